This is an optimization exercise on Yosys and OpenROAD, whose aim is small area, not a production implementation.
At most, simulation tests tie the RTL to the original design; equivalence was not proved.
Runs are listed by start time; runs that overlapped did not see each other's results, and the first one shown may already differ from the original design.
Not every run is shown, and edits may drop behaviour that the tests do not exercise.
For runs 4 to 6 and 9, only the layout was checked, not whether the RTL still works.

==> design.v <==
module clk_div(
	input clk_25M, reset,
	output reg clk_12_5M, clk_100k, clk_10k, clk_1k, clk_1s, clk_h, clk_step, clk_led,
	output tick_100k, tick_1k, tick_1s, tick_step
);
reg [7:0]	c1;
reg [11:0] c2;
reg [14:0] c3;
reg [25:0] c4;
reg [17:0] c5;
reg [16:0] c6;
reg [23:0] c7;
assign tick_100k = (c1 >= 8'd124) & ~clk_100k;
assign tick_1k   = (c3 >= 15'd12499) & ~clk_1k;
assign tick_1s   = (c4 >= 25'd12499999) & ~clk_1s;
assign tick_step = (c6 >= 17'd62499) & ~clk_step;
always@(posedge clk_25M or negedge reset) begin
	if(reset == 1'b0)
		begin
			c1 <= 0;	c2 <= 0;	c3 <= 0;	c4 <= 0;	c5 <= 0;	c6 <= 0;	c7 <= 0;
			clk_12_5M <= 0;	clk_100k <= 0;	clk_10k <= 0;	clk_1k <= 0;
			clk_1s <= 0;	clk_h <= 0;	clk_step <= 0;	clk_led <= 0;
		end
	else begin
		clk_12_5M <= ~clk_12_5M;
		if(c1 >= 8'd124)
			begin
				clk_100k <= ~clk_100k;
				c1 <= 0;
		end
		else c1 <= c1 + 1'b1;
		if(c2 >= 12'd1249)
			begin
				clk_10k <= ~clk_10k;
				c2 <= 0;
		end
		else c2 <= c2 + 1'b1;
		if(c3 >= 15'd12499)
			begin
				clk_1k <= ~clk_1k;
				c3 <= 0;
		end
		else c3 <= c3 + 1'b1;
		if(c4 >= 25'd12499999)
			begin
				clk_1s <= ~clk_1s;
				c4 <= 0;
		end
		else c4 <= c4 + 1'b1;
		if(c5 >= 18'd124999)
			begin
				clk_h <= ~clk_h;
				c5 <= 0;
		end
		else c5 <= c5 + 1'b1;
		if(c6 >= 17'd62499)
			begin
				clk_step <= ~clk_step;
				c6 <= 0;
		end
		else c6 <= c6 + 1'b1;
		if(c7 >= 24'd6249999)
			begin
				clk_led <= ~clk_led;
				c7 <= 0;
		end
		else c7 <= c7 + 1'b1;
	end	 
end
endmodule
module segment_decode(
	input clk, en, reset,
	input [3:0] data,
	output reg [7:0] seg_data
);
	always@(posedge clk or negedge reset) begin
		if(~reset) begin
			seg_data<=0;
		end
		else if(en) begin
			case(data)
				4'd0 : seg_data<=8'b0011_1111;  
				4'd1 : seg_data<=8'b0000_0110;
				4'd2 : seg_data<=8'b0101_1011;
				4'd3 : seg_data<=8'b0100_1111;
				4'd4 : seg_data<=8'b0110_0110;
				4'd5 : seg_data<=8'b0110_1101;
				4'd6 : seg_data<=8'b0111_1101;
				4'd7 : seg_data<=8'b0010_0111;
				4'd8 : seg_data<=8'b0111_1111;
				4'd9 : seg_data<=8'b0110_0111;
				default: seg_data<=seg_data;
			endcase
		end
	end
endmodule
module segment_clock(
	input clk, en_1k, reset,
	input key,key_1,key_2,key_3,key_4,	 
	output reg [15:0] led,
	output reg [7:0] seg_data, seg_com
);
	reg carry_1s, carry_10s, carry_1m, carry_10m, carry_1h, carry_10h, carry_1d;
	reg [3:0] c_1w, c_1s, c_1m, c_1h, c_1d;
	reg [3:0] c_10w, c_10s, c_10m, c_10h, c_10d;
	reg [2:0] sel_count;
	wire [3:0] cnt;
	wire rise_1s, rise_10s, rise_1m;
	assign rise_1s  = en_1k && key && (c_1s >= 9) && !carry_1s;
	assign rise_10s = rise_1s && (c_10s >= 5) && !carry_10s;
	assign rise_1m  = rise_10s && (c_1m >= 9) && !carry_1m;
	always@(posedge clk or negedge reset) begin
		if(~reset) begin
			seg_com <= 0; sel_count <= 3'd0;
			end  
		else if(en_1k) begin
			sel_count <= sel_count + 1;
			case(sel_count)
				3'b000   : seg_com<=8'b1111_1110;
				3'b001   : seg_com<=8'b1111_1101;
				3'b010   : seg_com<=8'b1111_1011;
				3'b011   : seg_com<=8'b1111_0111;
				3'b100   : seg_com<=8'b1110_1111;
				3'b101   : seg_com<=8'b1101_1111;
				3'b110 	 : seg_com<=8'b1011_1111;
				3'b111   : seg_com<=8'b0111_1111;
				default  : seg_com<=0;
			endcase
		end   
	end  
wire [7:0] seg_data_0, seg_data_1, seg_data_2, seg_data_3,
		   seg_data_4, seg_data_5, seg_data_6, seg_data_7;
segment_decode seg7(.clk(clk), .en(en_1k), .reset(reset), .data(c_10d), .seg_data(seg_data_7));
segment_decode seg6(.clk(clk), .en(en_1k), .reset(reset), .data(c_1d ), .seg_data(seg_data_6));
segment_decode seg5(.clk(clk), .en(en_1k), .reset(reset), .data(c_10h), .seg_data(seg_data_5));
segment_decode seg4(.clk(clk), .en(en_1k), .reset(reset), .data(c_1h ), .seg_data(seg_data_4));
segment_decode seg3(.clk(clk), .en(en_1k), .reset(reset), .data(c_10m), .seg_data(seg_data_3));
segment_decode seg2(.clk(clk), .en(en_1k), .reset(reset), .data(c_1m ), .seg_data(seg_data_2));
segment_decode seg1(.clk(clk), .en(en_1k), .reset(reset), .data(c_10s), .seg_data(seg_data_1));
segment_decode seg0(.clk(clk), .en(en_1k), .reset(reset), .data(c_1s ), .seg_data(seg_data_0));
always@(posedge clk or negedge reset) begin
		if(~reset) begin
			seg_data<=8'd0;
		end  
		else if(en_1k) begin
			case(sel_count)
				3'b000  : seg_data<=seg_data_0;
				3'b001  : seg_data<=seg_data_1;
				3'b010  : seg_data<=seg_data_2;
				3'b011  : seg_data<=seg_data_3;
				3'b100  : seg_data<=seg_data_4;
				3'b101  : seg_data<=seg_data_5;
				3'b110  : seg_data<=seg_data_6;
				3'b111  : seg_data<=seg_data_7;
				default : seg_data<=seg_data;
			endcase
		end  
	end  
always@(posedge clk or negedge reset) begin
	if(~reset) begin
		c_1s  	<= 0;
		carry_1s <= 0;
	end  
	else if(en_1k && key) begin
		if(c_1s >= 9) begin
			c_1s  	<= 0;
			carry_1s <= carry_1s + 1;
		end  
		else begin
			c_1s 		<= c_1s + 1;
			carry_1s <= 0;
		end  
	end  
end 
always@(posedge clk or negedge reset) begin
	if(~reset) begin
		c_10s		 <= 0;
		carry_10s <= 0;
	end  
	else if(rise_1s) begin
		if(c_10s >= 5) begin
			c_10s 	 <= 0;
			carry_10s <= carry_10s + 1;
		end  
		else begin
			c_10s 	 <= c_10s + 1;
			carry_10s <= 0;
		end  
	end  
end  
always@(posedge clk or negedge reset) begin
	if(~reset) begin
		c_1m 		<= 0;
		carry_1m <= 0;
	end  
	else if(rise_10s) begin
		if(c_1m >= 9) begin
			c_1m 		<= 0;
			carry_1m <= carry_1m + 1;
		end  
		else begin
			c_1m		<= c_1m + 1;
			carry_1m <= 0;
		end  
	end  
end  
always@(posedge clk or negedge reset) begin
	if(~reset) begin
		c_10m 	 <= 0;
		carry_10m <= 0;
	end  
	else if(rise_1m) begin
		if(c_10m >= 9) begin
			c_10m 	 <= 0;
		end  
		else begin
			c_10m 	 <= c_10m + 1;
		end  
	end  
end  
always@(posedge clk or negedge reset) begin
	if(~reset) begin
		c_1h		<= 0;
		carry_1h <= 0;
	end  
	else if(key_1) begin
		if(c_10h  >= 9) begin
			c_1h 		<= 0;
			carry_1h <= carry_1h + 1;
		end  
		else if(c_10h >= 9) begin
			c_1h 		<= 0;
			carry_1h <= carry_1h + 1;
		end  
		else begin
			c_1h 		<= c_1h + 1;
			carry_1h <= 0;
		end
	end  
 end  
always@(posedge clk or negedge reset) begin
	if(~reset) begin
		c_10h 	 <= 0;
		carry_10h <= 0;
	end  
	else if(key_2) begin
		if(c_10h >= 9) begin
			c_10h 	 <= 0;
			carry_10h <= carry_10h + 1;
		end  
		else begin
			c_10h <= c_10h + 1;
			carry_10h <= 0;
		end  
	end  
end  
always@(posedge clk or negedge reset) begin
	if(~reset) begin
		c_1d 		<= 0;
		carry_1d <= 0;
	end  
	else if(key_3) begin
		if(c_1d >= 9) begin
			c_1d <= 0;
			carry_1d <= carry_1d + 1;
		end  
		else begin
			c_1d <= c_1d + 1;
			carry_1d <= 0;
		end  
	end  
end  
always@(posedge clk or negedge reset) begin
	if(~reset) begin
		c_10d <= 0;
	end  
	else if(key_4) begin
		if(c_10d >= 9) begin
			c_10d <= 0;
		end  
		else begin
			c_10d <= c_10d + 1;
		end  
	end  
end  
always@(posedge clk or negedge reset)begin
	if(~reset) begin
		led <= 16'b0000_0000_0000_0000;
	end
	else if(!en_1k) ;
	else if(c_1s == c_1h && c_10s == c_10h && c_1m == c_1d && c_10m == c_10d)begin
		led <= 16'b1111_1111_1111_1111;
	end
	else if(c_1s == c_1h && c_10s == c_10h && c_1m == c_1d && c_10m != c_10d)begin
		led <= 16'b0011_1111_0011_1111;
	end
	else if(c_1s == c_1h && c_10s == c_10h && c_1m != c_1d && c_10m == c_10d)begin
		led <= 16'b1100_1111_1100_1111;
	end
	else if(c_1s == c_1h && c_10s != c_10h && c_1m == c_1d && c_10m == c_10d)begin
		led <= 16'b1111_0011_1111_0011;
	end
	else if(c_1s != c_1h && c_10s == c_10h && c_1m == c_1d && c_10m == c_10d)begin
		led <= 16'b1111_1100_1111_1100;
	end
	else if(c_1s == c_1h && c_10s == c_10h && c_1m != c_1d && c_10m != c_10d)begin
		led <= 16'b0000_1111_0000_1111;
	end	
	else if(c_1s == c_1h && c_10s != c_10h && c_1m == c_1d && c_10m != c_10d)begin
		led <= 16'b0011_0011_0011_0011;
	end
	else if(c_1s != c_1h && c_10s == c_10h && c_1m == c_1d && c_10m != c_10d)begin
		led <= 16'b0011_1100_0011_1100;
	end	
	else if(c_1s == c_1h && c_10s != c_10h && c_1m != c_1d && c_10m == c_10d)begin
		led <= 16'b1100_0011_1100_0011;
	end
	else if(c_1s != c_1h && c_10s == c_10h && c_1m != c_1d && c_10m == c_10d)begin
		led <= 16'b1100_1100_1100_1100;
	end	
	else if(c_1s != c_1h && c_10s != c_10h && c_1m == c_1d && c_10m == c_10d)begin
		led <= 16'b1111_0000_1111_0000;
	end	
	else if(c_1s == c_1h && c_10s != c_10h && c_1m != c_1d && c_10m != c_10d)begin
		led <= 16'b0000_0011_0000_0011;
	end
	else if(c_1s != c_1h && c_10s == c_10h && c_1m != c_1d && c_10m != c_10d)begin
		led <= 16'b0000_1100_0000_1100;
	end	
	else if(c_1s != c_1h && c_10s != c_10h && c_1m == c_1d && c_10m != c_10d)begin
		led <= 16'b0011_0000_0011_0000;
	end	
	else if(c_1s != c_1h && c_10s != c_10h && c_1m != c_1d && c_10m == c_10d)begin
		led <= 16'b1100_0000_1100_0000;
	end	
	else begin
	led <= 16'b0000_0000_0000_0000;
	end
end
endmodule
module dot_matrix(
	input clk, en, en_1s, reset,
	output reg [13:0] dot_row,
	output reg [9:0] dot_col
);
	reg [3:0] sel_count;
	reg [3:0] count;
	reg [13:0] temp;
	reg [13:0] dot_data_0, dot_data_1, dot_data_2, dot_data_3, dot_data_4, dot_data_5, dot_data_6, dot_data_7, dot_data_8, dot_data_9;
always@(posedge clk or negedge reset) begin
	if(reset == 1'b0) begin
		dot_col <= 0;
		sel_count <= 0;
	end
	else if(en) begin
		if(sel_count >= 9)
			sel_count <= 0;
		else
			sel_count <= sel_count + 1;
		case(sel_count)
			4'd0 : dot_col<=10'b10_0000_0000;
			4'd1 : dot_col<=10'b01_0000_0000;
			4'd2 : dot_col<=10'b00_1000_0000;
			4'd3 : dot_col<=10'b00_0100_0000;
			4'd4 : dot_col<=10'b00_0010_0000;
			4'd5 : dot_col<=10'b00_0001_0000;
			4'd6 : dot_col<=10'b00_0000_1000;
			4'd7 : dot_col<=10'b00_0000_0100;
			4'd8 : dot_col<=10'b00_0000_0010;
			4'd9 : dot_col<=10'b00_0000_0001;
			default: dot_col<=0;
		endcase
	end
end
always@(posedge clk or negedge reset) begin
	if(reset == 1'b0) begin
		dot_data_9 <= 14'b00_0000_0001_0000;	
		dot_data_8 <= 14'b00_0000_0001_1000;	
		dot_data_7 <= 14'b00_0000_0001_1100;	
		dot_data_6 <= 14'b11_1111_1111_1110;	
		dot_data_5 <= 14'b11_1111_1111_1111;	
		dot_data_4 <= 14'b11_1111_1111_1111;
		dot_data_3 <= 14'b11_1111_1111_1110;
		dot_data_2 <= 14'b00_0000_0001_1100;
		dot_data_1 <= 14'b00_0000_0001_1000;
		dot_data_0 <= 14'b00_0000_0001_0000;
		temp <= 0;
	end
end
always@(posedge clk or negedge reset) begin
	if(reset == 1'b0) begin
		dot_row <= 0;
	end
	else if(en) begin
		case(sel_count)
			4'd0 : dot_row <= dot_data_0;
			4'd1 : dot_row <= dot_data_1;
			4'd2 : dot_row <= dot_data_2;
			4'd3 : dot_row <= dot_data_3;
			4'd4 : dot_row <= dot_data_4;
			4'd5 : dot_row <= dot_data_5;
			4'd6 : dot_row <= dot_data_6;
			4'd7 : dot_row <= dot_data_7;
			4'd8 : dot_row <= dot_data_8;
			4'd9 : dot_row <= dot_data_9;
			default : dot_row <= 0;
		endcase
	end
end
endmodule
module step_motor(
	input clk, en, reset, sw,
	output reg [3:0] step_motor
);
reg [2:0] count;
reg switch, temp;
always@(posedge clk or negedge reset) begin
	if(reset == 1'b0) begin
		count <= 0;
		step_motor <= 0;
		switch <= 0;
	end
	else if(en) begin
		if(switch == 0) begin
			count <= count +1;
		end
		else count <= count;
		case(count)
			3'd0 : step_motor <= 4'b1000;
			3'd1 : step_motor <= 4'b1100;
			3'd2 : step_motor <= 4'b0100;
			3'd3 : step_motor <= 4'b0110;
			3'd4 : step_motor <= 4'b0010;
			3'd5 : step_motor <= 4'b0011;
			3'd6 : step_motor <= 4'b0001;
			3'd7 : step_motor <= 4'b1001;
		endcase
	end
end
endmodule
module text_lcd(
	input clk, en, clk_1k, reset,
	output lcd_en,
	output reg lcd_rs, lcd_rw,
	output reg [7:0] lcd_data
);
reg [9:0] count, shift_count;
reg [2:0] state;
parameter [2:0] delay		= 3'b000,
	        function_set		= 3'b001,
	        disp_on_off		= 3'b010,
	        entry_mode_set	= 3'b011,
	        Fline		= 3'b100,
	        Sline		= 3'b101;
assign lcd_en = clk_1k;
always@(posedge clk or negedge reset) begin
	if(reset == 1'b0) begin
		state <= delay;
		count <= 0;
	end
	else if(en)
		case(state)
			delay		: if(count == 10'd70) begin
						state <= function_set;
						count <= 0;
					end
					else count <= count +1;
			function_set	: if(count == 10'd30) begin
						state <= disp_on_off;
						count <= 0;
					end
					else count <= count +1;
			disp_on_off	: if(count == 10'd30) begin
						state <= entry_mode_set;
						count <= 0;
					end
					else count <= count +1;
			entry_mode_set	: if(count == 10'd30) begin
						state <= Fline;
						count <= 0;
					end
					else count <= count +1;
			Fline		: if(count == 10'd16) begin
						state <= Sline;
						count <= 0;
					end
					else count <= count +1;
			Sline		: if(count == 10'd16) begin
						count <= 0;
					end
					else count <= count +1;
			default	: ;
			endcase
end
always@(posedge clk or negedge reset) begin
	if(reset == 1'b0) begin
		lcd_rs <= 1; lcd_rw <= 1;
		lcd_data <= 8'b0000_0000;
		shift_count <= 0;
	end
	else if(en) begin
		shift_count <= shift_count +1;
		case(state)
			delay		: begin lcd_rs <= 0; lcd_rw <= 0; lcd_data <= 8'b0000_0000; end
			function_set	: begin lcd_rs <= 0; lcd_rw <= 0; lcd_data <= 8'b0011_1000; end
			disp_on_off	: begin lcd_rs <= 0; lcd_rw <= 0; lcd_data <= 8'b0000_1111; end
			entry_mode_set	: begin lcd_rs <= 0; lcd_rw <= 0; lcd_data <= 8'b0000_0110; end
			Fline		: begin
				lcd_rw <= 0;
					case(count)
						0  : begin lcd_rs <= 0; lcd_data <= 8'd128; end	 
						1  : begin lcd_rs <= 1; lcd_data <= 8'd83; end	  
						2  : begin lcd_rs <= 1; lcd_data <= 8'd84; end	  
						3  : begin lcd_rs <= 1; lcd_data <= 8'd79; end	  
						4  : begin lcd_rs <= 1; lcd_data <= 8'd80; end	  
						5  : begin lcd_rs <= 1; lcd_data <= 8'd87; end	  
						6  : begin lcd_rs <= 1; lcd_data <= 8'd65; end	  
						7  : begin lcd_rs <= 1; lcd_data <= 8'd84; end	  
						8  : begin lcd_rs <= 1; lcd_data <= 8'd67; end	  
						9  : begin lcd_rs <= 1; lcd_data <= 8'd72; end	  
						10 : begin lcd_rs <= 1; lcd_data <= 8'd32; end	  
						default	: ;
					endcase
				end
			Sline		: begin
				lcd_rw <= 0;
					case(count)
						0  : begin lcd_rs <= 0; lcd_data <= 8'd192; end	 
						1  : begin lcd_rs <= 1; lcd_data <= 8'd71; end	 
						2  : begin lcd_rs <= 1; lcd_data <= 8'd65; end	 
						3  : begin lcd_rs <= 1; lcd_data <= 8'd77; end	 
						4  : begin lcd_rs <= 1; lcd_data <= 8'd69; end	 
						5 : begin lcd_rs <= 1; lcd_data <= 8'd32; end	  
						default	: ;
					endcase
				end
		endcase
	end
end
endmodule
module key_pad(
	input clk, en, reset,
	input [3:0] key_pad_row,
	output reg [2:0] key_pad_col,
	output reg [11:0] key,	 
	output [11:0] key_rise	 
);
reg [1:0] count;
reg [11:0] key_n;
always@(*) begin
	key_n = key;
	case(key_pad_row)
		4'b0001 : begin
			if(count == 0) key_n[0] = 1;
			else if (count == 1) key_n[1] = 1;
			else if (count == 2) key_n[2] = 1;
			else;
		end
		4'b0010 : begin
			if(count == 0) key_n[3] = 1;
			else if (count == 1) key_n[4] = 1;
			else if (count == 2) key_n[5] = 1;
			else;
		end
		4'b0100 : begin
			if(count == 0) key_n[6] = 1;
			else if (count == 1) key_n[7] = 1;
			else if (count == 2) key_n[8] = 1;
			else;
		end
		4'b1000 : begin
			if(count == 0) key_n[9] = 1;
			else if (count == 1) key_n[10] = 1;
			else if (count == 2) key_n[11] = 1;
			else;
		end
		4'b0000 : begin
			if(count==0) begin key_n[0] =0; key_n[3] = 0; key_n[6] = 0; key_n[9] = 0; end
			else;
			if(count==1) begin key_n[1] =0; key_n[4] = 0; key_n[7] = 0; key_n[10] = 0; end
			else;
			if(count==2) begin key_n[2] =0; key_n[5] = 0; key_n[8] = 0; key_n[11] = 0; end
			else;
		end
		default	: ;
	endcase
end
assign key_rise = {12{en}} & key_n & ~key;
always@(posedge clk or negedge reset) begin
	if(reset == 1'b0) begin
		count <= 0;
		key_pad_col <= 0;
		key <= 0;
	end
	else if(en) begin
		if(count >= 2)
			count <= 0;
		else count <= count +1;
		case(count)
			2'd0	: key_pad_col <= 3'b001;
			2'd1	: key_pad_col <= 3'b010;
			2'd2	: key_pad_col <= 3'b100;
			default	: key_pad_col <= 3'b000;
		endcase
		key <= key_n;
	end
end
endmodule
module piezo(
	input clk, en, reset,
	input [11:0] sw2,
	output reg W1_piezo
);
	reg [8:0] cnt1;
	wire [8:0] cnt;
	assign cnt =
		   (sw2==12'b000_000_000_010)? 171:
		   (sw2==12'b000_000_000_100)? 152:
		   (sw2==12'b000_000_001_000)? 143:
		   (sw2==12'b000_000_010_000)? 128:
		   (sw2==12'b000_000_100_000)? 114:
		   (sw2==12'b000_001_000_000)? 101:
		   (sw2==12'b000_010_000_000)? 96:
		   (sw2==12'b000_100_000_000)? 85:
		   (sw2==12'b001_000_000_000)? 76:
		   (sw2==12'b010_000_000_000)? 72:
		   (sw2==12'b100_000_000_000)? 64:0;
	always@(posedge clk or negedge reset) begin
		if(reset==1'b0) begin
			cnt1<=0;
			W1_piezo<=0;
		end
		else if(en) begin
			if(cnt1 >= cnt) begin
				W1_piezo <= ~W1_piezo;
				cnt1 <= 0;
			end
			else cnt1 <= cnt1+1;
		end
	end
endmodule
module top(
	input clk, push_0, push_1, rst,
	input [3:0] key_pad_row,
	output [2:0] key_pad_col,
	output [7:0] seg_data, seg_com, lcd_data,
	output [9:0] dot_col,
	output [13:0] dot_row,
	output [3:0] step_motor,
	output [15:0] led,
	output W1_piezo,
	output lcd_rs, lcd_rw, lcd_en
);
	reg count;
	wire reset;
	assign reset = rst;
	wire clk_12_5M, clk_100k, clk_10k, clk_1k, clk_1s, clk_h, clk_step, clk_led;
	wire tick_100k, tick_1k, tick_1s, tick_step;
	wire [11:0] key, key_rise;
	clk_div u1(.clk_25M(clk), .reset(reset), .clk_12_5M(clk_12_5M), .clk_100k(clk_100k),
			.clk_10k(clk_10k), .clk_1k(clk_1k), .clk_1s(clk_1s), .clk_h(clk_h),
			.clk_step(clk_step), .clk_led(clk_led),
			.tick_100k(tick_100k), .tick_1k(tick_1k), .tick_1s(tick_1s), .tick_step(tick_step));
	segment_clock u2(.clk(clk), .en_1k(tick_1k), .reset(reset), .led(led), .key(key[0]),.key_1(key_rise[1]), .key_2(key_rise[4]), .key_3(key_rise[7]), .key_4(key_rise[10]), .seg_data(seg_data), .seg_com(seg_com));
	dot_matrix u3(.clk(clk), .en(tick_1k), .en_1s(tick_1s), .reset(reset), .dot_row(dot_row), .dot_col(dot_col));
	step_motor u4(.clk(clk), .en(tick_step), .reset(reset), .sw(key[1]), .step_motor(step_motor));
	text_lcd u5(.clk(clk), .en(tick_1k), .clk_1k(clk_1k), .reset(reset), .lcd_en(lcd_en), .lcd_rs(lcd_rs), .lcd_rw(lcd_rw), .lcd_data(lcd_data) );
	key_pad u7(.clk(clk), .en(tick_1k), .reset(reset), .key_pad_row(key_pad_row), .key_pad_col(key_pad_col), .key(key), .key_rise(key_rise));
	piezo u8(.clk(clk), .en(tick_100k), .reset(reset), .sw2(key), .W1_piezo(W1_piezo));
endmodule
==> run.sh <==
#!/bin/bash
# synth_recipe.tcl (not shown) runs the flow's synth.tcl, then flattens the netlist and writes it again
# the make line also repeats each setting of config.mk as NAME=value (left out here)
make -C /OpenROAD-flow-scripts/flow DESIGN_CONFIG=/design/flow/config.mk WORK_HOME=/design/flow/orfs CLKGATE_MAP_FILE= SYNTH_SCRIPT=/design/flow/synth_recipe.tcl finish
==> constraint.sdc <==
create_clock -name core_clock -period 40.0 [get_ports {clk}]
set_input_delay 8.0000 -clock core_clock [delete_from_list [all_inputs] [get_ports {clk}]]
set_output_delay 8.0000 -clock core_clock [all_outputs]
set_load 0.01 [all_outputs]
==> config.mk <==
export PLATFORM = sky130hd
export DESIGN_NAME = top
export DESIGN_NICKNAME = top
export VERILOG_FILES = /design/flow/design.v
export SDC_FILE = /design/flow/constraint.sdc
export NUM_CORES = 4
export LEC_CHECK = 0
export CAP_MARGIN = 20
export CORE_MARGIN = 2
export CORE_UTILIZATION = 40
export SLEW_MARGIN = 20
==> flow_summary.toml, run 1 <==
[sta]
final_hold_viol_count = 0
fin_crit_ns = 10.05
fin_tns_setup_ns = 0
worst_slack_ns = 29.95
fmax_ghz = 0.0995
setup_viol_count_final = 0
tightest_slew_ns = 1.03
max-slew-margin-rel = 0.300
skew_ns = 0.0221
finalMaxSlewViolations = 0
fin_crit_sh = 0.251
grt_setup_unrepaired = "false"

[critical_path]
reg2reg_slack_ns = 36.55
worstSetupPathType = "in2reg"
start_kind = "primary input"
cp.arrival_ns = 10.46
path_max_fanout = 8
endpoint_kind = "flop"
required_ns = 40.42

[floorplan]
fp.coreArea_mm2 = 0.0334
dieWidth_um = 188
fp-row-count = 67
start_util = 0.405
io-pin-count = 83
dieArea_mm2 = 0.0352
dieHeight_um = 188

[drt]
avgRoutedWirePerCell_um = 15.2
drt-initial-drc-count = 796
vias = 10523
drt-total-wl_um = 29600
ant_nets = 0
drc = 0
drtPass1Iterations = 5
viasPerCell = 5.42

[yosys]
synth_warnings = 8
syn_area_mm2 = 0.0135
synthFlopType = "dfrtp_1"
synth_area_per_cell_um2 = 9.23
synth-seq-area-share = 0.427
synthCells = 1463
synth_cell_type_count = 84
async_flop_share = 1.00
ys_seq_elements = 230
synth_edf_count = 0

[clock_network]
cts.sinks = 230
post_cts_buffers = 0
worstSkewPairLatency_ns = 0.54
h-tree-depth = 1
root_buffer = "clkbuf_16"
hold_buffers = 0
tritoncts = "built"
cts_buffers = 27
clock_path_buffers = 3
post_cts_resize_count = 0
clk_pin_slew_ns = 0.06

[min_path]
hold_path.class = "reg2reg"

[cells_and_area]
drive_gt1_frac = 0.0992
diodes = 0
nets = 1545
syn2layout_area_growth_pct = 13.8

[flow_run]
cap_violations = 0

[grt]
grt_max_degree = 87
grt_remaining_overflow = 0
antenna_found_initial = 0
first_global_vias = 9860
grt_usage = 0.169
grt_pass1_wl_um = 50500

[placement]
place.port_buffers = 79
place_hpwl_um = 20500
gp_congestion = 0.835
dp_slack_ns = 29.41

[status]
outcome = "complete, no violations"
-- layout make-up --
| cell class | instances | area, µm² |
|---|---|---|
| timing repair buffer | 83 | 826 |
| inverter | 72 | 270 |
| multi-input combinational | 1058 | 7020 |
| sequential | 230 | 5760 |
| clock inverter | 12 | 126 |
| clock buffer | 37 | 803 |
| fill | 3242 | 18000 |
| tap | 448 | 561 |
-- stage by stage --
step	utilization	hold slack, ns	cell area (µm²)	instances
global placement	0.432	0.443	14400	1891
finish	0.460	0.462	15400	1940
global route	0.460	0.491	15400	1940
detailed placement	0.432	0.446	14400	1891
floorplan	-	0.423	13500	1466
CTS	0.460	0.458	15300	1940
-- synthesized netlist by cell type, types with 13 or more instances --
cell type / count / area share
a21oi_1: 63 / 0.023
a31oi_1: 20 / 0.0093
and3_1: 19 / 0.0088
buf_4: 22 / 0.012
clkbuf_1: 67 / 0.019
dfrtp_1: 228 / 0.42
ha_1: 65 / 0.060
inv_1: 72 / 0.020
mux2_2: 68 / 0.057
nand2_1: 104 / 0.029
nand2b_1: 21 / 0.0097
nand3_1: 48 / 0.018
nand4_1: 15 / 0.0070
nor2_1: 164 / 0.046
nor2b_1: 13 / 0.0060
nor3_1: 36 / 0.013
o21ai_0: 109 / 0.040
o22ai_1: 14 / 0.0065
o31ai_1: 16 / 0.0089
xnor2_1: 39 / 0.025
xor2_1: 21 / 0.014
-- logic make-up (layout without fill, tap and decap cells) --
group	Yosys count	in the layout	synth area share
buf+inv	178	204	0.0572
compound gates	354	354	0.173
fa+ha+maj	65	65	0.0602
mux	79	79	0.0650
flops	230	230	0.427
other cells	1	4	0.000278
xor+xnor	60	60	0.0389
simple gates	496	496	0.179
-- per-layer routing --
| metal | part of all wire | global-route usage |
|---|---|---|
| met5 | 0 | 0 |
| met4 | 0.025 | 0.0466 |
| met3 | 0.034 | 0.0223 |
| met2 | 0.46 | 0.267 |
| met1 | 0.48 | 0.242 |
-- path summary, 6_finish.rpt --
path | startpoint | endpoint | cells past startpoint
max in group asynchronous | rst | u1.c1[4] | 2
min in group asynchronous | rst | u3.dot_row[12] | 1
max | key_pad_row[0] | u2.c_10d[2] | 6
max reg2reg | u2.c_1s[1] | u2.c_10m[3] | 8
min | u3.dot_col[6] | u3.dot_col[6] | 2
min reg2reg | u3.dot_col[6] | u3.dot_col[6] | 2
-- cells in the final DEF, fill, tap and decap left out, types with 7 or more instances in the layout --
cell type	netlist	final
nor4_1	10	10
a31oi_1	20	20
ha_1	65	65
nand3_1	48	48
a21oi_1	63	63
a221oi_1	7	7
o31ai_1	16	16
o22ai_1	14	14
nand2_1	104	104
clkbuf_16	0	27
nand2b_1	21	21
or3_1	9	9
nand3b_1	11	11
a41oi_1	8	8
nor3b_1	7	7
clkbuf_8	0	9
nor3_1	36	36
xnor2_1	39	39
mux2_2	68	68
xor2_1	21	21
nor2b_1	13	13
and3_1	19	19
mux2i_1	10	10
a222oi_1	8	8
nor2_1	164	163
nand4_1	15	15
o21ai_0	109	109
and2_1	7	7
inv_1	72	72
a21o_1	10	10
a22o_1	11	11
dfrtp_1	228	228
clkdlybuf4s50_1	0	78
-- worst max-delay path, cell delays in order --
cell	delay, ns
clkdlybuf4s50_1	0.55
or3_1	0.47
or3b_2	0.54
a211oi_4	0.46
o21ai_0	0.17
a22o_1	0.26
-- state kept, by name, indices dropped and copies added, names as in the netlist, 8 cells and up, named ones only --
name and cells:
u5.count 10, u1.c6 17, u3.dot_col 10, u1.c1 8, u8.cnt1 9, u1.c3 15, u5.lcd_data 8, u2.seg_com 8
Power of run 1 is not shown: the default activity estimate is doubtful for this run.
==> inputs of run 2 (changes only) <==
==> design.v (replaced) <==
module clk_div(
	input clk, reset,
	output tick_100k, tick_1k, tick_step, clk_1k
);
reg [7:0] a;	 
reg [5:0] b;	 
reg [3:0] c;	 
wire a_wrap = (a == 8'd249);
wire b_wrap = a_wrap & (b == 6'd49);
assign tick_100k = (a == 8'd124);
assign tick_1k   = b_wrap & ~c[0];
assign tick_step = b_wrap & (c == 4'd4);
assign clk_1k    = c[0];
always @(posedge clk or negedge reset) begin
	if (reset == 1'b0) begin
		a <= 0; b <= 0; c <= 0;
	end
	else begin
		a <= a_wrap ? 8'd0 : a + 1'b1;
		if (a_wrap) b <= (b == 6'd49) ? 6'd0 : b + 1'b1;
		if (b_wrap) c <= (c == 4'd9) ? 4'd0 : c + 1'b1;
	end
end
endmodule
module segment_decode(
	input [3:0] data,
	output reg [7:0] seg_data
);
	always @(*) begin
		case (data)
			4'd0 : seg_data = 8'b0011_1111;  
			4'd1 : seg_data = 8'b0000_0110;
			4'd2 : seg_data = 8'b0101_1011;
			4'd3 : seg_data = 8'b0100_1111;
			4'd4 : seg_data = 8'b0110_0110;
			4'd5 : seg_data = 8'b0110_1101;
			4'd6 : seg_data = 8'b0111_1101;
			4'd7 : seg_data = 8'b0010_0111;
			4'd8 : seg_data = 8'b0111_1111;
			4'd9 : seg_data = 8'b0110_0111;
			default: seg_data = 8'b0000_0000;
		endcase
	end
endmodule
module segment_clock(
	input clk, en_1k, reset, started,
	input key, key_1, key_2, key_3, key_4,	 
	output [15:0] led,
	output [7:0] seg_data, seg_com
);
	reg [3:0] c_1s, c_1m, c_10m, c_1h, c_10h, c_1d, c_10d;
	reg [2:0] c_10s;
	reg [2:0] sel_count;
	reg [3:0] pre, cur;
	reg [3:0] eq;
	wire inc_1s   = en_1k & key;
	wire rise_1s  = inc_1s & (c_1s == 4'd9);
	wire rise_10s = rise_1s & (c_10s == 3'd5);
	wire rise_1m  = rise_10s & (c_1m == 4'd9);
	genvar g;
	generate for (g = 0; g < 8; g = g + 1) begin : com
		assign seg_com[g] = started & (sel_count != ((g + 1) % 8));
	end endgenerate
	segment_decode dec(.data(cur), .seg_data(seg_data));
	assign led = {eq[3], eq[3], eq[2], eq[2], eq[1], eq[1], eq[0], eq[0],
	              eq[3], eq[3], eq[2], eq[2], eq[1], eq[1], eq[0], eq[0]};
	reg [3:0] nxt;
	always @(*) begin
		case (sel_count)
			3'd0 : nxt = {1'b0, c_10s};
			3'd1 : nxt = c_1m;
			3'd2 : nxt = c_10m;
			3'd3 : nxt = (c_1h > 4'd9) ? 4'd9 : c_1h;
			3'd4 : nxt = c_10h;
			3'd5 : nxt = c_1d;
			3'd6 : nxt = c_10d;
			default : nxt = c_1s;
		endcase
	end
	always @(posedge clk or negedge reset) begin
		if (~reset) begin
			sel_count <= 0;
			pre <= 4'd15;
			cur <= 4'd15;
			eq <= 0;
		end
		else if (en_1k) begin
			sel_count <= sel_count + 1'b1;
			pre <= nxt;
			cur <= pre;
			eq <= {c_10m == c_10d, c_1m == c_1d, {1'b0, c_10s} == c_10h, c_1s == c_1h};
		end
	end
	always @(posedge clk or negedge reset) begin
		if (~reset) begin
			c_1s <= 0; c_10s <= 0; c_1m <= 0; c_10m <= 0;
			c_1h <= 0; c_10h <= 0; c_1d <= 0; c_10d <= 0;
		end
		else begin
			if (inc_1s)   c_1s  <= (c_1s == 4'd9) ? 4'd0 : c_1s + 1'b1;
			if (rise_1s)  c_10s <= (c_10s == 3'd5) ? 3'd0 : c_10s + 1'b1;
			if (rise_10s) c_1m  <= (c_1m == 4'd9) ? 4'd0 : c_1m + 1'b1;
			if (rise_1m)  c_10m <= (c_10m == 4'd9) ? 4'd0 : c_10m + 1'b1;
			if (key_1)    c_1h  <= (c_10h == 4'd9) ? 4'd0 : c_1h + 1'b1;
			if (key_2)    c_10h <= (c_10h == 4'd9) ? 4'd0 : c_10h + 1'b1;
			if (key_3)    c_1d  <= (c_1d == 4'd9) ? 4'd0 : c_1d + 1'b1;
			if (key_4)    c_10d <= (c_10d == 4'd9) ? 4'd0 : c_10d + 1'b1;
		end
	end
endmodule
module dot_matrix(
	input clk, en, reset, started,
	output [13:0] dot_row,
	output [9:0] dot_col
);
	reg [3:0] sel_count;	 
	assign dot_col[0] = started & (sel_count == 4'd0);
	assign dot_col[1] = (sel_count == 4'd9);
	assign dot_col[2] = (sel_count == 4'd8);
	assign dot_col[3] = (sel_count == 4'd7);
	assign dot_col[4] = (sel_count == 4'd6);
	assign dot_col[5] = (sel_count == 4'd5);
	assign dot_col[6] = (sel_count == 4'd4);
	assign dot_col[7] = (sel_count == 4'd3);
	assign dot_col[8] = (sel_count == 4'd2);
	assign dot_col[9] = (sel_count == 4'd1);
	wire mid = ~sel_count[3] & sel_count[2];
	assign dot_row[13:5] = {9{mid}};
	assign dot_row[4] = started;
	assign dot_row[3] = started & ~(sel_count == 4'd1) & ~(sel_count == 4'd0);	 
	assign dot_row[2] = mid | (sel_count == 4'd3) | (sel_count == 4'd8);		 
	assign dot_row[1] = mid;
	assign dot_row[0] = (sel_count == 4'd5) | (sel_count == 4'd6);			 
	always @(posedge clk or negedge reset) begin
		if (reset == 1'b0)
			sel_count <= 0;
		else if (en)
			sel_count <= (sel_count == 4'd9) ? 4'd0 : sel_count + 1'b1;
	end
endmodule
module step_motor(
	input clk, en, reset,
	output reg [3:0] step_motor
);
always @(posedge clk or negedge reset) begin
	if (reset == 1'b0)
		step_motor <= 0;
	else if (en)
		case (step_motor)
			4'b1000 : step_motor <= 4'b1100;
			4'b1100 : step_motor <= 4'b0100;
			4'b0100 : step_motor <= 4'b0110;
			4'b0110 : step_motor <= 4'b0010;
			4'b0010 : step_motor <= 4'b0011;
			4'b0011 : step_motor <= 4'b0001;
			4'b0001 : step_motor <= 4'b1001;
			default : step_motor <= 4'b1000;
		endcase
end
endmodule
module text_lcd(
	input clk, en, reset, started,
	output reg lcd_rs,
	output lcd_rw,
	output reg [7:0] lcd_data
);
reg [2:0] hi;
reg [4:0] lo;
assign lcd_rw = ~started;
wire text = hi[2] & hi[1];
wire wrap = text ? (lo == 5'd16) : (lo == 5'd30);
always @(*) begin
	lcd_rs = ~started;
	lcd_data = 8'd0;
	case (hi)
		3'd3 : lcd_data = 8'b0011_1000;
		3'd4 : lcd_data = 8'b0000_1111;
		3'd5 : lcd_data = 8'b0000_0110;
		3'd6 : begin
			lcd_rs = 1'b1;
			case (lo)
				5'd0  : begin lcd_rs = 1'b0; lcd_data = 8'd128; end
				5'd1  : lcd_data = 8'd83;	 
				5'd2  : lcd_data = 8'd84;	 
				5'd3  : lcd_data = 8'd79;	 
				5'd4  : lcd_data = 8'd80;	 
				5'd5  : lcd_data = 8'd87;	 
				5'd6  : lcd_data = 8'd65;	 
				5'd7  : lcd_data = 8'd84;	 
				5'd8  : lcd_data = 8'd67;	 
				5'd9  : lcd_data = 8'd72;	 
				default : lcd_data = 8'd32;
			endcase
		end
		3'd7 : begin
			lcd_rs = 1'b1;
			case (lo)
				5'd0  : begin lcd_rs = 1'b0; lcd_data = 8'd192; end
				5'd1  : lcd_data = 8'd71;	 
				5'd2  : lcd_data = 8'd65;	 
				5'd3  : lcd_data = 8'd77;	 
				5'd4  : lcd_data = 8'd69;	 
				default : lcd_data = 8'd32;
			endcase
		end
		default : ;
	endcase
end
always @(posedge clk or negedge reset) begin
	if (reset == 1'b0) begin
		hi <= 3'd0;
		lo <= 5'd21;
	end
	else if (en) begin
		lo <= wrap ? 5'd0 : lo + 1'b1;
		if (wrap & ~(hi == 3'd7)) hi <= hi + 1'b1;
	end
end
endmodule
module key_pad(
	input clk, en, reset,
	input [3:0] key_pad_row,
	output [2:0] key_pad_col,
	output started,
	output reg [11:0] key,
	output [11:0] key_rise
);
reg [1:0] s;
assign key_pad_col = {s == 2'd3, s == 2'd2, s == 2'd1};
assign started = |s;
wire [2:0] pos = {s == 2'd2, s == 2'd1, ~(s[1] ^ s[0])};
wire [3:0] hot;
assign hot[0] = (key_pad_row == 4'b0001);
assign hot[1] = (key_pad_row == 4'b0010);
assign hot[2] = (key_pad_row == 4'b0100);
assign hot[3] = (key_pad_row == 4'b1000);
wire none = (key_pad_row == 4'b0000);
wire [11:0] set, clr;
genvar r, p;
generate for (r = 0; r < 4; r = r + 1) begin : row
	for (p = 0; p < 3; p = p + 1) begin : col
		assign set[3*r+p] = en & pos[p] & hot[r];
		assign clr[3*r+p] = en & pos[p] & none;
	end
end endgenerate
assign key_rise = set & ~key;
always @(posedge clk or negedge reset) begin
	if (reset == 1'b0) begin
		s <= 0;
		key <= 0;
	end
	else begin
		if (en) s <= {s[1] ^ s[0], s[1] | ~s[0]};
		key <= set | (key & ~clr);
	end
end
endmodule
module piezo(
	input clk, en, reset,
	input [11:0] sw2,
	output reg W1_piezo
);
	reg [7:0] cnt1;	 
	wire [11:0] below;	 
	wire [11:0] two;	 
	assign below[0] = 1'b0;
	assign two[0] = 1'b0;
	genvar i;
	generate for (i = 1; i < 12; i = i + 1) begin : oh
		assign below[i] = below[i-1] | sw2[i-1];
		assign two[i] = two[i-1] | (below[i] & sw2[i]);
	end endgenerate
	wire one = (below[11] | sw2[11]) & ~two[11] & ~sw2[0];
	wire [7:0] cnt =
		({8{sw2[1]}}  & 8'd171) |
		({8{sw2[2]}}  & 8'd152) |
		({8{sw2[3]}}  & 8'd143) |
		({8{sw2[4]}}  & 8'd128) |
		({8{sw2[5]}}  & 8'd114) |
		({8{sw2[6]}}  & 8'd101) |
		({8{sw2[7]}}  & 8'd96) |
		({8{sw2[8]}}  & 8'd85) |
		({8{sw2[9]}}  & 8'd76) |
		({8{sw2[10]}} & 8'd72) |
		({8{sw2[11]}} & 8'd64);
	wire toggle = ~one | (cnt1 >= cnt);
	always @(posedge clk or negedge reset) begin
		if (reset == 1'b0) begin
			cnt1 <= 0;
			W1_piezo <= 0;
		end
		else if (en) begin
			if (toggle) begin
				W1_piezo <= ~W1_piezo;
				cnt1 <= 0;
			end
			else cnt1 <= cnt1 + 1'b1;
		end
	end
endmodule
module top(
	input clk, push_0, push_1, rst,
	input [3:0] key_pad_row,
	output [2:0] key_pad_col,
	output [7:0] seg_data, seg_com, lcd_data,
	output [9:0] dot_col,
	output [13:0] dot_row,
	output [3:0] step_motor,
	output [15:0] led,
	output W1_piezo,
	output lcd_rs, lcd_rw, lcd_en
);
	wire tick_100k, tick_1k, tick_step;
	wire started;
	wire [11:0] key, key_rise;
	clk_div u1(.clk(clk), .reset(rst), .tick_100k(tick_100k), .tick_1k(tick_1k),
		.tick_step(tick_step), .clk_1k(lcd_en));
	key_pad u7(.clk(clk), .en(tick_1k), .reset(rst), .key_pad_row(key_pad_row),
		.key_pad_col(key_pad_col), .started(started), .key(key), .key_rise(key_rise));
	segment_clock u2(.clk(clk), .en_1k(tick_1k), .reset(rst), .started(started),
		.key(key[0]), .key_1(key_rise[1]), .key_2(key_rise[4]), .key_3(key_rise[7]),
		.key_4(key_rise[10]), .led(led), .seg_data(seg_data), .seg_com(seg_com));
	dot_matrix u3(.clk(clk), .en(tick_1k), .reset(rst), .started(started),
		.dot_row(dot_row), .dot_col(dot_col));
	step_motor u4(.clk(clk), .en(tick_step), .reset(rst), .step_motor(step_motor));
	text_lcd u5(.clk(clk), .en(tick_1k), .reset(rst), .started(started),
		.lcd_rs(lcd_rs), .lcd_rw(lcd_rw), .lcd_data(lcd_data));
	piezo u8(.clk(clk), .en(tick_100k), .reset(rst), .sw2(key), .W1_piezo(W1_piezo));
endmodule
==> flow/run.sh (new file) <==
#!/bin/bash
# Layout flow: the standard synthesis, then the combinational logic of
# the synthesised netlist is mapped again by ABC for area (the registers,
# their names and cell types are kept), checked equivalent to the standard
# netlist by SAT, and the standard layout runs on the result.
set -uo pipefail
W=$(pwd)
R=$W/orfs/results/$FLOW_PLATFORM/top/base
LIB=$FLOW_HOME/platforms/$FLOW_PLATFORM/lib/sky130_fd_sc_hd__tt_025C_1v80.lib
PCFG=$FLOW_HOME/platforms/$FLOW_PLATFORM/config.mk

bash standard.sh synth > $W/synth.log 2>&1 || exit 1
cp $R/1_2_yosys.v $W/std_synth.v

DU=$(sed -n '/DONT_USE_CELLS/,/^$/p' $PCFG | grep -o 'sky130_fd_sc_hd__[a-z0-9_]*' | sed 's/^/-dont_use /' | tr '\n' ' ')
SEQL=$(grep -o "sky130_fd_sc_hd__\(df\|edf\|sdf\|dl[rx]\)[a-z0-9_]*" $W/std_synth.v | sort -u)
SEQ=$(echo $SEQL | tr '\n' ' ')
SEL=$(for s in $SEQL; do echo -n "t:$s "; done)

best=$W/std_synth.v
best_area=$(yosys -p "read_liberty -lib $LIB; read_verilog $W/std_synth.v; hierarchy -top top; stat -liberty $LIB" 2>&1 | grep "Chip area" | awk '{print $NF}')
echo "standard: $best_area" > $W/resynth_summary.txt

i=0
while read -r S; do
  [ -z "$S" ] && continue
  i=$((i+1))
  C=$W/resynth_$i.v
  yosys -p "read_liberty -ignore_miss_func $LIB; blackbox $SEQ; read_verilog $W/std_synth.v; hierarchy -top top; flatten; rename -hide w:_*; opt_clean -purge; abc -liberty $LIB $DU -script +$(echo "$S" | sed 's/ /,/g'); opt_clean -purge; hilomap -singleton -hicell sky130_fd_sc_hd__conb_1 HI -locell sky130_fd_sc_hd__conb_1 LO; insbuf -buf sky130_fd_sc_hd__buf_1 A X; splitnets; opt_clean -purge; hierarchy -top top; select -assert-none t:\$lut; stat -liberty $LIB; write_verilog -noattr -nohex -nodec $C" > $W/resynth_$i.log 2>&1 || continue
  a=$(grep "Chip area" $W/resynth_$i.log | tail -1 | awk '{print $NF}')
  yosys -p "read_liberty -ignore_miss_func $LIB; blackbox $SEQ; read_verilog $W/std_synth.v; rename top gold; read_verilog $C; rename top gate; hierarchy; flatten gold gate; opt_clean -purge; expose -cut -evert $SEL; miter -equiv -flatten -make_assert gold gate miter; hierarchy -top miter; sat -verify -prove-asserts miter" > $W/equiv_$i.log 2>&1
  ok=$?
  # the same registers, by instance name and cell type
  r1=$(grep -o "sky130_fd_sc_hd__\(df\|edf\|sdf\|dl[rx]\)[a-z0-9_]* [^ ]*" $W/std_synth.v | sort | md5sum)
  r2=$(grep -o "sky130_fd_sc_hd__\(df\|edf\|sdf\|dl[rx]\)[a-z0-9_]* [^ ]*" $C | sort | md5sum)
  echo "script $i [$S]: area $a equiv_exit $ok regs_same $([ "$r1" == "$r2" ] && echo yes || echo no)" >> $W/resynth_summary.txt
  if [ $ok -eq 0 ] && [ "$r1" == "$r2" ] && awk "BEGIN{exit !($a < $best_area)}"; then
    best=$C; best_area=$a
  fi
done < $W/flow/abc_scripts.txt
echo "chosen: $best $best_area" >> $W/resynth_summary.txt

cp $best $R/1_2_yosys.v
touch $R/1_2_yosys.v
bash standard.sh finish > $W/layout.log 2>&1
==> flow/abc_scripts.txt (new file) <==
strash;dch -f;amap
strash;dch -f;map -a;topo
strash;&get -n;&deepsyn -I 4;&put;dch -f;amap
==> standard.sh (new file) <==
#!/bin/bash
# synth_recipe.tcl (not shown) runs the flow's synth.tcl, then flattens the netlist and writes it again
# the make line also repeats each setting of config.mk as NAME=value (left out here)
make -C /OpenROAD-flow-scripts/flow DESIGN_CONFIG=/design/flow/config.mk WORK_HOME=/design/flow/orfs CLKGATE_MAP_FILE= SYNTH_SCRIPT=/design/flow/synth_recipe.tcl "${@:-finish}"
removed: run.sh
==> run 2 against run 1 <==
Count of clock-buffer cells in the layout shrank 22. Highest routed layer unchanged. Synthesized area shrank 59%. Synthesized cell count shrank 52%. Critical endpoint is now seg_com[0]. Wire length shrank 56%. Die area shrank 58%. Core utilization grew 4.5 points. Non-clock buffer count shrank 1. Cell count shrank 51%. Final area shrank 56%. Critical path depth shrank 1. Worst hold slack gained 0.0039 ns. Still clean on timing, DRC and antenna. Worst setup slack lost 0.84 ns.
==> flow_summary.toml, run 2 <==
[drt]
vias = 5117
drt-total-wl_um = 13000
drt-initial-drc-count = 441
drc = 0
viasPerCell = 5.33
drtPass1Iterations = 4
ant_nets = 0
avgRoutedWirePerCell_um = 13.5

[critical_path]
path_max_fanout = 13
cp.arrival_ns = 2.89
crit_family = "simple AND/OR/NAND/NOR gates"
cp_num_buf_inv = 2
worst_path_max_delay_cell = "nor2_1"
start_kind = "flop"
worstSetupPathType = "reg2out"
max_stage_delay_ns = 0.81
cp_cell_sequence = "nor2_1 -> clkinv_1 -> nand2_1 -> o21ai_0 -> clkdlybuf4s50_1"
endpoint_kind = "output pin"
required_ns = 32.00

[clock_network]
worstSkewPairLatency_ns = 0.34
cts_buffers = 9
clk_pin_slew_ns = 0.06
cts.sinks = 103
tritoncts = "built"
post_cts_resize_count = 0
clock_path_buffers = 2
post_cts_buffers = 0
hold_buffers = 0
root_buffer = "clkbuf_16"
h-tree-depth = 3

[flow_run]
cap_violations = 0

[cells_and_area]
fill_cells = 1318
diodes = 0
regMostFlops = "u7.key"
drive_gt1_frac = 0.0332
nets = 788
syn2layout_area_growth_pct = 22.2
largest_register_ffs = 12
reg.largest.list = "u7.key x12, u1.a x8, u8.cnt1 x8"
layout_common_cells = "nor2_1 (156), clkinv_1 (103), dfrtp_1 (92)"
layout_commonest_cell = "nor2_1"

[sta]
max-slew-margin-rel = 0.302
grt_setup_unrepaired = "false"
tightest_slew_ns = 1.04
setup_viol_count_final = 0
fin_tns_setup_ns = 0
fin_crit_ns = 10.89
fin_crit_sh = 0.272
fmax_ghz = 0.0918
final_hold_viol_count = 0
skew_ns = 0.00567
finalMaxSlewViolations = 0

[yosys]
synth_warnings = 8
syn_area_mm2 = 0.00552
synth_area_per_cell_um2 = 7.78
synthCells = 709

[floorplan]
dieArea_mm2 = 0.0148
fp.coreArea_mm2 = 0.0133
io-pin-count = 83
start_util = 0.413
dieWidth_um = 121
dieHeight_um = 121
fp-row-count = 42

[grt]
grt_max_degree = 74
grt_remaining_overflow = 0
first_global_vias = 4714
grt_usage = 0.187
grt_pass1_wl_um = 22000
antenna_found_initial = 0

[placement]
place_hpwl_um = 9680
gp_congestion = 0.890
place.port_buffers = 79

[status]
outcome = "complete, no violations"

[min_path]
hold_path.class = "reg2reg"
-- run 2: per-layer routing --
layer / up-vias / share of wire / wire [µm] / global-route usage
met5: - / 0 / 0 / 0
met4: 0 / 0.022 / 279 / 0.0776
met3: 18 / 0.028 / 361 / 0.0273
met2: 78 / 0.48 / 6230 / 0.311
met1: 2431 / 0.47 / 6090 / 0.243
li1: 2590 / - / - / -
-- run 2: worst reg2reg max path, stage by stage, from the launching register on --
cell and delay (ns):
dfrtp_1 0.38, clkinv_1 0.07, nand3_1 0.06, nor4_1 0.59, clkinv_1 0.27, nor4_1 0.69, nand2_1 0.16, buf_4 0.28
nor2_1 0.17, nand2_1 0.13, clkinv_1 0.08, nand2_1 0.11, or3_1 0.41, nor3_1 0.32, clkinv_1 0.14, nor2_1 0.23
nand3_1 0.10, o221ai_1 0.08
-- run 2: layout make-up --
type	instances	area, µm²	share of cell area
Sequential cell	103	2590	0.384
Multi-Input combinational cell	481	2460	0.365
Timing Repair Buffer	82	807	0.120
Inverter	103	387	0.0574
Clock buffer	15	278	0.0412
Tap cell	176	220	0.0327
-- run 2: stage by stage --
stage / utilization / area (µm²) / hold slack (ns) / cells / setup WS (ns)
after floorplan: - / 5520 / 0.434 / 709 / 30.20
after global placement: 0.484 / 6460 / 0.450 / 944 / 29.54
after detailed placement: 0.484 / 6460 / 0.459 / 944 / 29.39
after CTS: 0.505 / 6740 / 0.470 / 959 / 29.01
after global routing: 0.505 / 6740 / 0.488 / 960 / 28.91
final: 0.505 / 6740 / 0.466 / 960 / 29.11
-- run 2: final timing paths --
kind                            slack (ns)           to  cells after the start       from
worst max-delay path                 29.11   seg_com[0]                      5    u7.s[0]
worst min-delay path                  0.47    u2.cur[1]                      2  u2.pre[1]
worst max register to register       35.60  u2.c_10m[3]                     17    u1.a[2]
worst min register to register        0.47    u2.cur[1]                      2  u2.pre[1]
max in group asynchronous            31.19      u1.a[2]                      2        rst
min in group asynchronous             7.57     u5.hi[2]                      1        rst
Power of run 2 is not shown: the default activity estimate is doubtful for this run.
==> inputs of run 3 (changes only) <==
==> run.sh (new file) <==
#!/bin/bash
# synth_recipe.tcl (not shown) runs the flow's synth.tcl, then flattens the netlist and writes it again
# the make line also repeats each setting of config.mk as NAME=value (left out here)
make -C /OpenROAD-flow-scripts/flow DESIGN_CONFIG=/design/flow/config.mk WORK_HOME=/design/flow/orfs CLKGATE_MAP_FILE= SYNTH_SCRIPT=/design/flow/synth_recipe.tcl finish
--- a/config.mk
+++ b/config.mk
@@ -5,6 +5,7 @@
 export SDC_FILE = /design/flow/constraint.sdc
 export NUM_CORES = 4
 export LEC_CHECK = 0
+export ABC_AREA = 1
 export CAP_MARGIN = 20
 export CORE_MARGIN = 2
 export CORE_UTILIZATION = 40
removed: flow/run.sh
removed: flow/abc_scripts.txt
removed: standard.sh
==> run 3 against run 2 <==
Die area increased by 21%. Core utilization decreased by 3.1 points. Global-route usage decreased by 2.2 points.
==> flow_summary.toml, run 3 <==
[clock_network]
clock_path_buffers = 2
clk_pin_slew_ns = 0.07
hold_buffers = 0
post_cts_buffers = 0
cts_buffers = 9
worstSkewPairLatency_ns = 0.35
tritoncts = "built"
post_cts_resize_count = 0
root_buffer = "clkbuf_16"
h-tree-depth = 3
cts.sinks = 103

[critical_path]
path_max_fanout = 7
cp.arrival_ns = 2.48
endpoint_kind = "output pin"
start_kind = "flop"
required_ns = 32.00
worstSetupPathType = "reg2out"

[cells_and_area]
nets = 962
diodes = 0
largest_register_ffs = 12
fill_cells = 1647
layout_commonest_cell = "nand2_1"
seq_area_mm2 = 0.00259
drive_gt1_frac = 0.0656
layout_common_cells = "nand2_1 (145), inv_1 (125), nor2_1 (93)"
reg.largest.list = "u7.key x12, u1.a x8, u8.cnt1 x8"
regMostFlops = "u7.key"
syn2layout_area_growth_pct = 16.4
multi_input_area_mm2 = 0.00336

[grt]
grt_max_degree = 62
grt_remaining_overflow = 0
grt_pass1_wl_um = 24200
grt_usage = 0.165
first_global_vias = 5102
antenna_found_initial = 0

[sta]
fin_tns_setup_ns = 0
setup_viol_count_final = 0
final_hold_viol_count = 0
whs_ns = 0.497
max-slew-margin-rel = 0.453
fin_crit_ns = 10.48
skew_ns = 0.00857
tightest_slew_ns = 0.818
fin_crit_sh = 0.262
fmax_ghz = 0.0955
finalMaxSlewViolations = 0
grt_setup_unrepaired = "false"

[yosys]
synth_edf_count = 0
synth_warnings = 8
synth_area_leaders = "dfrtp_1 (34%), ha_1 (8.4%), nand2_1 (8.1%), inv_1 (7.0%), nor2_1 (5.2%)"
synthTopCellsByCount = "nand2_1 (145), inv_1 (125), nor2_1 (93)"
yosysMostFrequentCell = "nand2_1"
async_flop_share = 1.00
synth-seq-area-share = 0.387
ys_seq_elements = 103
synth_top_area_share = 0.343
synthFlopType = "dfrtp_1"
synthCells = 857
synth_cell_type_count = 49
synth_area_per_cell_um2 = 7.82
yosys.area.top_type = "dfrtp_1"
syn_area_mm2 = 0.00670

[drt]
drtPass1Iterations = 4
avgRoutedWirePerCell_um = 12.3
ant_nets = 0
vias = 5486
drt-total-wl_um = 14000
drc = 0
viasPerCell = 4.84
drt-initial-drc-count = 341

[floorplan]
fp.coreArea_mm2 = 0.0165
start_util = 0.407
io-pin-count = 83
dieHeight_um = 133
dieWidth_um = 133
dieArea_mm2 = 0.0178
fp-row-count = 47

[placement]
place_hpwl_um = 10600
gp_congestion = 0.816
place.port_buffers = 79

[min_path]
hold_path.class = "reg2reg"

[flow_run]
cap_violations = 0

[status]
outcome = "complete, no violations"
-- run 3: layout make-up --
| type | count | area share |
|---|---|---|
| clock inverters | 2 | 0.00128 |
| flip-flops and latches | 103 | 0.332 |
| well taps | 220 | 0.0353 |
| multi-input cells | 578 | 0.431 |
| inverters | 137 | 0.0659 |
| repair buffers | 80 | 0.102 |
| clock buffers | 14 | 0.0326 |
-- run 3: path summary, 6_finish.rpt --
check	startpoint	to	slack (ns)	cells after the start
worst max register to register	u1.a[1]	u7.key[2]	37.46	11
worst min register to register	u1.b[5]	u1.b[5]	0.50	1
worst min-delay path	u1.b[5]	u1.b[5]	0.50	1
max in group asynchronous	rst	u3.sel_count[1]	31.20	2
min in group asynchronous	rst	u7.key[8]	7.64	1
worst max-delay path	u5.lo[0]	lcd_data[5]	29.52	9
-- run 3: cell families (layout without fill, tap and decap cells) --
kind of cell / Yosys count / in the layout / synth area share
compound gates: 154 / 154 / 0.131
xor+xnor: 35 / 35 / 0.0457
fa+ha+maj: 45 / 45 / 0.0840
buf+inv: 176 / 233 / 0.112
flops: 103 / 103 / 0.387
other cells: 1 / 1 / 0.000559
simple gates: 343 / 343 / 0.240
-- run 3: worst max-delay path, stage by stage, from the launching register on --
cell             delay [ns]
dfstp_2                0.58
inv_1                  0.14
ha_1                   0.24
nand2_1                0.07
a31oi_1                0.11
a31o_2                 0.25
nor2_1                 0.09
nand2_1                0.05
nand3_1                0.07
clkdlybuf4s50_1        0.53
-- run 3: per-stage QoR --
stage	cells	util	worst slack (ns)	instance area (µm²)
floorplan	857	-	30.49	6700
CTS	1134	0.474	29.51	7800
finish	1134	0.474	29.52	7800
global placement	1118	0.458	29.90	7530
detailed placement	1118	0.458	29.90	7530
global route	1134	0.474	29.36	7800
-- run 3: per-layer routing --
| layer | share of wire | vias to the layer above | track usage |
|---|---|---|---|
| li1 | - | 2866 | - |
| met1 | 0.51 | 2527 | 0.235 |
| met2 | 0.45 | 80 | 0.261 |
| met3 | 0.027 | 13 | 0.0183 |
| met4 | 0.015 | 0 | 0.0567 |
| met5 | 0 | - | 0 |
Power of run 3 is not shown: the default activity estimate is doubtful for this run.
==> inputs of run 4 (changes only) <==
--- a/design.v
+++ b/design.v
@@ -1,24 +1,25 @@
 module clk_div(
 	input clk, reset,
-	output tick_100k, tick_1k, tick_step, clk_1k
+	output tick_100k, tick_1k,
+	output reg clk_1k
 );
-reg [7:0] a;	 
+reg [6:0] a;
+reg lvl;
 reg [5:0] b;	 
-reg [3:0] c;	 
-wire a_wrap = (a == 8'd249);
-wire b_wrap = a_wrap & (b == 6'd49);
-assign tick_100k = (a == 8'd124);
-assign tick_1k   = b_wrap & ~c[0];
-assign tick_step = b_wrap & (c == 4'd4);
-assign clk_1k    = c[0];
+wire a_end  = (a[5:0] == 6'b010101);
+wire b_en   = a_end & lvl;
+wire b_wrap = b_en & b[5] & b[4] & b[0];	 
+assign tick_100k = a_end & ~lvl;
+assign tick_1k   = b_wrap & ~clk_1k;
 always @(posedge clk or negedge reset) begin
 	if (reset == 1'b0) begin
-		a <= 0; b <= 0; c <= 0;
+		a <= 7'b0101011; lvl <= 0; b <= 0; clk_1k <= 0;
 	end
 	else begin
-		a <= a_wrap ? 8'd0 : a + 1'b1;
-		if (a_wrap) b <= (b == 6'd49) ? 6'd0 : b + 1'b1;
-		if (b_wrap) c <= (c == 4'd9) ? 4'd0 : c + 1'b1;
+		a <= {a[5:0], (a[6] ^ a[5]) | a_end};
+		lvl <= lvl ^ a_end;
+		if (b_en) b <= (b[5] & b[4] & b[0]) ? 6'd0 : b + 1'b1;
+		clk_1k <= clk_1k ^ b_wrap;
 	end
 end
 endmodule
@@ -51,9 +52,9 @@
 	reg [3:0] c_1s, c_1m, c_10m, c_1h, c_10h, c_1d, c_10d;
 	reg [2:0] c_10s;
 	reg [2:0] sel_count;
-	reg [3:0] pre, cur;
-	reg [3:0] eq;
-	wire inc_1s   = en_1k & key;
+	reg [3:0] cur;
+	reg p_1s, p_1h, p_10h, p_1d, p_10d;
+	wire inc_1s   = en_1k & p_1s;
 	wire rise_1s  = inc_1s & (c_1s == 4'd9);
 	wire rise_10s = rise_1s & (c_10s == 3'd5);
 	wire rise_1m  = rise_10s & (c_1m == 4'd9);
@@ -62,33 +63,34 @@
 		assign seg_com[g] = started & (sel_count != ((g + 1) % 8));
 	end endgenerate
 	segment_decode dec(.data(cur), .seg_data(seg_data));
+	wire [3:0] eq = {4{started}} &
+		{c_10m == c_10d, c_1m == c_1d, {1'b0, c_10s} == c_10h, c_1s == c_1h};
 	assign led = {eq[3], eq[3], eq[2], eq[2], eq[1], eq[1], eq[0], eq[0],
 	              eq[3], eq[3], eq[2], eq[2], eq[1], eq[1], eq[0], eq[0]};
 	reg [3:0] nxt;
 	always @(*) begin
 		case (sel_count)
-			3'd0 : nxt = {1'b0, c_10s};
-			3'd1 : nxt = c_1m;
-			3'd2 : nxt = c_10m;
-			3'd3 : nxt = (c_1h > 4'd9) ? 4'd9 : c_1h;
-			3'd4 : nxt = c_10h;
-			3'd5 : nxt = c_1d;
-			3'd6 : nxt = c_10d;
-			default : nxt = c_1s;
+			3'd0 : nxt = c_1s;
+			3'd1 : nxt = {1'b0, c_10s};
+			3'd2 : nxt = c_1m;
+			3'd3 : nxt = c_10m;
+			3'd4 : nxt = (c_1h > 4'd9) ? 4'd9 : c_1h;
+			3'd5 : nxt = c_10h;
+			3'd6 : nxt = c_1d;
+			default : nxt = c_10d;
 		endcase
 	end
 	always @(posedge clk or negedge reset) begin
 		if (~reset) begin
 			sel_count <= 0;
-			pre <= 4'd15;
 			cur <= 4'd15;
-			eq <= 0;
+			p_1s <= 0; p_1h <= 0; p_10h <= 0; p_1d <= 0; p_10d <= 0;
 		end
 		else if (en_1k) begin
 			sel_count <= sel_count + 1'b1;
-			pre <= nxt;
-			cur <= pre;
-			eq <= {c_10m == c_10d, c_1m == c_1d, {1'b0, c_10s} == c_10h, c_1s == c_1h};
+			cur <= started ? nxt : 4'd15;
+			p_1s <= key;
+			p_1h <= key_1; p_10h <= key_2; p_1d <= key_3; p_10d <= key_4;
 		end
 	end
 	always @(posedge clk or negedge reset) begin
@@ -101,15 +103,16 @@
 			if (rise_1s)  c_10s <= (c_10s == 3'd5) ? 3'd0 : c_10s + 1'b1;
 			if (rise_10s) c_1m  <= (c_1m == 4'd9) ? 4'd0 : c_1m + 1'b1;
 			if (rise_1m)  c_10m <= (c_10m == 4'd9) ? 4'd0 : c_10m + 1'b1;
-			if (key_1)    c_1h  <= (c_10h == 4'd9) ? 4'd0 : c_1h + 1'b1;
-			if (key_2)    c_10h <= (c_10h == 4'd9) ? 4'd0 : c_10h + 1'b1;
-			if (key_3)    c_1d  <= (c_1d == 4'd9) ? 4'd0 : c_1d + 1'b1;
-			if (key_4)    c_10d <= (c_10d == 4'd9) ? 4'd0 : c_10d + 1'b1;
+			if (en_1k & p_1h)  c_1h  <= (c_10h == 4'd9) ? 4'd0 : c_1h + 1'b1;
+			if (en_1k & p_10h) c_10h <= (c_10h == 4'd9) ? 4'd0 : c_10h + 1'b1;
+			if (en_1k & p_1d)  c_1d  <= (c_1d == 4'd9) ? 4'd0 : c_1d + 1'b1;
+			if (en_1k & p_10d) c_10d <= (c_10d == 4'd9) ? 4'd0 : c_10d + 1'b1;
 		end
 	end
 endmodule
 module dot_matrix(
 	input clk, en, reset, started,
+	output step_phase,
 	output [13:0] dot_row,
 	output [9:0] dot_col
 );
@@ -124,6 +127,7 @@
 	assign dot_col[7] = (sel_count == 4'd3);
 	assign dot_col[8] = (sel_count == 4'd2);
 	assign dot_col[9] = (sel_count == 4'd1);
+	assign step_phase = sel_count[1] & ~(sel_count[2] ^ sel_count[0]);
 	wire mid = ~sel_count[3] & sel_count[2];
 	assign dot_row[13:5] = {9{mid}};
 	assign dot_row[4] = started;
@@ -271,19 +275,19 @@
 		assign two[i] = two[i-1] | (below[i] & sw2[i]);
 	end endgenerate
 	wire one = (below[11] | sw2[11]) & ~two[11] & ~sw2[0];
-	wire [7:0] cnt =
-		({8{sw2[1]}}  & 8'd171) |
-		({8{sw2[2]}}  & 8'd152) |
-		({8{sw2[3]}}  & 8'd143) |
-		({8{sw2[4]}}  & 8'd128) |
-		({8{sw2[5]}}  & 8'd114) |
-		({8{sw2[6]}}  & 8'd101) |
-		({8{sw2[7]}}  & 8'd96) |
-		({8{sw2[8]}}  & 8'd85) |
-		({8{sw2[9]}}  & 8'd76) |
-		({8{sw2[10]}} & 8'd72) |
-		({8{sw2[11]}} & 8'd64);
-	wire toggle = ~one | (cnt1 >= cnt);
+	wire [11:1] ge;
+	assign ge[1]  = cnt1 >= 8'd171;
+	assign ge[2]  = cnt1 >= 8'd152;
+	assign ge[3]  = cnt1 >= 8'd143;
+	assign ge[4]  = cnt1 >= 8'd128;
+	assign ge[5]  = cnt1 >= 8'd114;
+	assign ge[6]  = cnt1 >= 8'd101;
+	assign ge[7]  = cnt1 >= 8'd96;
+	assign ge[8]  = cnt1 >= 8'd85;
+	assign ge[9]  = cnt1 >= 8'd76;
+	assign ge[10] = cnt1 >= 8'd72;
+	assign ge[11] = cnt1 >= 8'd64;
+	wire toggle = ~one | |(sw2[11:1] & ge);
 	always @(posedge clk or negedge reset) begin
 		if (reset == 1'b0) begin
 			cnt1 <= 0;
@@ -313,15 +317,17 @@
 	wire tick_100k, tick_1k, tick_step;
 	wire started;
 	wire [11:0] key, key_rise;
+	wire step_phase;
 	clk_div u1(.clk(clk), .reset(rst), .tick_100k(tick_100k), .tick_1k(tick_1k),
-		.tick_step(tick_step), .clk_1k(lcd_en));
+		.clk_1k(lcd_en));
+	assign tick_step = tick_1k & step_phase;
 	key_pad u7(.clk(clk), .en(tick_1k), .reset(rst), .key_pad_row(key_pad_row),
 		.key_pad_col(key_pad_col), .started(started), .key(key), .key_rise(key_rise));
 	segment_clock u2(.clk(clk), .en_1k(tick_1k), .reset(rst), .started(started),
 		.key(key[0]), .key_1(key_rise[1]), .key_2(key_rise[4]), .key_3(key_rise[7]),
 		.key_4(key_rise[10]), .led(led), .seg_data(seg_data), .seg_com(seg_com));
 	dot_matrix u3(.clk(clk), .en(tick_1k), .reset(rst), .started(started),
-		.dot_row(dot_row), .dot_col(dot_col));
+		.step_phase(step_phase), .dot_row(dot_row), .dot_col(dot_col));
 	step_motor u4(.clk(clk), .en(tick_step), .reset(rst), .step_motor(step_motor));
 	text_lcd u5(.clk(clk), .en(tick_1k), .reset(rst), .started(started),
 		.lcd_rs(lcd_rs), .lcd_rw(lcd_rw), .lcd_data(lcd_data));
==> flow/run.sh (new file) <==
#!/bin/bash
# Layout flow: the standard synthesis, then the combinational logic of
# the synthesised netlist is mapped again by ABC for area (the registers,
# their names and cell types are kept), checked equivalent to the standard
# netlist by SAT, and the standard layout runs on the result.
set -uo pipefail
W=$(pwd)
R=$W/orfs/results/$FLOW_PLATFORM/top/base
LIB=$FLOW_HOME/platforms/$FLOW_PLATFORM/lib/sky130_fd_sc_hd__tt_025C_1v80.lib
PCFG=$FLOW_HOME/platforms/$FLOW_PLATFORM/config.mk

bash standard.sh synth > $W/synth.log 2>&1 || exit 1
cp $R/1_2_yosys.v $W/std_synth.v

DU=$(sed -n '/DONT_USE_CELLS/,/^$/p' $PCFG | grep -o 'sky130_fd_sc_hd__[a-z0-9_]*' | sed 's/^/-dont_use /' | tr '\n' ' ')
SEQL=$(grep -o "sky130_fd_sc_hd__\(df\|edf\|sdf\|dl[rx]\)[a-z0-9_]*" $W/std_synth.v | sort -u)
SEQ=$(echo $SEQL | tr '\n' ' ')
SEL=$(for s in $SEQL; do echo -n "t:$s "; done)

best=$W/std_synth.v
best_area=$(yosys -p "read_liberty -lib $LIB; read_verilog $W/std_synth.v; hierarchy -top top; stat -liberty $LIB" 2>&1 | grep "Chip area" | awk '{print $NF}')
echo "standard: $best_area" > $W/resynth_summary.txt

i=0
while read -r S; do
  [ -z "$S" ] && continue
  i=$((i+1))
  C=$W/resynth_$i.v
  yosys -p "read_liberty -ignore_miss_func $LIB; blackbox $SEQ; read_verilog $W/std_synth.v; hierarchy -top top; flatten; rename -hide w:_*; opt_clean -purge; abc -liberty $LIB $DU -script +$(echo "$S" | sed 's/ /,/g'); opt_clean -purge; hilomap -singleton -hicell sky130_fd_sc_hd__conb_1 HI -locell sky130_fd_sc_hd__conb_1 LO; insbuf -buf sky130_fd_sc_hd__buf_1 A X; splitnets; opt_clean -purge; hierarchy -top top; select -assert-none t:\$lut; stat -liberty $LIB; write_verilog -noattr -nohex -nodec $C" > $W/resynth_$i.log 2>&1 || continue
  a=$(grep "Chip area" $W/resynth_$i.log | tail -1 | awk '{print $NF}')
  yosys -p "read_liberty -ignore_miss_func $LIB; blackbox $SEQ; read_verilog $W/std_synth.v; rename top gold; read_verilog $C; rename top gate; hierarchy; flatten gold gate; opt_clean -purge; expose -cut -evert $SEL; miter -equiv -flatten -make_assert gold gate miter; hierarchy -top miter; sat -verify -prove-asserts miter" > $W/equiv_$i.log 2>&1
  ok=$?
  # the same registers, by instance name and cell type
  r1=$(grep -o "sky130_fd_sc_hd__\(df\|edf\|sdf\|dl[rx]\)[a-z0-9_]* [^ ]*" $W/std_synth.v | sort | md5sum)
  r2=$(grep -o "sky130_fd_sc_hd__\(df\|edf\|sdf\|dl[rx]\)[a-z0-9_]* [^ ]*" $C | sort | md5sum)
  echo "script $i [$S]: area $a equiv_exit $ok regs_same $([ "$r1" == "$r2" ] && echo yes || echo no)" >> $W/resynth_summary.txt
  if [ $ok -eq 0 ] && [ "$r1" == "$r2" ] && awk "BEGIN{exit !($a < $best_area)}"; then
    best=$C; best_area=$a
  fi
done < $W/flow/abc_scripts.txt
echo "chosen: $best $best_area" >> $W/resynth_summary.txt

cp $best $R/1_2_yosys.v
touch $R/1_2_yosys.v
set -a; source $W/flow/layout.env; set +a
bash standard.sh finish > $W/layout.log 2>&1
==> flow/abc_scripts.txt (new file) <==
strash;dch -f;amap
strash;dch -f;map -a;topo
==> flow/layout.env (new file) <==
BUFFER_PORTS_ARGS="-buffer_cell sky130_fd_sc_hd__buf_1"
CTS_ARGS="-sink_clustering_enable -repair_clock_nets -dont_use_dummy_load -buf_list sky130_fd_sc_hd__clkbuf_8"
==> standard.sh (new file) <==
#!/bin/bash
# synth_recipe.tcl (not shown) runs the flow's synth.tcl, then flattens the netlist and writes it again
# the make line also repeats each setting of config.mk as NAME=value (left out here)
make -C /OpenROAD-flow-scripts/flow DESIGN_CONFIG=/design/flow/config.mk WORK_HOME=/design/flow/orfs CLKGATE_MAP_FILE= SYNTH_SCRIPT=/design/flow/synth_recipe.tcl "${@:-finish}"
removed: run.sh
==> run 4 against run 3 <==
Still clean on timing, DRC and antenna. Critical path depth is 4 lower. Synthesized area is 23% lower. Clock skew up 0.014 ns. Global-route usage up 1.7 points. Flip-flop and latch count shrank 6. Via count decreased by 11%. Worst setup slack improved by 0.15 ns. Highest routed layer unchanged.
==> flow_summary.toml, run 4 <==
[sta]
fmax_ghz = 0.0969
fin_crit_ns = 10.32
max-slew-margin-rel = 0.358
final_hold_viol_count = 0
fin_tns_setup_ns = 0
finalMaxSlewViolations = 0
setup_viol_count_final = 0
tightest_slew_ns = 0.963
fin_crit_sh = 0.258
skew_ns = 0.0222
grt_setup_unrepaired = "false"

[clock_network]
post_cts_resize_count = 0
hold_buffers = 0
worstSkewPairLatency_ns = 0.37
clk_pin_slew_ns = 0.09
cts_buffers = 9
tritoncts = "built"
clock_path_buffers = 2
root_buffer = "clkbuf_8"
cts.sinks = 97
post_cts_buffers = 0
h-tree-depth = 3

[drt]
drt-total-wl_um = 12400
vias = 4864
ant_nets = 0
drt-initial-drc-count = 349
drc = 0
avgRoutedWirePerCell_um = 13.9
viasPerCell = 5.46
drtPass1Iterations = 5

[placement]
place.port_buffers = 79
place_hpwl_um = 9270
dp_cells = 882
gp_congestion = 0.892

[floorplan]
dieHeight_um = 117
dieArea_mm2 = 0.0138
start_util = 0.409
io-pin-count = 83
fp-row-count = 41
fp.coreArea_mm2 = 0.0126
dieWidth_um = 117

[critical_path]
endpoint_kind = "output pin"
cp.arrival_ns = 2.32
required_ns = 32.00
worstSetupPathType = "reg2out"
start_kind = "flop"
path_max_fanout = 4

[min_path]
hold_path.class = "reg2reg"

[grt]
grt_remaining_overflow = 0
grt_max_degree = 79
grt_usage = 0.182
grt_pass1_wl_um = 20700
first_global_vias = 4364
antenna_found_initial = 0

[flow_run]
cap_violations = 0

[yosys]
syn_area_mm2 = 0.00514
synth_area_per_cell_um2 = 7.92
synth_warnings = 8
synthCells = 649

[cells_and_area]
fill_cells = 1253
diodes = 0
nets = 729
reg.largest.list = "u7.key x12, u8.cnt1 x8, u1.a x7"
largest_register_ffs = 12
regMostFlops = "u7.key"
drive_gt1_frac = 0.0348
instances_no_fill = 891
syn2layout_area_growth_pct = 11.4
layout_common_cells = "nor2_1 (140), clkinv_1 (101), dfrtp_1 (86)"
layout_commonest_cell = "nor2_1"

[status]
outcome = "complete, no violations"
-- run 4: path summary, 6_finish.rpt --
check                            start          end  slack (ns)  cells after the start
min reg2reg                    u1.a[0]      u1.a[1]        0.37                      0
max in group asynchronous          rst  u2.c_10s[0]       31.20                      2
max                        u2.c_10m[1]      led[15]       29.68                      5
min in group asynchronous          rst   u2.c_1d[1]        7.53                      1
max reg2reg                    u1.a[0]  u2.c_10m[2]       35.09                     17
min                            u1.a[0]      u1.a[1]        0.37                      0
-- run 4: worst max-delay path, stage by stage, from the launching register on --
cell	delay, ns
dfrtp_1	0.45
clkinv_1	0.16
a222oi_1	0.38
clkinv_1	0.10
a2111oi_0	0.66
buf_1	0.22
-- run 4: routing by layer --
| layer | global-route usage | routed length (µm) |
|---|---|---|
| met3 | 0.0336 | 612 |
| met4 | 0.0723 | 219 |
| met2 | 0.290 | 5700 |
| met5 | 0 | 0 |
| met1 | 0.247 | 5850 |
-- run 4: through the flow --
stage	setup slack, ns	hold slack (ns)	utilization	area [µm²]
global placement	30.05	0.358	0.446	5600
floorplan	30.00	0.354	-	5140
finish	29.68	0.372	0.456	5730
detailed placement	29.90	0.362	0.446	5600
CTS	29.49	0.375	0.455	5720
global route	29.42	0.378	0.456	5730
-- run 4: cell type report --
type                       count  area, µm²  area share
tap                          172        215      0.0376
inverter                     101        379      0.0662
timing repair buffer          83        330      0.0577
multi-input combinational    429       2240       0.391
clock buffer                   9        124      0.0216
sequential                    97       2440       0.426
Power of run 4 is not shown: the default activity estimate is doubtful for this run.
==> inputs of run 5 (changes only) <==
==> flow/abc_scripts.txt (replaced) <==
strash;dch -f;amap
strash;dc2;dch -f;amap
strash;&get -n;&deepsyn -T 30;&put;dc2;dch -f;amap
==> flow/layout.env (replaced) <==
BUFFER_PORTS_ARGS="-buffer_cell sky130_fd_sc_hd__buf_1"
CTS_ARGS="-sink_clustering_enable -repair_clock_nets -dont_use_dummy_load -buf_list sky130_fd_sc_hd__clkbuf_8 -sink_clustering_size 30 -sink_clustering_max_diameter 200"
==> run 5 against run 4 <==
Worst setup slack got worse by 0.49 ns. Final area decreased by 4.5%. Flip-flop and latch count unchanged. Worst hold slack improved by 0.016 ns. Clock skew decreased by 0.0036 ns. Wire length decreased by 11%. Still clean on timing, DRC and antenna. Register-to-register slack improved by 0.76 ns. Non-clock buffer count decreased by 2.
==> flow_summary.toml, run 5 <==
[clock_network]
clock_path_buffers = 2
root_buffer = "clkbuf_8"
tritoncts = "built"
cts.sinks = 97
clk_pin_slew_ns = 0.09
cts_buffers = 9
post_cts_buffers = 0
post_cts_resize_count = 0
worstSkewPairLatency_ns = 0.36
hold_buffers = 0
h-tree-depth = 3

[yosys]
synthCells = 622
syn_area_mm2 = 0.00492
synth_area_per_cell_um2 = 7.92
synth_warnings = 8

[flow_run]
cap_violations = 0

[grt]
grt_usage = 0.175
grt_pass1_wl_um = 18500
grt_remaining_overflow = 0
antenna_found_initial = 0
grt_max_degree = 55
first_global_vias = 3985

[drt]
wl_met2_um = 5240
dr_wl_met3_um = 307
drc = 0
highest_layer = "met4"
met1Wirelength_um = 5220
ant_nets = 0
drtPass1Iterations = 6
vias = 4387
drt-total-wl_um = 11000
viasPerCell = 5.24
avgRoutedWirePerCell_um = 13.2
drt-initial-drc-count = 197

[floorplan]
io-pin-count = 83
start_util = 0.410
fp.coreArea_mm2 = 0.0120
dieArea_mm2 = 0.0132
dieHeight_um = 115
fp-row-count = 40
dieWidth_um = 115

[critical_path]
crit_start = "u7.s[0]"
r2r.worst_path.cells = 24
cp_num_buf_inv = 2
endpoint_kind = "output pin"
required_ns = 32.00
path_max_fanout = 12
max_stage_delay_ns = 0.87
worstSetupPathType = "reg2out"
cp_cell_sequence = "nor2_1 -> clkinv_1 -> o2111ai_1 -> a221oi_1 -> buf_1"
cp.arrival_ns = 2.82
start_kind = "flop"
worst_path_max_delay_cell = "nor2_1"
rr_startpoint = "u1.a[3]"
cp.depth = 5
crit_family = "simple AND/OR/NAND/NOR gates"

[status]
outcome = "complete, no violations"

[cells_and_area]
instances_no_fill = 837
diodes = 0
largest_register_ffs = 12
reg.largest.list = "u7.key x12, u8.cnt1 x8, u1.a x7"
design_area_mm2 = 0.00547
layout_common_cells = "nor2_1 (148), clkinv_1 (88), dfrtp_1 (86)"
drive_gt1_frac = 0.0333
nets = 700
layout_commonest_cell = "nor2_1"
fill_cells = 1236
syn2layout_area_growth_pct = 11.0
regMostFlops = "u7.key"

[placement]
dpl_cell_area_mm2 = 0.00534
dp_cells = 828
place_hpwl_um = 8260
place.port_buffers = 79
gp_congestion = 0.884

[sta]
fin_crit_sh = 0.270
setup_viol_count_final = 0
grt_setup_unrepaired = "false"
finalMaxSlewViolations = 0
fmax_ghz = 0.0924
final_hold_viol_count = 0
fin_tns_setup_ns = 0
skew_ns = 0.0186
tightest_slew_ns = 1.14
fin_crit_ns = 10.82
max-slew-margin-rel = 0.239

[min_path]
min_from = "u1.a[0]"
hold_path.class = "reg2reg"
hold_path_depth = 0
## run 5: path summary, 6_finish.rpt
path                                         end  slack [ns]
worst max-delay path                     led[12]       29.18
max in group asynchronous              u7.key[1]       31.23
worst min-delay path                     u1.a[1]        0.39
worst min register to register           u1.a[1]        0.39
worst max register to register       u2.c_10m[1]       35.85
min in group asynchronous       u4.step_motor[2]        7.67
## run 5: area by class of cell
cell class,count,area (µm²),share of cell area
flip-flops and latches,97,2440,0.447
multi-input cells,415,2070,0.379
inverters,88,330,0.0604
repair buffers,81,315,0.0577
well taps,147,184,0.0336
clock buffers,9,124,0.0227
## run 5: per-layer routing
| layer | track usage | vias up |
|---|---|---|
| met2 | 0.279 | 75 |
| met1 | 0.237 | 2043 |
| met5 | 0 | - |
| met3 | 0.0258 | 17 |
| li1 | - | 2252 |
| met4 | 0.0787 | 0 |
## run 5: stage by stage
step / utilization / hold WS [ns] / setup slack (ns)
floorplan: - / 0.354 / 30.01
global placement: 0.445 / 0.361 / 29.64
detailed placement: 0.445 / 0.364 / 29.55
CTS: 0.455 / 0.384 / 29.12
global route: 0.455 / 0.382 / 29.06
finish: 0.455 / 0.388 / 29.18
Power of run 5 is not shown: the default activity estimate is doubtful for this run.
==> inputs of run 6 (changes only) <==
==> flow/layout.env (replaced) <==
BUFFER_PORTS_ARGS="-buffer_cell sky130_fd_sc_hd__buf_1"
CTS_ARGS="-sink_clustering_enable -repair_clock_nets -dont_use_dummy_load -buf_list sky130_fd_sc_hd__clkbuf_8 -sink_clustering_size 20 -sink_clustering_max_diameter 150"
==> run 6 against run 5 <==
Still clean. Cell count stayed put. Wire length stayed put. Flip-flop and latch count stayed put. Die area stayed put. Worst setup slack stayed put. First-iteration DRC count stayed put. Count of clock-buffer cells in the layout stayed put. Synthesized cell count stayed put.
==> flow_summary.toml, run 6 <==
[floorplan]
fp.coreArea_mm2 = 0.0120
dieHeight_um = 115
dieArea_mm2 = 0.0132
io-pin-count = 83
fp-row-count = 40
dieWidth_um = 115
start_util = 0.410

[critical_path]
endpoint = "led[12]"
worstSetupPathType = "reg2out"
r2r.worst_path.cells = 24
crit_start = "u7.s[0]"
path_max_fanout = 12
reg2reg_slack_ns = 35.85
start_kind = "flop"
cp.arrival_ns = 2.82
regToRegEndpoint = "u2.c_10m[1]"
rr_startpoint = "u1.a[3]"
required_ns = 32.00
endpoint_kind = "output pin"

[placement]
gp_congestion = 0.884
place.port_buffers = 79
place_hpwl_um = 8260
dp_slack_ns = 29.55

[sta]
fmax_ghz = 0.0924
final_hold_viol_count = 0
finalMaxSlewViolations = 0
tightest_slew_ns = 1.14
whs_ns = 0.388
worst_slack_ns = 29.18
grt_setup_unrepaired = "false"
fin_crit_sh = 0.270
fin_crit_ns = 10.82
fin_tns_setup_ns = 0
max-slew-margin-rel = 0.239
setup_viol_count_final = 0
skew_ns = 0.0186

[grt]
grt_max_degree = 55
first_global_vias = 3985
grt_remaining_overflow = 0
grt_pass1_wl_um = 18500
antenna_found_initial = 0
grt_usage = 0.175

[drt]
vias = 4387
viasPerCell = 5.24
drc = 0
ant_nets = 0
drtPass1Iterations = 6
drt-initial-drc-count = 197
drt-total-wl_um = 11000
avgRoutedWirePerCell_um = 13.2

[status]
outcome = "complete, no violations"

[cells_and_area]
layout_commonest_cell = "nor2_1"
multi_input_area_mm2 = 0.00207
syn2layout_area_growth_pct = 11.0
seq_area_mm2 = 0.00244
layout_common_cells = "nor2_1 (148), clkinv_1 (88), dfrtp_1 (86)"
diodes = 0
nets = 700
drive_gt1_frac = 0.0333
reg.largest.list = "u7.key x12, u8.cnt1 x8, u1.a x7"
fill_cells = 1236
regMostFlops = "u7.key"
largest_register_ffs = 12

[clock_network]
post_cts_buffers = 0
worstSkewPairLatency_ns = 0.36
tritoncts = "built"
clock_path_buffers = 2
cts_buffers = 9
hold_buffers = 0
cts.sinks = 97
clk_pin_slew_ns = 0.09
h-tree-depth = 3
post_cts_resize_count = 0
root_buffer = "clkbuf_8"

[yosys]
synthCells = 622
syn_area_mm2 = 0.00492
synth_area_per_cell_um2 = 7.92
synth_warnings = 8

[min_path]
hold_path.class = "reg2reg"

[flow_run]
cap_violations = 0
[run 6: worst min-delay path by stage]
stage,from,endpoint,slack [ns],cells past startpoint
floorplan,u1.a[0],u1.a[1],0.35,0
global placement,u1.a[4],u1.a[5],0.36,0
detailed placement,u1.a[0],u1.a[1],0.36,0
CTS,u1.a[0],u1.a[1],0.38,0
global route,u1.a[0],u1.a[1],0.38,0
finish,u1.a[0],u1.a[1],0.39,0
[run 6: stage by stage]
stage | util | instances | cell area [µm²]
after floorplan | - | 622 | 4920
after global placement | 0.445 | 828 | 5340
after detailed placement | 0.445 | 828 | 5340
after CTS | 0.455 | 837 | 5470
after global routing | 0.455 | 837 | 5470
final | 0.455 | 837 | 5470
[run 6: routing by layer]
layer  share of wire  track usage  vias to the layer above
li1                -            -                     2252
met1            0.47        0.237                     2043
met2            0.48        0.279                       75
met5               0            0                        -
met4           0.022       0.0787                        0
met3           0.028       0.0258                       17
[run 6: cell type report]
cell class              instances  area share
multi-input cells             415       0.379
well taps                     147      0.0336
flip-flops and latches         97       0.447
inverters                      88      0.0604
repair buffers                 81      0.0577
clock buffers                   9      0.0227
[run 6: critical path, cell delays in order, from the launching register on]
cell	delay, ns
dfrtp_1	0.41
nor2_1	0.87
clkinv_1	0.61
o2111ai_1	0.28
a221oi_1	0.12
buf_1	0.16
Power of run 6 is not shown: the default activity estimate is doubtful for this run.
==> inputs of run 7 (changes only) <==
--- a/design.v
+++ b/design.v
@@ -46,6 +46,7 @@
 module segment_clock(
 	input clk, en_1k, reset, started,
 	input key, key_1, key_2, key_3, key_4,	 
+	output par,	 
 	output [15:0] led,
 	output [7:0] seg_data, seg_com
 );
@@ -62,6 +63,7 @@
 	generate for (g = 0; g < 8; g = g + 1) begin : com
 		assign seg_com[g] = started & (sel_count != ((g + 1) % 8));
 	end endgenerate
+	assign par = sel_count[0];
 	segment_decode dec(.data(cur), .seg_data(seg_data));
 	wire [3:0] eq = {4{started}} &
 		{c_10m == c_10d, c_1m == c_1d, {1'b0, c_10s} == c_10h, c_1s == c_1h};
@@ -111,35 +113,38 @@
 	end
 endmodule
 module dot_matrix(
-	input clk, en, reset, started,
+	input clk, en, reset, started, par,
 	output step_phase,
 	output [13:0] dot_row,
 	output [9:0] dot_col
 );
-	reg [3:0] sel_count;	 
-	assign dot_col[0] = started & (sel_count == 4'd0);
-	assign dot_col[1] = (sel_count == 4'd9);
-	assign dot_col[2] = (sel_count == 4'd8);
-	assign dot_col[3] = (sel_count == 4'd7);
-	assign dot_col[4] = (sel_count == 4'd6);
-	assign dot_col[5] = (sel_count == 4'd5);
-	assign dot_col[6] = (sel_count == 4'd4);
-	assign dot_col[7] = (sel_count == 4'd3);
-	assign dot_col[8] = (sel_count == 4'd2);
-	assign dot_col[9] = (sel_count == 4'd1);
-	assign step_phase = sel_count[1] & ~(sel_count[2] ^ sel_count[0]);
-	wire mid = ~sel_count[3] & sel_count[2];
+	reg [2:0] m5;	 
+	wire [9:0] j;
+	assign j[0] = ~par & (m5 == 3'd0);
+	assign j[1] =  par & (m5 == 3'd1);
+	assign j[2] = ~par & (m5 == 3'd2);
+	assign j[3] =  par & (m5 == 3'd3);
+	assign j[4] = ~par & (m5 == 3'd4);
+	assign j[5] =  par & (m5 == 3'd0);
+	assign j[6] = ~par & (m5 == 3'd1);
+	assign j[7] =  par & (m5 == 3'd2);
+	assign j[8] = ~par & (m5 == 3'd3);
+	assign j[9] =  par & (m5 == 3'd4);
+	assign dot_col[0] = started & j[0];
+	assign dot_col[9:1] = {j[1], j[2], j[3], j[4], j[5], j[6], j[7], j[8], j[9]};
+	assign step_phase = (m5 == 3'd2);
+	wire mid = j[4] | j[5] | j[6] | j[7];
 	assign dot_row[13:5] = {9{mid}};
 	assign dot_row[4] = started;
-	assign dot_row[3] = started & ~(sel_count == 4'd1) & ~(sel_count == 4'd0);	 
-	assign dot_row[2] = mid | (sel_count == 4'd3) | (sel_count == 4'd8);		 
+	assign dot_row[3] = started & ~j[1] & ~j[0];	 
+	assign dot_row[2] = mid | j[3] | j[8];		 
 	assign dot_row[1] = mid;
-	assign dot_row[0] = (sel_count == 4'd5) | (sel_count == 4'd6);			 
+	assign dot_row[0] = j[5] | j[6];			 
 	always @(posedge clk or negedge reset) begin
 		if (reset == 1'b0)
-			sel_count <= 0;
+			m5 <= 0;
 		else if (en)
-			sel_count <= (sel_count == 4'd9) ? 4'd0 : sel_count + 1'b1;
+			m5 <= (m5 == 3'd4) ? 3'd0 : m5 + 1'b1;
 	end
 endmodule
 module step_motor(
@@ -315,7 +320,7 @@
 	output lcd_rs, lcd_rw, lcd_en
 );
 	wire tick_100k, tick_1k, tick_step;
-	wire started;
+	wire started, par;
 	wire [11:0] key, key_rise;
 	wire step_phase;
 	clk_div u1(.clk(clk), .reset(rst), .tick_100k(tick_100k), .tick_1k(tick_1k),
@@ -325,8 +330,8 @@
 		.key_pad_col(key_pad_col), .started(started), .key(key), .key_rise(key_rise));
 	segment_clock u2(.clk(clk), .en_1k(tick_1k), .reset(rst), .started(started),
 		.key(key[0]), .key_1(key_rise[1]), .key_2(key_rise[4]), .key_3(key_rise[7]),
-		.key_4(key_rise[10]), .led(led), .seg_data(seg_data), .seg_com(seg_com));
-	dot_matrix u3(.clk(clk), .en(tick_1k), .reset(rst), .started(started),
+		.key_4(key_rise[10]), .par(par), .led(led), .seg_data(seg_data), .seg_com(seg_com));
+	dot_matrix u3(.clk(clk), .en(tick_1k), .reset(rst), .started(started), .par(par),
 		.step_phase(step_phase), .dot_row(dot_row), .dot_col(dot_col));
 	step_motor u4(.clk(clk), .en(tick_step), .reset(rst), .step_motor(step_motor));
 	text_lcd u5(.clk(clk), .en(tick_1k), .reset(rst), .started(started),
==> flow/layout.env (replaced) <==
BUFFER_PORTS_ARGS="-buffer_cell sky130_fd_sc_hd__buf_1"
CTS_ARGS="-sink_clustering_enable -repair_clock_nets -dont_use_dummy_load -buf_list sky130_fd_sc_hd__clkbuf_8"
==> run 7 against run 6 <==
Still clean. Critical path depth increased by 8. First-iteration DRC count increased by 26%. Flip-flop and latch count decreased by 1. Core utilization increased by 0.33 points. Critical endpoint is now lcd_data[2]. Wire length increased by 2.4%. Sequential share of layout area decreased by 0.96 points. Die area increased by 0.58%. Final area increased by 1.1%. Maximum frequency decreased by 0.45%.
==> flow_summary.toml, run 7 <==
[yosys]
synth_area_per_cell_um2 = 7.94
synth_warnings = 8
synthCells = 624
syn_area_mm2 = 0.00495

[cells_and_area]
layout_commonest_cell = "nor2_1"
drive_gt1_frac = 0.0346
design_area_mm2 = 0.00553
reg.largest.list = "u7.key x12, u8.cnt1 x8, u1.a x7"
nets = 703
multi_input_area_mm2 = 0.00211
layout_common_cells = "nor2_1 (160), clkinv_1 (93), dfrtp_1 (85)"
fill_cells = 1214
seq_area_mm2 = 0.00242
syn2layout_area_growth_pct = 11.6
regMostFlops = "u7.key"
postLayoutCoreUtil = 0.458
diodes = 0
largest_register_ffs = 12

[floorplan]
fp.coreArea_mm2 = 0.0121
dieHeight_um = 115
dieArea_mm2 = 0.0133
io-pin-count = 83
dieWidth_um = 115
start_util = 0.411
fp-row-count = 40

[critical_path]
regToRegEndpoint = "u2.c_10m[1]"
cp_num_buf_inv = 3
cp_cell_sequence = "clkinv_1 -> nor2_1 -> clkinv_1 -> nor3_1 -> o21ai_0 -> nor2_1 -> nor2_1 -> o41ai_1 -> nor2_1 -> nor2_1 -> nand2_1 -> o21ai_0 -> buf_1"
endpoint_kind = "output pin"
r2r.worst_path.cells = 20
worst_path_max_delay_cell = "dfrtp_1"
endpoint = "lcd_data[2]"
crit_family = "simple AND/OR/NAND/NOR gates"
start_kind = "flop"
worstSetupPathType = "reg2out"
max_stage_delay_ns = 0.38
cp.depth = 13
path_max_fanout = 5
reg2reg_slack_ns = 36.22
crit_start = "u5.hi[1]"
required_ns = 32.00
crit_top_cell = "nor2_1"
rr_startpoint = "u1.a[0]"
cp.arrival_ns = 2.87

[grt]
first_global_vias = 4265
grt_pass1_wl_um = 19100
grt_usage = 0.179
grt_max_degree = 65
grt_remaining_overflow = 0
antenna_found_initial = 0

[clock_network]
post_cts_resize_count = 0
clk_pin_slew_ns = 0.07
post_cts_buffers = 0
clock_path_buffers = 2
cts_buffers = 9
hold_buffers = 0
tritoncts = "built"
root_buffer = "clkbuf_8"
worstSkewPairLatency_ns = 0.38
cts.sinks = 96
h-tree-depth = 3

[sta]
tightest_slew_ns = 0.896
setup_viol_count_final = 0
final_hold_viol_count = 0
fmax_ghz = 0.0920
fin_crit_ns = 10.87
max-slew-margin-rel = 0.387
fin_crit_sh = 0.272
skew_ns = 0.0283
finalMaxSlewViolations = 0
fin_tns_setup_ns = 0
grt_setup_unrepaired = "false"

[drt]
ant_nets = 0
drtPass1Iterations = 4
viasPerCell = 5.22
drc = 0
drt-initial-drc-count = 248
avgRoutedWirePerCell_um = 13.1
vias = 4497
drt-total-wl_um = 11300

[placement]
place.port_buffers = 79
dpl_cell_area_mm2 = 0.00541
place_hpwl_um = 8580
gp_congestion = 0.882

[flow_run]
cap_violations = 0

[min_path]
hold_path.class = "reg2reg"
hold_path_depth = 0

[status]
outcome = "complete, no violations"
[run 7: routing by layer]
| metal | track usage | up-vias | part of all wire |
|---|---|---|---|
| met5 | 0 | - | 0 |
| met4 | 0.0787 | 0 | 0.017 |
| met3 | 0.0358 | 14 | 0.043 |
| met2 | 0.301 | 103 | 0.48 |
| met1 | 0.223 | 2106 | 0.46 |
| li1 | - | 2274 | - |
[run 7: layout make-up]
cell class / instances / share of cell area
sequential: 96 / 0.437
multi-input combinational: 413 / 0.381
inverter: 93 / 0.0631
timing repair buffer: 82 / 0.0584
tap: 168 / 0.0380
clock buffer: 9 / 0.0224
[run 7: worst min-delay path by stage]
stage,start,to
after floorplan,u1.a[0],u1.a[1]
after global placement,u1.a[0],u1.a[1]
after detailed placement,u1.a[0],u1.a[1]
after CTS,u1.a[0],u1.a[1]
after global routing,u1.a[0],u1.a[1]
final,u1.a[0],u1.a[1]
[run 7: through the flow]
| step | worst slack (ns) | std cells | hold slack [ns] |
|---|---|---|---|
| after floorplan | 29.95 | 624 | 0.354 |
| after global placement | 29.53 | 852 | 0.356 |
| after detailed placement | 29.55 | 852 | 0.363 |
| after CTS | 29.12 | 861 | 0.374 |
| after global routing | 28.75 | 861 | 0.378 |
| final | 29.13 | 861 | 0.371 |
[run 7: worst reg2reg max path, delay by kind of cell (launching register included)]
family | cells | cell delay (ns)
AO/OA/AOI/OAI | 1 | 0.26
buffers and inverters | 6 | 0.73
flip-flops | 1 | 0.54
AND/OR/NAND/NOR | 13 | 2.17
Power of run 7 is not shown: the default activity estimate is doubtful for this run.
==> inputs of run 8 (changes only) <==
==> flow/layout.env (replaced) <==
BUFFER_PORTS_ARGS="-buffer_cell sky130_fd_sc_hd__buf_1"
CTS_ARGS="-sink_clustering_enable -repair_clock_nets -dont_use_dummy_load -buf_list sky130_fd_sc_hd__clkbuf_8 -sink_buffer_max_cap_derate 0.5"
==> run 8 against run 7 <==
Still clean. Wire length stayed put. Critical path depth stayed put. Flip-flop and latch count stayed put. Worst setup slack stayed put. Highest routed layer unchanged.
==> flow_summary.toml, run 8 <==
[clock_network]
h-tree-depth = 3
clock_path_buffers = 2
cts_buffers = 9
cts.sinks = 96
tritoncts = "built"
clk_pin_slew_ns = 0.07
worstSkewPairLatency_ns = 0.38
hold_buffers = 0
root_buffer = "clkbuf_8"
post_cts_buffers = 0
post_cts_resize_count = 0

[floorplan]
dieHeight_um = 115
start_util = 0.411
dieWidth_um = 115
fp.coreArea_mm2 = 0.0121
fp-row-count = 40
io-pin-count = 83
dieArea_mm2 = 0.0133

[sta]
fin_tns_setup_ns = 0
max-slew-margin-rel = 0.387
fin_crit_ns = 10.87
finalMaxSlewViolations = 0
grt_setup_unrepaired = "false"
final_hold_viol_count = 0
tightest_slew_ns = 0.896
fmax_ghz = 0.0920
fin_crit_sh = 0.272
setup_viol_count_final = 0
skew_ns = 0.0283

[grt]
grt_pass1_wl_um = 19100
antenna_found_initial = 0
first_global_vias = 4265
grt_max_degree = 65
grt_usage = 0.179
grt_remaining_overflow = 0

[min_path]
hold_path.class = "reg2reg"
min_from = "u1.a[0]"
worstHoldEndpoint = "u1.a[1]"
hold_path_depth = 0

[cells_and_area]
syn2layout_area_growth_pct = 11.6
largest_register_ffs = 12
layout_commonest_cell = "nor2_1"
nets = 703
drive_gt1_frac = 0.0346
regMostFlops = "u7.key"
reg.largest.list = "u7.key x12, u8.cnt1 x8, u1.a x7"
layout_common_cells = "nor2_1 (160), clkinv_1 (93), dfrtp_1 (85)"
diodes = 0

[drt]
avgRoutedWirePerCell_um = 13.1
viasPerCell = 5.22
drt-initial-drc-count = 248
drc = 0
drtPass1Iterations = 4
vias = 4497
ant_nets = 0
drt-total-wl_um = 11300

[placement]
place_hpwl_um = 8580
place.port_buffers = 79
gp_congestion = 0.882

[critical_path]
worst_path_max_delay_cell = "dfrtp_1"
cp.arrival_ns = 2.87
rr_startpoint = "u1.a[0]"
max_stage_delay_ns = 0.38
path_max_fanout = 5
worstSetupPathType = "reg2out"
start_kind = "flop"
crit_top_cell = "nor2_1"
cp_cell_sequence = "clkinv_1 -> nor2_1 -> clkinv_1 -> nor3_1 -> o21ai_0 -> nor2_1 -> nor2_1 -> o41ai_1 -> nor2_1 -> nor2_1 -> nand2_1 -> o21ai_0 -> buf_1"
r2r.worst_path.cells = 20
required_ns = 32.00
reg2reg_slack_ns = 36.22
endpoint_kind = "output pin"
regToRegEndpoint = "u2.c_10m[1]"

[yosys]
synth_area_per_cell_um2 = 7.94
synth_warnings = 8
syn_area_mm2 = 0.00495
synthCells = 624

[flow_run]
cap_violations = 0

[status]
outcome = "complete, no violations"
run 8: routing by layer:
metal,vias up,track usage,routed length [µm],share of wire
met5,-,0,0,0
met4,0,0.0787,189,0.017
met1,2106,0.223,5210,0.46
met2,103,0.301,5390,0.48
li1,2274,-,-,-
met3,14,0.0358,483,0.043
run 8: worst max-delay path by stage:
stage	slack, ns	start	end
after global routing	28.75	u5.hi[1]	lcd_data[2]
after global placement	29.53	u5.hi[1]	lcd_data[2]
after CTS	29.12	u5.hi[1]	lcd_data[2]
after floorplan	29.95	u5.hi[1]	lcd_data[2]
after detailed placement	29.55	u5.hi[1]	lcd_data[2]
final	29.13	u5.hi[1]	lcd_data[2]
run 8: critical path: cells and delay by family, from the launching register on:
| kind | cells | cell delay, ns |
|---|---|---|
| flip-flops | 1 | 0.38 |
| AO/OA/AOI/OAI | 3 | 0.61 |
| AND/OR/NAND/NOR | 7 | 1.09 |
| buffers and inverters | 3 | 0.43 |
run 8: final cells by class:
class / count / area [µm²]
Sequential cell: 96 / 2420
Inverter: 93 / 349
Timing Repair Buffer: 82 / 323
Clock buffer: 9 / 124
Fill cell: 1214 / 6530
Multi-Input combinational cell: 413 / 2110
Tap cell: 168 / 210
run 8: stage by stage:
step / worst slack, ns / cells / utilization / cell area (µm²) / hold WS [ns]
detailed placement: 29.55 / 852 / 0.448 / 5410 / 0.363
floorplan: 29.95 / 624 / - / 4950 / 0.354
finish: 29.13 / 861 / 0.458 / 5530 / 0.371
CTS: 29.12 / 861 / 0.458 / 5530 / 0.374
global route: 28.75 / 861 / 0.458 / 5530 / 0.378
global placement: 29.53 / 852 / 0.448 / 5410 / 0.356
Power of run 8 is not shown: the default activity estimate is doubtful for this run.
==> inputs of run 9 (changes only) <==
--- a/design.v
+++ b/design.v
@@ -176,8 +176,8 @@
 reg [2:0] hi;
 reg [4:0] lo;
 assign lcd_rw = ~started;
-wire text = hi[2] & hi[1];
-wire wrap = text ? (lo == 5'd16) : (lo == 5'd30);
+wire wrap = &lo;
+wire to_text = hi[2] & (hi[1] | hi[0]);
 always @(*) begin
 	lcd_rs = ~started;
 	lcd_data = 8'd0;
@@ -188,27 +188,27 @@
 		3'd6 : begin
 			lcd_rs = 1'b1;
 			case (lo)
-				5'd0  : begin lcd_rs = 1'b0; lcd_data = 8'd128; end
-				5'd1  : lcd_data = 8'd83;	 
-				5'd2  : lcd_data = 8'd84;	 
-				5'd3  : lcd_data = 8'd79;	 
-				5'd4  : lcd_data = 8'd80;	 
-				5'd5  : lcd_data = 8'd87;	 
-				5'd6  : lcd_data = 8'd65;	 
-				5'd7  : lcd_data = 8'd84;	 
-				5'd8  : lcd_data = 8'd67;	 
-				5'd9  : lcd_data = 8'd72;	 
+				5'd15 : begin lcd_rs = 1'b0; lcd_data = 8'd128; end
+				5'd16 : lcd_data = 8'd83;	 
+				5'd17 : lcd_data = 8'd84;	 
+				5'd18 : lcd_data = 8'd79;	 
+				5'd19 : lcd_data = 8'd80;	 
+				5'd20 : lcd_data = 8'd87;	 
+				5'd21 : lcd_data = 8'd65;	 
+				5'd22 : lcd_data = 8'd84;	 
+				5'd23 : lcd_data = 8'd67;	 
+				5'd24 : lcd_data = 8'd72;	 
 				default : lcd_data = 8'd32;
 			endcase
 		end
 		3'd7 : begin
 			lcd_rs = 1'b1;
 			case (lo)
-				5'd0  : begin lcd_rs = 1'b0; lcd_data = 8'd192; end
-				5'd1  : lcd_data = 8'd71;	 
-				5'd2  : lcd_data = 8'd65;	 
-				5'd3  : lcd_data = 8'd77;	 
-				5'd4  : lcd_data = 8'd69;	 
+				5'd15 : begin lcd_rs = 1'b0; lcd_data = 8'd192; end
+				5'd16 : lcd_data = 8'd71;	 
+				5'd17 : lcd_data = 8'd65;	 
+				5'd18 : lcd_data = 8'd77;	 
+				5'd19 : lcd_data = 8'd69;	 
 				default : lcd_data = 8'd32;
 			endcase
 		end
@@ -218,10 +218,10 @@
 always @(posedge clk or negedge reset) begin
 	if (reset == 1'b0) begin
 		hi <= 3'd0;
-		lo <= 5'd21;
+		lo <= 5'd22;
 	end
 	else if (en) begin
-		lo <= wrap ? 5'd0 : lo + 1'b1;
+		lo <= wrap ? (to_text ? 5'd15 : 5'd1) : lo + 1'b1;
 		if (wrap & ~(hi == 3'd7)) hi <= hi + 1'b1;
 	end
 end
==> flow/run.sh (replaced) <==
#!/bin/bash
# Layout flow: the standard synthesis, then the combinational logic of
# the synthesised netlist is mapped again by ABC for area with several
# scripts (the registers, their names and cell types are kept); each result
# is checked equivalent to the standard netlist by SAT, the smallest is
# kept, and the standard layout runs on it with the settings of
# flow/layout.env (port buffer cell, clock tree options).
set -uo pipefail
W=$(pwd)
R=$W/orfs/results/$FLOW_PLATFORM/top/base
LIB=$FLOW_HOME/platforms/$FLOW_PLATFORM/lib/sky130_fd_sc_hd__tt_025C_1v80.lib
PCFG=$FLOW_HOME/platforms/$FLOW_PLATFORM/config.mk

bash standard.sh synth > $W/synth.log 2>&1 || exit 1
cp $R/1_2_yosys.v $W/std_synth.v

DU=$(sed -n '/DONT_USE_CELLS/,/^$/p' $PCFG | grep -o 'sky130_fd_sc_hd__[a-z0-9_]*' | sed 's/^/-dont_use /' | tr '\n' ' ')
SEQL=$(grep -o "sky130_fd_sc_hd__\(df\|edf\|sdf\|dl[rx]\)[a-z0-9_]*" $W/std_synth.v | sort -u)
SEQ=$(echo $SEQL | tr '\n' ' ')
SEL=$(for s in $SEQL; do echo -n "t:$s "; done)
regs() { grep -o "sky130_fd_sc_hd__\(df\|edf\|sdf\|dl[rx]\)[a-z0-9_]* [^ ]*" $1 | sort | md5sum; }
R0=$(regs $W/std_synth.v)

one() {
  i=$1; S=$2; C=$W/resynth_$i.v
  yosys -p "read_liberty -ignore_miss_func $LIB; blackbox $SEQ; read_verilog $W/std_synth.v; hierarchy -top top; flatten; rename -hide w:_*; opt_clean -purge; abc -liberty $LIB $DU -script +$(echo "$S" | sed 's/ /,/g'); opt_clean -purge; hilomap -singleton -hicell sky130_fd_sc_hd__conb_1 HI -locell sky130_fd_sc_hd__conb_1 LO; insbuf -buf sky130_fd_sc_hd__buf_1 A X; splitnets; opt_clean -purge; hierarchy -top top; select -assert-none t:\$lut; stat -liberty $LIB; write_verilog -noattr -nohex -nodec $C" > $W/resynth_$i.log 2>&1 || { echo "script $i [$S]: failed" > $W/res_$i.txt; return; }
  a=$(grep "Chip area" $W/resynth_$i.log | tail -1 | awk '{print $NF}')
  yosys -p "read_liberty -ignore_miss_func $LIB; blackbox $SEQ; read_verilog $W/std_synth.v; rename top gold; read_verilog $C; rename top gate; hierarchy; flatten gold gate; opt_clean -purge; expose -cut -evert $SEL; miter -equiv -flatten -make_assert gold gate miter; hierarchy -top miter; sat -verify -prove-asserts miter" > $W/equiv_$i.log 2>&1
  ok=$?
  same=no; [ "$(regs $C)" == "$R0" ] && same=yes
  echo "script $i [$S]: area $a equiv_exit $ok regs_same $same" > $W/res_$i.txt
}

i=0; pids=()
while read -r S; do
  [ -z "$S" ] && continue
  i=$((i+1))
  one $i "$S" &
  pids+=($!)
  if [ ${#pids[@]} -ge ${NUM_CORES:-4} ]; then wait ${pids[0]}; pids=("${pids[@]:1}"); fi
done < $W/flow/abc_scripts.txt
wait

best=$W/std_synth.v
best_area=$(yosys -p "read_liberty -lib $LIB; read_verilog $W/std_synth.v; hierarchy -top top; stat -liberty $LIB" 2>&1 | grep "Chip area" | awk '{print $NF}')
echo "standard: $best_area" > $W/resynth_summary.txt
for f in $(ls $W/res_*.txt | sort -V); do
  cat $f >> $W/resynth_summary.txt
  j=$(basename $f .txt | cut -d_ -f2)
  read a ok same < <(sed -n 's/.*area \([0-9.]*\) equiv_exit \([0-9]*\) regs_same \([a-z]*\).*/\1 \2 \3/p' $f)
  [ -z "${a:-}" ] && continue
  if [ "$ok" == "0" ] && [ "$same" == "yes" ] && awk "BEGIN{exit !($a < $best_area)}"; then
    best=$W/resynth_$j.v; best_area=$a
  fi
done
echo "chosen: $best $best_area" >> $W/resynth_summary.txt

cp $best $R/1_2_yosys.v
touch $R/1_2_yosys.v
set -a; source $W/flow/layout.env; set +a
bash standard.sh finish > $W/layout.log 2>&1
==> flow/abc_scripts.txt (replaced) <==
strash;dch -f;amap
strash;dc2;dch -f;amap
strash;&get -n;&deepsyn -T 60 -S 1;&put;dc2;dch -f;amap
strash;&get -n;&deepsyn -T 60 -S 2;&put;dc2;dch -f;amap
strash;&get -n;&deepsyn -T 60 -S 3;&put;dc2;dch -f;amap
strash;&get -n;&deepsyn -T 60 -S 4;&put;dc2;dch -f;amap
strash;&get -n;&deepsyn -T 60 -S 5;&put;dch -f;amap
strash;&get -n;&deepsyn -T 60 -S 6;&put;dch -f;amap
==> flow/layout.env (replaced) <==
BUFFER_PORTS_ARGS="-buffer_cell sky130_fd_sc_hd__buf_1"
CTS_ARGS="-sink_clustering_enable -repair_clock_nets -dont_use_dummy_load -buf_list sky130_fd_sc_hd__clkbuf_8"
==> run 9 against run 8 <==
Final area fell by 1.6%. Synthesized area shrank 1.1%. Maximum frequency up 1.3%. Flip-flop and latch count unchanged. First-iteration DRC count fell by 0.40%. Synthesized cell count decreased by 0.64%. Die area down 1.0%. Worst hold slack barely moved. Register-to-register slack lost 0.65 ns. Clock skew is 0.0082 ns lower. Via count up 0.18%. Critical path type unchanged. Critical endpoint is now led[8].
==> flow_summary.toml, run 9 <==
[status]
outcome = "complete, no violations"

[critical_path]
worstSetupPathType = "reg2out"
worst_path_max_delay_cell = "nor2_1"
cp_cell_sequence = "nor2_1 -> clkinv_1 -> o2111ai_1 -> a211oi_1 -> buf_1"
cp.arrival_ns = 2.73
start_kind = "flop"
required_ns = 32.00
cp_num_buf_inv = 2
endpoint_kind = "output pin"
crit_family = "simple AND/OR/NAND/NOR gates"
path_max_fanout = 13
max_stage_delay_ns = 0.83

[clock_network]
post_cts_resize_count = 0
clk_pin_slew_ns = 0.08
cts.sinks = 96
tritoncts = "built"
root_buffer = "clkbuf_8"
h-tree-depth = 3
post_cts_buffers = 0
hold_buffers = 0
worstSkewPairLatency_ns = 0.38
cts_buffers = 9
clock_path_buffers = 2

[drt]
avgRoutedWirePerCell_um = 13.7
drt-total-wl_um = 11400
ant_nets = 0
drt-initial-drc-count = 247
viasPerCell = 5.40
drc = 0
drtPass1Iterations = 5
vias = 4505

[grt]
antenna_found_initial = 0
grt_remaining_overflow = 0
grt_max_degree = 51
first_global_vias = 4071
grt_usage = 0.184
grt_pass1_wl_um = 19200

[sta]
fin_tns_setup_ns = 0
grt_setup_unrepaired = "false"
fin_crit_sh = 0.268
whs_ns = 0.371
skew_ns = 0.0201
tightest_slew_ns = 1.07
finalMaxSlewViolations = 0
final_hold_viol_count = 0
setup_viol_count_final = 0
max-slew-margin-rel = 0.281
fin_crit_ns = 10.73
fmax_ghz = 0.0932

[placement]
place_hpwl_um = 8610
gp_congestion = 0.949
place.port_buffers = 79

[floorplan]
fp-row-count = 40
dieHeight_um = 115
io-pin-count = 83
dieArea_mm2 = 0.0132
fp.coreArea_mm2 = 0.0120
dieWidth_um = 115
start_util = 0.410

[yosys]
synthCells = 620
synth_warnings = 8
syn_area_mm2 = 0.00490
synth_area_per_cell_um2 = 7.90

[cells_and_area]
nets = 698
reg.largest.list = "u7.key x12, u8.cnt1 x8, u1.a x7"
syn2layout_area_growth_pct = 11.0
layout_commonest_cell = "nor2_1"
regMostFlops = "u7.key"
largest_register_ffs = 12
layout_common_cells = "nor2_1 (156), dfrtp_1 (85), clkinv_1 (83)"
drive_gt1_frac = 0.0334
diodes = 0
fill_cells = 1227

[min_path]
hold_path.class = "reg2reg"

[flow_run]
cap_violations = 0
run 9: per-layer routing:
layer | track usage | up-vias | routed length, µm | part of all wire
li1 | - | 2246 | - | -
met1 | 0.246 | 2112 | 5350 | 0.47
met2 | 0.298 | 133 | 5260 | 0.46
met3 | 0.0386 | 14 | 619 | 0.054
met4 | 0.0675 | 0 | 192 | 0.017
met5 | 0 | - | 0 | 0
run 9: final timing paths:
path	endpoint	depth (start not counted)	slack [ns]	startpoint
max	led[8]	5	29.27	u7.s[0]
min in group asynchronous	u5.lo[3]	1	7.68	rst
min reg2reg	u1.a[1]	0	0.37	u1.a[0]
max reg2reg	u2.c_10m[3]	21	35.57	u1.a[3]
min	u1.a[1]	0	0.37	u1.a[0]
max in group asynchronous	u2.c_10s[0]	2	31.25	rst
run 9: worst reg2reg max path: stages (launching register included):
cell,delay [ns]
dfstp_2,0.37
nor3_1,0.19
nand3_1,0.19
clkinv_1,0.09
and3_1,0.22
nand3_1,0.16
nor2_1,0.12
buf_4,0.21
clkinv_1,0.59
nor2_1,0.35
nand2_1,0.15
o21ai_0,0.23
nor2_1,0.09
nand2_1,0.16
nor3_1,0.10
nand2_1,0.14
o21ai_0,0.13
nor2_1,0.18
nand3_1,0.15
nor2_1,0.15
a21oi_1,0.07
o32a_1,0.28
run 9: final cells by class:
cell class,count,area [µm²],share of cell area
sequential,96,2420,0.444
multi-input combinational,419,2090,0.384
timing repair buffer,81,315,0.0579
inverter,83,312,0.0573
tap,147,184,0.0338
clock buffer,9,124,0.0228
run 9: stage by stage:
step                      worst slack (ns)  area [µm²]   util  cells
final                                29.27        5440  0.455    835
after global routing                 29.07        5440  0.455    835
after CTS                            29.24        5440  0.455    835
after detailed placement             29.65        5320  0.445    826
after global placement               29.67        5320  0.445    826
after floorplan                      30.21        4900      -    620
Power of run 9 is not shown: the default activity estimate is doubtful for this run.
==> inputs of run 10 (changes only) <==
--- a/design.v
+++ b/design.v
@@ -54,7 +54,8 @@
 	reg [2:0] c_10s;
 	reg [2:0] sel_count;
 	reg [3:0] cur;
-	reg p_1s, p_1h, p_10h, p_1d, p_10d;
+	reg n_1s, n_1h, n_10h, n_1d, n_10d;	 
+	wire p_1s = ~n_1s, p_1h = ~n_1h, p_10h = ~n_10h, p_1d = ~n_1d, p_10d = ~n_10d;
 	wire inc_1s   = en_1k & p_1s;
 	wire rise_1s  = inc_1s & (c_1s == 4'd9);
 	wire rise_10s = rise_1s & (c_10s == 3'd5);
@@ -86,13 +87,13 @@
 		if (~reset) begin
 			sel_count <= 0;
 			cur <= 4'd15;
-			p_1s <= 0; p_1h <= 0; p_10h <= 0; p_1d <= 0; p_10d <= 0;
+			n_1s <= 1; n_1h <= 1; n_10h <= 1; n_1d <= 1; n_10d <= 1;
 		end
 		else if (en_1k) begin
 			sel_count <= sel_count + 1'b1;
 			cur <= started ? nxt : 4'd15;
-			p_1s <= key;
-			p_1h <= key_1; p_10h <= key_2; p_1d <= key_3; p_10d <= key_4;
+			n_1s <= ~key;
+			n_1h <= ~key_1; n_10h <= ~key_2; n_1d <= ~key_3; n_10d <= ~key_4;
 		end
 	end
 	always @(posedge clk or negedge reset) begin
--- a/config.mk
+++ b/config.mk
@@ -8,5 +8,5 @@
 export ABC_AREA = 1
 export CAP_MARGIN = 20
 export CORE_MARGIN = 2
-export CORE_UTILIZATION = 40
+export CORE_UTILIZATION = 70
 export SLEW_MARGIN = 20
==> run 10 against run 9 <==
Final area fell by 1.1%. Synthesized cell count decreased by 2.3%. Wire length fell by 4.4%. First-iteration DRC count rose by 11%. Worst setup slack better by 0.27 ns. Clock skew rose by 0.012 ns. Maximum frequency up 2.5%. Worst hold slack better by 0.0063 ns.
==> flow_summary.toml, run 10 <==
[critical_path]
required_ns = 32.00
cp.arrival_ns = 2.46
worst_path_max_delay_cell = "dfrtp_1"
crit_start = "u5.hi[0]"
max_stage_delay_ns = 0.51
worstSetupPathType = "reg2out"
path_max_fanout = 8
start_kind = "flop"
cp_cell_sequence = "clkinv_1 -> o21ai_0 -> o21ai_0 -> a21oi_1 -> nor2_1 -> nor2_1 -> nand3_1 -> nand2_1 -> buf_1"
endpoint_kind = "output pin"
rr_startpoint = "u1.a[2]"
r2r.worst_path.cells = 27

[floorplan]
dieWidth_um = 87.6
dieArea_mm2 = 0.00768
fp.coreArea_mm2 = 0.00679
start_util = 0.720
io-pin-count = 83
dieHeight_um = 87.6
fp-row-count = 30

[drt]
ant_nets = 0
viasPerCell = 5.85
avgRoutedWirePerCell_um = 14.2
drtPass1Iterations = 5
met1Wirelength_um = 4880
drt-initial-drc-count = 273
wl_met2_um = 5240
drt-total-wl_um = 10900
vias = 4514
drc = 0
highest_layer = "met4"
dr_wl_met3_um = 533

[sta]
grt_setup_unrepaired = "false"
fin_tns_setup_ns = 0
setup_viol_count_final = 0
max-slew-margin-rel = 0.444
finalMaxSlewViolations = 0
fin_crit_ns = 10.46
worst_slack_ns = 29.54
tightest_slew_ns = 0.822
fin_crit_sh = 0.262
skew_ns = 0.0319
fmax_ghz = 0.0956
final_hold_viol_count = 0

[grt]
grt_remaining_overflow = 0
antenna_found_initial = 0
first_global_vias = 4087
grt_pass1_wl_um = 18000
grt_usage = 0.298
grt_max_degree = 56

[clock_network]
h-tree-depth = 3
root_buffer = "clkbuf_8"
hold_buffers = 0
post_cts_buffers = 0
cts_buffers = 9
cts.sinks = 96
post_cts_resize_count = 0
tritoncts = "built"
clk_pin_slew_ns = 0.08
clock_path_buffers = 2
worstSkewPairLatency_ns = 0.36

[cells_and_area]
largest_register_ffs = 12
syn2layout_area_growth_pct = 9.92
regMostFlops = "u7.key"
layout_commonest_cell = "nor2_1"
drive_gt1_frac = 0.0430
reg.largest.list = "u7.key x12, u8.cnt1 x8, u1.a x7"
layout_common_cells = "nor2_1 (144), dfrtp_1 (80), buf_1 (78)"
fill_cells = 496
nets = 685
diodes = 0

[yosys]
synth_area_per_cell_um2 = 8.08
synthCells = 606
syn_area_mm2 = 0.00489
synth_warnings = 8

[min_path]
hold_path_depth = 0
min_from = "u1.a[0]"
hold_path.class = "reg2reg"

[placement]
gp_congestion = 0.922
place_hpwl_um = 8330
place.port_buffers = 79
dp_slack_ns = 29.98

[status]
outcome = "complete, no violations"

[flow_run]
cap_violations = 0
==> run 10: cell types whose count changed in the layout (fill, tap and decap cells not counted), sizes merged, moves of 4 or more <==
cell / change
o22ai: -6
nor2: -12
o32ai: +4
clkinv: -8
dfstp: +5
o22a: +5
o21ai: +16
a21oi: -11
nor3: -4
dfrtp: -5
==> run 10: metrics by stage <==
| stage | util | std cells | hold WS, ns | cell area, µm² |
|---|---|---|---|---|
| after floorplan | - | 606 | 0.354 | 4890 |
| after global placement | 0.773 | 762 | 0.365 | 5260 |
| after detailed placement | 0.773 | 762 | 0.360 | 5260 |
| after CTS | 0.792 | 771 | 0.379 | 5380 |
| after global routing | 0.792 | 771 | 0.384 | 5380 |
| final | 0.792 | 771 | 0.378 | 5380 |
==> run 10: metal layers <==
metal,GRT usage,up-vias
met5,0,-
met4,0.141,0
met3,0.0490,21
met2,0.490,158
met1,0.390,2111
li1,-,2224
==> run 10: worst paths after layout <==
path,slack (ns),end
max,29.54,lcd_data[4]
min,0.38,u1.a[1]
max reg2reg,34.59,u2.c_10m[1]
min reg2reg,0.38,u1.a[1]
max in group asynchronous,31.26,u2.c_1d[0]
min in group asynchronous,7.66,u2.c_10h[2]
==> run 10: critical path: cells and delay by family, from the launching register on <==
kind,cells,cell delay (ns)
AOI/OAI and AO/OA,3,0.81
buffers and inverters,2,0.39
DFF,1,0.51
and+or+nand+nor,4,0.41
==> run 10: area by class of cell <==
| class | count | area (µm²) | area share |
|---|---|---|---|
| sequential | 96 | 2420 | 0.450 |
| multi-input combinational | 413 | 2110 | 0.392 |
| timing repair buffer | 82 | 323 | 0.0600 |
| inverter | 75 | 282 | 0.0523 |
| clock buffer | 9 | 124 | 0.0230 |
| tap | 96 | 120 | 0.0223 |
Power of run 10 is not shown: the default activity estimate is doubtful for this run.
==> inputs of run 11 (changes only) <==
--- a/config.mk
+++ b/config.mk
@@ -8,5 +8,5 @@
 export ABC_AREA = 1
 export CAP_MARGIN = 20
 export CORE_MARGIN = 2
-export CORE_UTILIZATION = 70
+export CORE_UTILIZATION = 40
 export SLEW_MARGIN = 20
==> run 11 against run 10 <==
Die area rose by 71%. Cell count is 6.6% higher. Still clean on timing, DRC and antenna. Flip-flop and latch count stayed put. Sequential share of layout area decreased by 0.53 points. Worst hold slack lost 0.0059 ns. First-iteration DRC count is 16% lower. Highest routed layer unchanged.
==> flow_summary.toml, run 11 <==
[cells_and_area]
layout_common_cells = "nor2_1 (144), dfrtp_1 (80), buf_1 (78)"
drive_gt1_frac = 0.0430
reg.largest.list = "u7.key x12, u8.cnt1 x8, u1.a x7"
syn2layout_area_growth_pct = 11.2
nets = 685
diodes = 0
regMostFlops = "u7.key"
largest_register_ffs = 12
layout_commonest_cell = "nor2_1"

[floorplan]
dieWidth_um = 115
fp-row-count = 40
dieArea_mm2 = 0.0131
dieHeight_um = 115
start_util = 0.409
fp.coreArea_mm2 = 0.0120
io-pin-count = 83

[sta]
fin_crit_sh = 0.260
fin_tns_setup_ns = 0
fin_crit_ns = 10.40
skew_ns = 0.0344
tightest_slew_ns = 0.747
max-slew-margin-rel = 0.495
final_hold_viol_count = 0
fmax_ghz = 0.0962
grt_setup_unrepaired = "false"
finalMaxSlewViolations = 0
setup_viol_count_final = 0

[drt]
drtPass1Iterations = 5
viasPerCell = 5.45
ant_nets = 0
avgRoutedWirePerCell_um = 13.3
vias = 4484
drt-initial-drc-count = 230
drt-total-wl_um = 10900
drc = 0

[clock_network]
clk_pin_slew_ns = 0.08
tritoncts = "built"
post_cts_resize_count = 0
cts.sinks = 96
h-tree-depth = 3
root_buffer = "clkbuf_8"
cts_buffers = 9
clock_path_buffers = 2
post_cts_buffers = 0
hold_buffers = 0
worstSkewPairLatency_ns = 0.37

[critical_path]
cp.arrival_ns = 2.40
worstSetupPathType = "reg2out"
rr_startpoint = "u1.a[3]"
endpoint_kind = "output pin"
start_kind = "flop"
r2r.worst_path.cells = 26
crit_start = "u5.hi[0]"
reg2reg_slack_ns = 34.61
regToRegEndpoint = "u2.c_10m[1]"
path_max_fanout = 8
required_ns = 32.00

[placement]
place_hpwl_um = 8360
gp_congestion = 0.962
place.port_buffers = 79

[grt]
grt_max_degree = 60
grt_usage = 0.171
antenna_found_initial = 0
grt_remaining_overflow = 0
grt_pass1_wl_um = 18300
first_global_vias = 4013

[yosys]
synth_warnings = 8
synthCells = 606
synth_area_per_cell_um2 = 8.08
syn_area_mm2 = 0.00489

[min_path]
min_from = "u1.a[0]"
hold_path.class = "reg2reg"
worstHoldEndpoint = "u1.a[1]"
hold_path_depth = 0

[flow_run]
cap_violations = 0

[status]
outcome = "complete, no violations"
-- run 11: area by class of cell --
type                            count  area [µm²]
Fill cell                        1208        6520
Sequential cell                    96        2420
Multi-Input combinational cell    413        2110
Timing Repair Buffer               82         323
Inverter                           75         282
Tap cell                          147         184
Clock buffer                        9         124
-- run 11: stage by stage --
step | instances | hold WS, ns | util | worst slack (ns) | instance area [µm²]
after CTS | 822 | 0.373 | 0.455 | 29.67 | 5440
after floorplan | 606 | 0.354 | - | 30.07 | 4890
after global placement | 813 | 0.360 | 0.445 | 30.06 | 5320
after global routing | 822 | 0.381 | 0.455 | 29.37 | 5440
final | 822 | 0.372 | 0.455 | 29.60 | 5440
after detailed placement | 813 | 0.361 | 0.445 | 30.08 | 5320
-- run 11: how the worst max path moves through the flow --
stage | endpoint | slack [ns]
finish | lcd_data[4] | 29.60
global route | lcd_data[4] | 29.37
CTS | lcd_data[4] | 29.67
detailed placement | lcd_data[4] | 30.08
global placement | lcd_data[4] | 30.06
floorplan | led[1] | 30.07
-- run 11: metal layers --
metal  up-vias  routed length [µm]  global-route usage
met5         -                   0                   0
met4         0                 271              0.0691
met3        23                 574              0.0323
met2       138                5130               0.285
met1      2111                4980               0.218
li1       2212                   -                   -
-- run 11: critical path, cell delays in order (launching register included) --
cell and delay (ns):
dfrtp_1 0.49, clkinv_1 0.22, o21ai_0 0.38, o21ai_0 0.22, a21oi_1 0.23, nor2_1 0.07
nor2_1 0.14, nand3_1 0.09, nand2_1 0.06, buf_1 0.14
Power of run 11 is not shown: the default activity estimate is doubtful for this run.
==> inputs of run 12 (changes only) <==
--- a/config.mk
+++ b/config.mk
@@ -6,7 +6,7 @@
 export NUM_CORES = 4
 export LEC_CHECK = 0
 export ABC_AREA = 1
-export CAP_MARGIN = 20
+export CAP_MARGIN = 0
 export CORE_MARGIN = 2
 export CORE_UTILIZATION = 40
-export SLEW_MARGIN = 20
+export SLEW_MARGIN = 0
==> run 12 against run 11 <==
Global-route usage unchanged. Wire length about the same. Worst hold slack unchanged. Worst setup slack unchanged. Die area unchanged. Highest routed layer unchanged.
==> flow_summary.toml, run 12 <==
[floorplan]
start_util = 0.409
fp.coreArea_mm2 = 0.0120
dieWidth_um = 115
fp-row-count = 40
dieHeight_um = 115
dieArea_mm2 = 0.0131
io-pin-count = 83

[cells_and_area]
regMostFlops = "u7.key"
largest_register_ffs = 12
layout_commonest_cell = "nor2_1"
instances_no_fill = 822
postLayoutCoreUtil = 0.455
nets = 685
layout_common_cells = "nor2_1 (144), dfrtp_1 (80), buf_1 (78)"
syn2layout_area_growth_pct = 11.2
diodes = 0
drive_gt1_frac = 0.0430
reg.largest.list = "u7.key x12, u8.cnt1 x8, u1.a x7"

[yosys]
synth_warnings = 8
synthCells = 606
synth_area_per_cell_um2 = 8.08
syn_area_mm2 = 0.00489

[critical_path]
cp.arrival_ns = 2.40
rr_startpoint = "u1.a[3]"
path_max_fanout = 8
required_ns = 32.00
worstSetupPathType = "reg2out"
endpoint_kind = "output pin"
crit_start = "u5.hi[0]"
start_kind = "flop"

[drt]
vias = 4473
drtPass1Iterations = 6
drc = 0
avgRoutedWirePerCell_um = 13.3
drt-initial-drc-count = 231
viasPerCell = 5.44
ant_nets = 0
drt-total-wl_um = 11000

[grt]
antenna_found_initial = 0
grt_pass1_wl_um = 18300
grt_max_degree = 60
grt_usage = 0.171
top_usage_layer = "met2"
met1_usage = 0.218
first_global_vias = 4013
grt_remaining_overflow = 0
grt_use_met3 = 0.0323
use_met2 = 0.285

[sta]
fin_tns_setup_ns = 0
fmax_ghz = 0.0962
final_hold_viol_count = 0
setup_viol_count_final = 0
max-slew-margin-rel = 0.330
skew_ns = 0.0350
tightest_slew_ns = 0.980
finalMaxSlewViolations = 0
fin_crit_ns = 10.40
fin_crit_sh = 0.260
grt_setup_unrepaired = "false"

[min_path]
min_from = "u1.a[0]"
hold_path.class = "reg2reg"

[clock_network]
root_buffer = "clkbuf_8"
post_cts_resize_count = 0
cts_buffers = 9
clk_pin_slew_ns = 0.08
post_cts_buffers = 0
worstSkewPairLatency_ns = 0.37
tritoncts = "built"
h-tree-depth = 3
clock_path_buffers = 2
hold_buffers = 0
cts.sinks = 96

[placement]
place_hpwl_um = 8360
place.port_buffers = 79
gp_congestion = 0.962
dp_cells = 813

[status]
outcome = "complete, no violations"

[flow_run]
cap_violations = 0
-- run 12: metal layers --
metal  part of all wire  up-vias  wire length [µm]
met5                  0        -                 0
met4              0.026        0               285
met3              0.053       25               579
met2               0.47      138              5110
met1               0.45     2101              4980
li1                   -     2209                 -
-- run 12: worst paths after layout --
path | to | slack [ns] | depth (start not counted)
setup / recovery | lcd_data[4] | 29.60 | 9
hold / removal | u1.a[1] | 0.37 | 0
setup reg to reg | u2.c_10m[1] | 34.59 | 26
hold reg to reg | u1.a[1] | 0.37 | 0
max in group asynchronous | u1.b[2] | 31.24 | 2
min in group asynchronous | u3.m5[2] | 7.62 | 1
-- run 12: final cells by class --
| type | instances | area, µm² |
|---|---|---|
| clock buffers | 9 | 124 |
| fillers | 1206 | 6520 |
| inverters | 75 | 282 |
| multi-input cells | 413 | 2110 |
| flip-flops and latches | 96 | 2420 |
| well taps | 147 | 184 |
| repair buffers | 82 | 323 |
-- run 12: stage by stage --
stage | hold slack (ns) | area (µm²) | worst slack [ns]
after global routing | 0.381 | 5440 | 29.37
after floorplan | 0.354 | 4890 | 30.07
after global placement | 0.360 | 5320 | 30.06
final | 0.372 | 5440 | 29.60
after detailed placement | 0.361 | 5320 | 30.08
after CTS | 0.373 | 5440 | 29.67
-- run 12: critical path: stages, from the launching register on --
cell and delay (ns):
dfrtp_1 0.49, clkinv_1 0.22, o21ai_0 0.38, o21ai_0 0.22, a21oi_1 0.23, nor2_1 0.07
nor2_1 0.14, nand3_1 0.09, nand2_1 0.06, buf_1 0.14
Power of run 12 is not shown: the default activity estimate is doubtful for this run.

-- what the ideal ports hide --
The flow's constraints put no driver on any port. The routed layouts listed below were extracted and timed again, unchanged, in two steps.
Step 1, drivers: a clkbuf_16 drives clk and a buf_2 each remaining input, both assumed.
Step 2 moves the port delays by t, midway between the first and last clock arrival at a register: inputs arrive t later, outputs are due t later. That takes back most of the time a late clock gives input paths.
Three values: ideal, step 1, step 2; two values: the first two.
run	t (ns)	setup WS [ns]	worst slew at a driven data input, ns
run 1	0.575	29.953 / 29.973 / 29.398	0.05
run 2	0.383	29.108 / 29.067 / 29.450	0.03
run 3	0.384	29.525 / 29.485 / 29.868	0.03
run 4	0.389	29.676 / 29.645 / 30.034	0.03
run 5	0.387	29.183 / 29.150 / 29.536	0.03
run 6	0.387	29.183 / 29.150 / 29.536	0.03
run 7	0.396	29.134 / 29.102 / 29.498	0.03
run 8	0.396	29.134 / 29.102 / 29.498	0.03
run 9	0.398	29.273 / 29.240 / 29.638	0.04
run 10	0.383	29.538 / 29.504 / 29.887	0.03
run 11	0.383	29.602 / 29.569 / 29.952	0.03
run 12	0.384	29.602 / 29.569 / 29.952	0.03
After both steps setup and hold are still met in every run listed. The setup slack of run 1, which loses most, moves by +0.020 ns with the drivers and by -0.555 ns with both steps.
